From an optimization exercise on the open Yosys and OpenROAD flow, aimed at small area and a short achievable clock period; shortcuts taken in it are not production practice. The RTL was checked by simulation tests, not by an equivalence proof against the original design. Runs are listed by start time; runs that overlapped did not see each other's results, and the first one shown may already differ from the original design. Some runs may be left out. An edit can pass the tests and still lose a function that they never use. Power figures rest on the tool's default switching activity, not on a simulated workload.

File: flow/config.mk
export PLATFORM = sky130hd
export DESIGN_NAME = cse_bubble
export DESIGN_NICKNAME = cse_bubble
export VERILOG_FILES = /design/flow/design.v
export SDC_FILE = /design/flow/constraint.sdc
export NUM_CORES = 4
export LEC_CHECK = 0
export CAP_MARGIN = 20
export CORE_MARGIN = 2
export CORE_UTILIZATION = 40
export SETUP_SLACK_MARGIN = 0.8
export SLEW_MARGIN = 20
File: flow/constraint.sdc
create_clock -name core_clock -period 11.0 [get_ports {clk}]
set_input_delay 2.2000 -clock core_clock [delete_from_list [all_inputs] [get_ports {clk}]]
set_output_delay 2.2000 -clock core_clock [all_outputs]
set_load 0.01 [all_outputs]
File: flow/design.v
module adder (
    input [31:0] a, b,
    output [31:0] result
);
assign result = a + b ;
endmodule
module subtractor (
    input [31:0] a, b,
    input c_in,
output [31:0] result 
);
assign result = a - b;
endmodule
module and_gate (
input [31:0] a, b,
output [31:0] result
);
assign result = a & b;
endmodule
module or_gate (
input [31:0] a, b,
output [31:0] result
);
assign result = a | b;
endmodule
module slte (
input [31:0] a, b,
output [31:0] result
);
assign result = (a <= b) ? 1 : 0;
endmodule
module slt (
input [31:0] a, b,
output [31:0] result
);
assign result = (a < b) ? 1 : 0;
endmodule
module shift_left (
input [31:0] a,
input [4:0] b,
output [31:0] result
);
assign result = a << b;
endmodule
module shift_right (
input [31:0] a,
input [4:0] b,
output [31:0] result
);
assign result = a >> b;
endmodule
module alu (
    input [31:0] op1, op2,
    input [2:0] alu_ctrl,
    output reg [31:0] result
);
wire [31:0] adder_out;
wire [31:0] sub_out;
wire [31:0] and_out;
wire [31:0] or_out;
wire [31:0] slte_out;
wire [31:0] slt_out;
wire [31:0] shift_left_out;
wire [31:0] shift_right_out;
adder adder_inst (
    .a(op1),
    .b(op2),
    .result(adder_out)
);
subtractor sub_inst (
    .a(op1),
    .b(op2),
    .c_in(1'b1),
    .result(sub_out)
);
and_gate and_inst (
    .a(op1),
    .b(op2),
    .result(and_out)
);
or_gate or_inst (
    .a(op1),
    .b(op2),
    .result(or_out)
);
slte slte_inst (
    .a(op1),
    .b(op2),
    .result(slte_out)
);
slt slt_inst (
    .a(op1),
    .b(op2),
    .result(slt_out)
);
shift_left shift_left_inst (
    .a(op1),
    .b(op2[4:0]),
    .result(shift_left_out)
);
shift_right shift_right_inst (
    .a(op1),
    .b(op2[4:0]),
    .result(shift_right_out)
);
always @(*)
begin
    case (alu_ctrl)
        3'b000: result = adder_out;  
        3'b001: result = sub_out;  
        3'b010: result = and_out;  
        3'b011: result = or_out;  
        3'b100: result = slte_out;  
        3'b101: result = slt_out;  
        3'b110: result = shift_left_out;  
        3'b111: result = shift_right_out;  
        default: result = 32'h0;  
    endcase
end
endmodule
module register_veda(
    input[4:0] read_reg_num1,
    input[4:0] read_reg_num2,
    input[4:0] write_reg,
    input[31:0] write_data,
    output[31:0] read_data1,
    output[31:0] read_data2,
    input write_enable,
    input clock,
    input mode,
    input reset
);
function [31:0] init_value;
input [4:0] idx;
begin
case(idx)
5'd0: init_value=17;
5'd17: init_value=16;
5'd18: init_value=4;
5'd19: init_value=2;
5'd20: init_value=3;
5'd21: init_value=10;
5'd22: init_value=9;
5'd23: init_value=11;
5'd24: init_value=8;
5'd25: init_value=7;
5'd26: init_value=6;
5'd27: init_value=1;
5'd29: init_value=1;
5'd30: init_value=11;
default: init_value=0;
endcase
end
endfunction
wire [31:0] mem[31:0];
genvar g;
generate
for (g = 0; g < 32; g = g + 1) begin:regs
reg [31:0] r;
always @(posedge clock or posedge reset)
begin
  if (reset) begin:loop0
    r <= init_value(g);
  end
  else if (write_enable && write_reg == g) begin:loop1
    r <= write_data;
  end
end
assign mem[g] = r;
end
endgenerate
assign read_data1=mem[read_reg_num1];
assign read_data2=mem[read_reg_num2];
endmodule
module control(opcode,alu_control,regwrite_ctrl,brnch_ctrl,imm_ctrl,lw_ctrl,sw_ctrl);
input[5:0] opcode;
output reg[2:0] alu_control;
output reg regwrite_ctrl;
output reg brnch_ctrl;
output reg imm_ctrl;
output reg lw_ctrl;
output reg sw_ctrl;
parameter Add=6'b000000;
parameter sub=6'b000001;
parameter addu=6'b000010;
parameter subu=6'b000011;
parameter addi=6'b000100;
parameter addiu=6'b000101;
parameter And=6'b000110;
parameter OR=6'b000111;
parameter andi=6'b001000;
parameter ori=6'b001001;
parameter sll=6'b001010;
parameter srl=6'b001011;
parameter lw=6'b001100;
parameter sw=6'b001101;
parameter beq=6'b001110;
parameter bne=6'b001111;
parameter bgt=6'b010000;
parameter bgte=6'b010001;
parameter ble=6'b010010;
parameter bleq=6'b010011;
parameter j=6'b010100;
parameter jr=6'b010101;
parameter jal=6'b010110;
parameter slt=6'b010111;
parameter slti=6'b011000;
always@(*) begin
case(opcode)
  Add: begin
    alu_control = 3'b000;
    regwrite_ctrl = 1'b1;
    brnch_ctrl = 1'b0;
    imm_ctrl=1'b0;
    lw_ctrl=1'b0;
    sw_ctrl=1'b0;
  end
  sub:begin 
    alu_control=3'b001;
    regwrite_ctrl=1'b1;
    brnch_ctrl=1'b0;
    imm_ctrl=1'b0;
    lw_ctrl=1'b0;
    sw_ctrl=1'b0;
  end
  addu:begin
    alu_control=3'b000;
    regwrite_ctrl=1'b1;
    brnch_ctrl=1'b0;
    imm_ctrl=1'b0;
    lw_ctrl=1'b0;
    sw_ctrl=1'b0;
  end
  subu:begin
    alu_control=3'b001;
    regwrite_ctrl=1'b1;
    brnch_ctrl=1'b0;
    imm_ctrl=1'b0;
    lw_ctrl=1'b0;
    sw_ctrl=1'b0;
  end
  addi:begin
    alu_control = 3'b000;
    regwrite_ctrl = 1'b1;
    brnch_ctrl = 1'b0;
    imm_ctrl=1'b1;
    lw_ctrl=1'b0;
    sw_ctrl=1'b0;
  end
  addiu:begin
    alu_control = 3'b000;
    regwrite_ctrl = 1'b1;
    brnch_ctrl = 1'b0;
    imm_ctrl=1'b1;
    lw_ctrl=1'b0;
    sw_ctrl=1'b0;
  end
  And:begin
    alu_control=3'b010;
    regwrite_ctrl=1'b1;
    brnch_ctrl=1'b0;
    imm_ctrl=1'b0;
    lw_ctrl=1'b0;
    sw_ctrl=1'b0;
  end
  OR:begin
    alu_control = 3'b011;
    regwrite_ctrl = 1'b1;
    brnch_ctrl = 1'b0;
    imm_ctrl=1'b0;
    lw_ctrl=1'b0;
    sw_ctrl=1'b0;
  end
  andi:begin
    alu_control = 3'b010;
    regwrite_ctrl = 1'b1;
    brnch_ctrl = 1'b0;
    imm_ctrl=1'b1;
    lw_ctrl=1'b0;
    sw_ctrl=1'b0;
  end
  ori:begin
    alu_control = 3'b011;
    regwrite_ctrl = 1'b1;
    brnch_ctrl = 1'b0;
    imm_ctrl=1'b1;
    lw_ctrl=1'b0;
    sw_ctrl=1'b0;
  end
  sll:begin
    alu_control = 3'b110;
    regwrite_ctrl = 1'b1;
    brnch_ctrl = 1'b0;
    imm_ctrl=1'b0;
    lw_ctrl=1'b0;
    sw_ctrl=1'b0;
  end
  srl:begin
    alu_control = 3'b111;
    regwrite_ctrl = 1'b1;
    brnch_ctrl = 1'b0;
    imm_ctrl=1'b0;
    lw_ctrl=1'b0;
    sw_ctrl=1'b0;
  end
  lw:begin
    alu_control=3'b0;
    regwrite_ctrl=1'b1;
    brnch_ctrl=1'b0;
    imm_ctrl=1'b0;
    lw_ctrl=1'b1;
    sw_ctrl=1'b0;
  end
  sw:begin
    alu_control=3'b0;
    regwrite_ctrl=1'b1;
    brnch_ctrl=1'b0;
    imm_ctrl=1'b0;
    lw_ctrl=1'b0;
    sw_ctrl=1'b1;
  end
  beq:begin
    alu_control=3'b001;
    regwrite_ctrl=1'b0;
    brnch_ctrl=1'b1;
    imm_ctrl=1'b1;
    lw_ctrl=1'b0;
    sw_ctrl=1'b0;
  end
  bne:begin
    alu_control=3'b001;
    regwrite_ctrl=1'b0;
    brnch_ctrl=1'b1;
    imm_ctrl=1'b0;
    lw_ctrl=1'b0;
    sw_ctrl=1'b0;
  end
  bgt:begin
    alu_control=3'b001;
    regwrite_ctrl=1'b0;
    brnch_ctrl=1'b1;
    imm_ctrl=1'b0;
    lw_ctrl=1'b0;
    sw_ctrl=1'b0;
  end
  bgte:begin
    alu_control=3'b101;
    regwrite_ctrl=1'b0;
    brnch_ctrl=1'b1;
    imm_ctrl=1'b0;
    lw_ctrl=1'b0;
    sw_ctrl=1'b0;
  end
  ble:begin
    alu_control=3'b100;
    regwrite_ctrl=1'b0;
    brnch_ctrl=1'b1;
    imm_ctrl=1'b0;
    lw_ctrl=1'b0;
    sw_ctrl=1'b0;
  end
  bleq:begin
    alu_control=3'b101;
    regwrite_ctrl=1'b0;
    brnch_ctrl=1'b1;
    imm_ctrl=1'b0;
    lw_ctrl=1'b0;
    sw_ctrl=1'b0;
  end
  j:begin
    alu_control=3'b000;
    regwrite_ctrl=1'b0;
    brnch_ctrl=1'b1;
    imm_ctrl=1'b0;
    lw_ctrl=1'b0;
    sw_ctrl=1'b0;
  end
  jr:begin
    alu_control=3'b000;
    regwrite_ctrl=1'b0;
    brnch_ctrl=1'b1;
    imm_ctrl=1'b0;
    lw_ctrl=1'b0;
    sw_ctrl=1'b0;
  end
  jal:begin
    alu_control=3'b000;
    regwrite_ctrl=1'b0;
    brnch_ctrl=1'b1;
    imm_ctrl=1'b0;
    lw_ctrl=1'b0;
    sw_ctrl=1'b0;
  end
  slt:begin
    alu_control=3'b101;
    regwrite_ctrl=1'b1;
    brnch_ctrl=1'b1;
    imm_ctrl=1'b0;
    lw_ctrl=1'b0;
    sw_ctrl=1'b0;
  end
  slti:begin
    alu_control=3'b101;
    regwrite_ctrl=1'b1;
    brnch_ctrl=1'b0;
    imm_ctrl=1'b1;
    lw_ctrl=1'b0;
    sw_ctrl=1'b0;
  end
  default:begin
    alu_control=3'b000;
    regwrite_ctrl=1'b0;
    brnch_ctrl=1'b0;
    imm_ctrl=1'b0;
    lw_ctrl=1'b0;
    sw_ctrl=1'b0;
  end
  endcase
end
endmodule
module datapath(
    input[4:0] read_reg_num1,
    input[4:0] read_reg_num2,
    input[4:0] write_reg,
    input[2:0] alu_control,
    input write_enable,
    input clock,
    input reset,
    input mode,
    input [15:0] immediate,
    input imm_ctrl,
    input lw_ctrl,
    input sw_ctrl,
    output[31:0] result,
    output[31:0] jr_data,
    output[4:0] dest_reg
);
    wire [31:0]read_data1;
    wire [31:0]read_data2;
        wire[31:0] result2;
    wire[4:0] write_reg1;
    wire[31:0] read_data12;
    wire[31:0] read_data22;
   register_veda reg_file_module(
    read_reg_num1,
    read_reg_num2,
    write_reg1,
    result,
    read_data1,
    read_data2,
    write_enable,
    clock,
    mode,
    reset
    );
    reg[31:0] rdata2;
    reg[31:0] rdata1;
    reg[4:0]  reg_write;
    reg[31:0] result1;
    always@(*) begin
    rdata1=read_data1;
    rdata2=read_data2;
    reg_write=write_reg;
    if(imm_ctrl) begin:loop1
    rdata1=immediate;
    rdata2=read_data2;
    end
    if(lw_ctrl) begin:loop3
    reg_write=read_reg_num1;
    rdata1=32'b0;
    rdata2=read_data2;
    end
    if(sw_ctrl) begin:loop5
    reg_write=read_reg_num2;
    rdata1=read_data1;
    rdata2=32'b0;
    end
    end
    assign read_data12=rdata1;
    assign read_data22=rdata2;
    assign write_reg1=reg_write;
    alu alu_module(read_data12,read_data22, alu_control, result);
    assign jr_data=read_data1;
    assign dest_reg=write_reg1;
endmodule
module cse_bubble(
input clk,
input reset,
output [7:0] imem_addr,
input [31:0] imem_data,
output rf_we,
output [4:0] rf_waddr,
output [31:0] rf_wdata
);
reg[7:0] program_counter;
reg[31:0] instruction;
reg[7:0] new_pc;
assign imem_addr=program_counter;
always@(posedge clk,posedge reset) begin
   if(reset) begin
     program_counter<=8'b0;
     instruction<=32'b0;
   end
   else begin
     program_counter<=new_pc;
     instruction<=imem_data;
   end
end
wire[2:0] aluctrl;
wire regwrite_ctrl;
wire brnch_ctrl;
wire imm_ctrl;
wire lw_ctrl;
wire sw_ctrl;
control cntrl(instruction[31:26],aluctrl,regwrite_ctrl,brnch_ctrl,imm_ctrl,lw_ctrl,sw_ctrl);
wire[31:0] result;
wire[31:0] read_data1;
wire[4:0] dest_reg;
datapath dp1(
.read_reg_num1(instruction[25:21]),
.read_reg_num2(instruction[20:16]),
.write_reg(instruction[15:11]),
.alu_control(aluctrl),
.write_enable(regwrite_ctrl),
.clock(clk),
.reset(reset),
.mode(1'b0),
.lw_ctrl(lw_ctrl),
.sw_ctrl(sw_ctrl),
.imm_ctrl(imm_ctrl),
.immediate(instruction[15:0]),
.result(result),
.jr_data(read_data1),
.dest_reg(dest_reg)
);
assign rf_we=regwrite_ctrl;
assign rf_waddr=dest_reg;
assign rf_wdata=result;
always @(*) begin
    if(brnch_ctrl) begin:loop1
    case(instruction[31:26])
    6'b001110:begin
    if(result==0) begin:loop2
    new_pc=program_counter+1+instruction[15:0];
    end
    else begin:loop3
    new_pc=program_counter+1;
    end
    end
    6'b001111:begin
    if(result==0) begin:loop4
    new_pc=program_counter+1;
    end
    else begin:loop5
    new_pc=program_counter+1+instruction[15:0];
    end
    end
    6'b01000:begin
    if(result==0) begin:loop6
    new_pc=program_counter+1+instruction[15:0];
    end
    else begin:loop7
    new_pc=program_counter+instruction[15:0];
    end
    end
    6'b010001:begin
    if(result==0) begin:loop8
    new_pc=program_counter+1+instruction[15:0];
    end
    else begin:loop9
    new_pc=program_counter+1;
    end
    end
    6'b010010:begin
     if(result== 1) begin:loop13
    new_pc=program_counter+1+instruction[15:0];
    end
    else begin:loop14
    new_pc=program_counter+1;
    end
    end
    6'b010011:begin
    if(result==1) begin:loop10
    new_pc=program_counter+1+instruction[15:0];
    end
    else begin:loop11
    new_pc=program_counter+1;
    end
    end
    6'b010100:begin
    new_pc=instruction[7:0];
    end
    6'b010101:begin
    new_pc=read_data1[7:0];
    end
    6'b010110:begin
    new_pc=program_counter+1;
    new_pc=instruction[7:0];
    end
    default:new_pc=program_counter+1;
    endcase
    end
    else begin:loop12
       new_pc = program_counter+1;
    end
end
endmodule
File: flow/run.sh
#!/bin/bash
# synth_recipe.tcl (not shown) runs the flow's synth.tcl, then flattens the netlist and writes it again
# the make line also repeats each setting of config.mk as NAME=value (left out here)
make -C /OpenROAD-flow-scripts/flow DESIGN_CONFIG=/design/flow/config.mk WORK_HOME=/design/flow/orfs CLKGATE_MAP_FILE= SYNTH_SCRIPT=/design/flow/synth_recipe.tcl finish
==> qor.csv, run 1 <==
stage,metric,value,unit
run_status,status,finished clean,
job,MaxCap Viol Count,0,
floorplanning,number of top-level design ports,80,
drt,"wirelength, routed",425000,um
clock_tree,master cell of the clock root buffer,clkbuf_16,
clock_tree,CTS max path bufs,3,
critical_path,startpoint-to-endpoint class of the critical path,register to output pin,
timing,largest clock skew in the final design,0.0992,ns
timing,f_max,97.1,MHz
synthesis,"Top FF cell, synth",dfrtp_1,
clock_tree,clock network latency to the later pin of the worst-skew pair,0.83,ns
floorplanning,core region area,158000,um2
pwr,standby leakage power,0.0337,uW
drt,number of search-and-repair iterations in the first detailed-routing pass,10,
floorplanning,die footprint,162000,um2
critical_path,CP required,8.80,ns
clock_tree,clock sink count,1064,
critical_path,arrival time reported for the critical path endpoint,8.10,ns
floorplanning,chip height,403,um
critical_path,cell with the largest stage delay on the worst path,a21oi_2,
finish,Final Net Count,8048,
global_routing,largest net degree at the start of global routing,141,
place,weighted congestion reported at the end of routability-driven placement,1.09,
pwr,Peak supply drop,0.151,mV
timing,period utilization,93.6,%
timing,Worst slew margin,11.2,%
drt,total vias in the final route,72800,
timing,unrepaired setup endpoints after global routing,false,
critical_path,count of cell instances traversed by the critical path,19,
critical_path,RR Startpoint,instruction[18],
synthesis,fraction of the yosys area taken by sequential cells,41.9,%
finish,area of combinational cells with multiple inputs,35200,um2
floorplanning,horizontal die dimension,403,um
critical_path,CP cell instances,"buf_6, nor2b_4, buf_4, buf_6, nand3_1, nand4_1, nor4_1, a21oi_2, ha_1, inv_1, nand4_1, nor3_1, nand4_1, o21ai_0, a41oi_1, nand3_1, nor4_1, a32oi_2, clkdlybuf4s50_1",
synthesis,fraction of registers with async set/reset,100,%
timing,shortest clock period the worst path allows after layout,10.30,ns
clock_tree,number of buffers created by CTS,118,
floorplanning,standard-cell rows,146,
place,count of buffers from port buffering,79,
pwr,power per unit of standard cell area,188,nW/um2
synthesis,summed instance area of the synthesized netlist,63700,um2
finish,combined flip-flop and latch cell area,26700,um2
synthesis,Yosys cell types,103,
drt,Initial DRC Count,12500,
global_routing,first-pass GRT wire length,570000,um
global_routing,via count of the first global-routing pass,65900,
global_routing,GR Overflow Total,0,
critical_path,endpoint of the worst register-to-register path,program_counter[5],
critical_path,type of destination of the critical path,output pin,
timing,setup violation total in the final timing report,0,
synthesis,warnings from Yosys,5,
critical_path,peak per-stage delay on the critical path,0.65,ns
synthesis,number of enable flip-flop cells after synthesis,0,
finish,"commonest non-fill, non-tap cells in the layout","1878 x nand2_1, 1029 x dfrtp_1, 808 x o21ai_0",
min_path,type of the most critical hold path,register to register,
critical_path,"delay-heaviest family, CP",buffers and inverters,
critical_path,Reg2Reg Depth,23,
synthesis,register bit count reported by yosys,1064,
floorplanning,initial core utilization,40.2,%
global_routing,Total GRT Usage,50.7,%
critical_path,Critical Path Start Type,register,
critical_path,Critical Path Source,instruction[21],
finish,Non-Filler Instances,10100,
critical_path,Crit path top cell by count,nand4_1,
timing,final hold slack,0.473,ns
drt,remaining design rule violation count,0,
timing,Max Transition Viols Final,0,
finish,most frequent standard cell in the layout excluding fill and tap cells,nand2_1,
timing,number of hold violations in the final report,0,
drt,antenna-violating nets left,0,
finish,number of filler instances in the final layout,15500,
timing,worst-margin pin slew,1.33,ns
pwr,Final Power,14000,uW
drt,via density per instance,7.20,
clock_tree,CTS Hold Buffers Added,0,
synthesis,syn_nets,8034,
timing,setup_tns,0,ns
synthesis,Mapped Avg Cell Area,8.07,um2
finish,"Area growth, synth to finish",16.9,%
clock_tree,clk slew on worst S/H paths,0.07,ns
synthesis,number of cells produced by synthesis,7885,
place,placed wire-length estimate after detailed placement,283000,um
critical_path,setup slack of the worst register-to-register path,1.85,ns
critical_path,buffering stage count on the worst path with inverters included,5,
clock_tree,CTS tree,yes,
clock_tree,H-tree levels,3,
critical_path,end point of the critical path,rf_wdata[0],
place,Placed Instances,9760,
critical_path,crit path max fanout,51,
drt,WL per Instance,42.1,um
finish,proportion of layout cells with a drive suffix above 1,14.3,%
global_routing,number of antenna violations at the first check in global routing,41,
## power by group
part,internal (uW),switching (uW),leakage [uW]
Combinational,1280,3090,0.0172
Clock,2480,1900,0.00203
Sequential,4510,744,0.0144
Total,8270,5740,0.0337
## kinds of logic (layout without fill, tap and decap cells)
family | Yosys count | count (layout) | share of synthesized area (%)
buffers and inverters | 845 | 953 | 5.17
AND/OR/NAND/NOR | 3530 | 3540 | 25.4
adder cells (fa/ha/maj) | 115 | 115 | 2.31
other | 0 | 32 | 0
AO/OA/AOI/OAI | 2104 | 2104 | 21.5
flip-flops | 1064 | 1064 | 41.9
multiplexers | 188 | 188 | 3.19
XOR/XNOR | 39 | 39 | 0.536
## routing by layer
layer | global-route usage (%) | part of all wire (%) | wire length (um)
met5 | 2.41 | 0.20 | 837
met4 | 39.2 | 10 | 43400
met1 | 60.8 | 35 | 148000
met2 | 69.6 | 39 | 167000
met3 | 23.6 | 16 | 66100
## synth_stat cells, types with 110 or more instances
master,n,area (um2)
dfrtp_1,1039,26000
a22oi_1,437,3280
nand3_1,510,2550
ha_1,111,1390
a21oi_1,241,1210
nand4_1,180,1130
o21ai_0,811,4060
nand2_1,1901,7140
inv_1,139,522
and3_1,226,1410
nor2_1,293,1100
clkbuf_1,586,2200
nor3_1,110,551
## worst register-to-register path, stage by stage, from the launching register on
cell	delay, ns
dfrtp_1	0.53
buf_4	0.28
and2_2	0.36
buf_4	0.27
and3_1	0.21
a2111o_1	0.37
or4_1	0.52
o21bai_4	0.40
buf_4	0.67
mux2_2	0.61
o2bb2ai_1	0.17
nor3_1	1.01
o22ai_1	0.15
a21o_1	0.22
a221o_1	0.48
buf_4	0.35
nor4_1	0.82
nand4_2	0.24
buf_4	0.25
nor3_4	0.34
buf_4	0.21
mux2i_1	0.26
o41ai_1	0.10
a21oi_1	0.23
## state kept, by name, indices dropped and copies added, names as in the netlist
signal                      count
instruction                    32
program_counter                 8
dp1.reg_file_module.regs.r   1024
## through the flow
stage               utilization [%]  cell area, um2  setup slack [ns]
finish                         47.1           74400             0.703
global route                   47.0           74400             0.783
detailed placement             43.3           68500             0.322
floorplan                         -           63700             -5.85
global placement               43.3           68500             0.179
CTS                            46.6           73700             0.768
## layout make-up
type,instances,share of cell area [%]
Multi-Input combinational cell,5986,47.3
Clock inverter,68,1.25
Sequential cell,1064,35.8
Inverter,147,0.755
Antenna cell,32,0.108
Timing Repair Buffer,582,6.84
Clock buffer,156,4.41
Tap cell,2072,3.48
## how the worst min path moves through the flow
| stage | start | to | slack (ns) | cells after the start |
|---|---|---|---|---|
| after floorplan | dp1.reg_file_module.regs[23].r[1] | dp1.reg_file_module.regs[23].r[1] | 0.44 | 2 |
| after global placement | dp1.reg_file_module.regs[26].r[1] | dp1.reg_file_module.regs[26].r[1] | 0.45 | 2 |
| after detailed placement | dp1.reg_file_module.regs[26].r[1] | dp1.reg_file_module.regs[26].r[1] | 0.46 | 2 |
| after CTS | dp1.reg_file_module.regs[26].r[1] | dp1.reg_file_module.regs[26].r[1] | 0.47 | 2 |
| after global routing | dp1.reg_file_module.regs[26].r[1] | dp1.reg_file_module.regs[26].r[1] | 0.50 | 2 |
| final | dp1.reg_file_module.regs[21].r[3] | dp1.reg_file_module.regs[21].r[3] | 0.47 | 2 |
## what timing repair did
item / in CTS / in global routing
setup endpoints to repair: 23 / 18
resized for setup: 87 / 97
pin swaps: 19 / 19
buffers inserted: 49 / 29
gates cloned: 5 / 5
==> run 2, diff against run 1 <==
==> flow/design.v (replaced) <==
module alu (
    input  [31:0] a,
    input  [31:0] b,
    input         sub,       
    input         lu_ka,     
    input         lu_kb,
    input         s_sum,
    input         s_lu,
    input         s_sll,
    input         s_srl,
    input         s_lt,
    output [31:0] result,
    output        lt,        
    output        eq         
);
wire [32:0] sum = {1'b0, a} + {1'b0, b ^ {32{sub}}} + {32'b0, sub};
assign lt = ~sum[32];
assign eq = (a == b);
wire [31:0] lu  = (a & ({32{lu_ka}} | b)) | (b & {32{lu_kb}});
wire [31:0] shl = a << b[4:0];
wire [31:0] shr = a >> b[4:0];
assign result = ({32{s_sum}} & sum[31:0]) |
                ({32{s_lu}}  & lu) |
                ({32{s_sll}} & shl) |
                ({32{s_srl}} & shr) |
                {31'b0, s_lt & lt};
endmodule
module register_veda(
    input         clock,
    input         reset,
    input  [4:0]  read_reg_num1,
    input  [4:0]  read_reg_num2,
    input         write_enable,
    input  [4:0]  write_reg,
    input  [31:0] write_data,
    output [31:0] read_data1,
    output [31:0] read_data2
);
function [31:0] init_value;
input [4:0] idx;
begin
case(idx)
5'd0: init_value=17;
5'd17: init_value=16;
5'd18: init_value=4;
5'd19: init_value=2;
5'd20: init_value=3;
5'd21: init_value=10;
5'd22: init_value=9;
5'd23: init_value=11;
5'd24: init_value=8;
5'd25: init_value=7;
5'd26: init_value=6;
5'd27: init_value=1;
5'd29: init_value=1;
5'd30: init_value=11;
default: init_value=0;
endcase
end
endfunction
wire [31:0] bus0 = write_data & {32{~reset}};    
wire [31:0] bus1 = write_data | {32{reset}};     
wire [31:0] mem [31:0];
wire [31:0] sel1, sel2;
genvar g, b;
generate
for (g = 0; g < 32; g = g + 1) begin : regs
  localparam [31:0] IV = init_value(g);
  wire wr = reset | (write_enable & (write_reg == g));
  reg [31:0] r;
  for (b = 0; b < 32; b = b + 1) begin : bits
    always @(posedge clock)
      if (wr) r[b] <= IV[b] ? bus1[b] : bus0[b];
  end
  assign mem[g] = r;
  assign sel1[g] = (read_reg_num1 == g);
  assign sel2[g] = (read_reg_num2 == g);
end
endgenerate
function [31:0] rd;
input [31:0] sel;
input [1023:0] flat;
integer i;
begin
  rd = 32'b0;
  for (i = 0; i < 32; i = i + 1)
    rd = rd | (flat[i*32 +: 32] & {32{sel[i]}});
end
endfunction
wire [1023:0] flat;
generate
for (g = 0; g < 32; g = g + 1) begin : fl
  assign flat[g*32 +: 32] = mem[g];
end
endgenerate
assign read_data1 = rd(sel1, flat);
assign read_data2 = rd(sel2, flat);
endmodule
module control(
    input  [5:0] op,
    output       we,
    output       imm_a,      
    output       dst_rs,     
    output       dst_rt,     
    output       sub,
    output       lu_ka,
    output       lu_kb,
    output       s_sum,
    output       s_lu,
    output       s_sll,
    output       s_srl,
    output       s_lt,
    output       b_eq,       
    output       b_ne,       
    output       b_ge,       
    output       b_le,       
    output       b_lt,       
    output       jmp_abs,    
    output       jmp_reg     
);
wire o_add  = (op == 6'd0) | (op == 6'd2) | (op == 6'd4) | (op == 6'd5);
wire o_sub  = (op == 6'd1) | (op == 6'd3);
wire o_and  = (op == 6'd6) | (op == 6'd8);
wire o_or   = (op == 6'd7) | (op == 6'd9);
wire o_sll  = (op == 6'd10);
wire o_srl  = (op == 6'd11);
wire o_lw   = (op == 6'd12);
wire o_sw   = (op == 6'd13);
wire o_slt  = (op == 6'd23) | (op == 6'd24);
assign we      = o_add | o_sub | o_and | o_or | o_sll | o_srl | o_lw | o_sw | o_slt;
assign imm_a   = (op == 6'd4) | (op == 6'd5) | (op == 6'd8) | (op == 6'd9) |
                 (op == 6'd14) | (op == 6'd24);
assign dst_rs  = o_lw;
assign dst_rt  = o_sw;
assign sub     = ~(o_add);
assign lu_ka   = o_or | o_sw;
assign lu_kb   = o_or | o_lw;
assign s_sum   = o_add | o_sub;
assign s_lu    = o_and | o_or | o_lw | o_sw;
assign s_sll   = o_sll;
assign s_srl   = o_srl;
assign s_lt    = o_slt;
assign b_eq    = (op == 6'd14);
assign b_ne    = (op == 6'd15);
assign b_ge    = (op == 6'd17);
assign b_le    = (op == 6'd18);
assign b_lt    = (op == 6'd19);
assign jmp_abs = (op == 6'd20) | (op == 6'd22);
assign jmp_reg = (op == 6'd21);
endmodule
module datapath(
    input         clock,
    input         reset,
    input  [31:0] instr,
    input         wb_we,
    input  [4:0]  wb_waddr,
    input  [31:0] wb_data,
    output        we,
    output [4:0]  waddr,
    output [31:0] result,
    output        taken,
    output        rel,       
    output [7:0]  tgt
);
wire [4:0] rs = instr[25:21];
wire [4:0] rt = instr[20:16];
wire [4:0] rd = instr[15:11];
wire imm_a, dst_rs, dst_rt, sub, lu_ka, lu_kb, s_sum, s_lu, s_sll, s_srl, s_lt;
wire b_eq, b_ne, b_ge, b_le, b_lt, jmp_abs, jmp_reg;
control cntrl(
    .op(instr[31:26]), .we(we), .imm_a(imm_a), .dst_rs(dst_rs), .dst_rt(dst_rt),
    .sub(sub), .lu_ka(lu_ka), .lu_kb(lu_kb), .s_sum(s_sum), .s_lu(s_lu),
    .s_sll(s_sll), .s_srl(s_srl), .s_lt(s_lt), .b_eq(b_eq), .b_ne(b_ne),
    .b_ge(b_ge), .b_le(b_le), .b_lt(b_lt), .jmp_abs(jmp_abs), .jmp_reg(jmp_reg));
wire [31:0] rd1, rd2;
register_veda reg_file_module(
    .clock(clock), .reset(reset),
    .read_reg_num1(rs), .read_reg_num2(rt),
    .write_enable(wb_we), .write_reg(wb_waddr), .write_data(wb_data),
    .read_data1(rd1), .read_data2(rd2));
wire fwd1 = wb_we & (wb_waddr == rs);
wire fwd2 = wb_we & (wb_waddr == rt);
wire [31:0] r1 = fwd1 ? wb_data : rd1;
wire [31:0] r2 = fwd2 ? wb_data : rd2;
wire [31:0] a = imm_a ? {16'b0, instr[15:0]} : r1;
wire [31:0] b = r2;
wire lt, eq;
alu alu_module(
    .a(a), .b(b), .sub(sub), .lu_ka(lu_ka), .lu_kb(lu_kb),
    .s_sum(s_sum), .s_lu(s_lu), .s_sll(s_sll), .s_srl(s_srl), .s_lt(s_lt),
    .result(result), .lt(lt), .eq(eq));
assign waddr = dst_rs ? rs : dst_rt ? rt : rd;
assign taken = (b_eq & eq) | (b_ne & ~eq) | (b_ge & ~lt) | (b_le & (lt | eq)) |
               (b_lt & lt) | jmp_abs | jmp_reg;
assign rel   = ~(jmp_abs | jmp_reg);
assign tgt   = jmp_reg ? r1[7:0] : instr[7:0];
endmodule
module cse_bubble(
input clk,
input reset,
output [7:0] imem_addr,
input [31:0] imem_data,
output rf_we,
output [4:0] rf_waddr,
output [31:0] rf_wdata
);
reg [7:0]  program_counter;
reg        we_r;
reg [4:0]  waddr_r;
reg [31:0] result_r;
reg        taken_r;
reg        rel_r;
reg [7:0]  tgt_r;
wire        we;
wire [4:0]  waddr;
wire [31:0] result;
wire        taken, rel;
wire [7:0]  tgt;
datapath dp1(
    .clock(clk), .reset(reset), .instr(imem_data),
    .wb_we(we_r), .wb_waddr(waddr_r), .wb_data(result_r),
    .we(we), .waddr(waddr), .result(result),
    .taken(taken), .rel(rel), .tgt(tgt));
wire [7:0] pc1 = program_counter + 8'd1;
wire [7:0] new_pc = ~taken_r ? pc1 : rel_r ? pc1 + tgt_r : tgt_r;
always @(posedge clk, posedge reset) begin
  if (reset) begin
    program_counter <= 8'd0;
    we_r     <= 1'b1;
    waddr_r  <= 5'd0;
    result_r <= 32'd34;
    taken_r  <= 1'b0;
    rel_r    <= 1'b1;
    tgt_r    <= 8'd0;
  end else begin
    program_counter <= new_pc;
    we_r     <= we;
    waddr_r  <= waddr;
    result_r <= result;
    taken_r  <= taken;
    rel_r    <= rel;
    tgt_r    <= tgt;
  end
end
assign imem_addr = program_counter;
assign rf_we     = we_r;
assign rf_waddr  = waddr_r;
assign rf_wdata  = result_r;
endmodule
==> qor.csv, run 2 <==
stage,metric,value,unit
run_status,status,finished clean,
min_path,hold worst-path end,program_counter[7],
global_routing,GR Overflow Total,0,
pwr,switching power share of the total,33.9,%
synthesis,Synth Area in Compound Gates,17.2,%
critical_path,setup slack of the worst register-to-register path,4.19,ns
job,MaxCap Viol Count,0,
critical_path,type of destination of the critical path,register,
synthesis,cell types with the highest counts after synthesis,"1024 x edfxtp_1, 577 x and3_1, 416 x nand3_1, 373 x a22oi_1, 317 x clkbuf_1",
critical_path,cell with the largest stage delay on the worst path,a31oi_1,
critical_path,"delay-heaviest family, CP",compound AO/OA/AOI/OAI gates,
drt,number of search-and-repair iterations in the first detailed-routing pass,13,
timing,worst-margin pin slew,1.35,ns
synthesis,cell types occupying the most area after synthesis,"edfxtp_1 54%, and3_1 6.4%, a22oi_1 4.9%",
finish,"commonest non-fill, non-tap cells in the layout","1024 x edfxtp_1, 575 x and3_1, 414 x nand3_1",
critical_path,Reg2Reg Depth,19,
critical_path,RR Startpoint,waddr_r[1],
synthesis,Mapped Avg Cell Area,11.3,um2
timing,setup violation total in the final timing report,0,
min_path,worst hold stages,1,
timing,Max Transition Viols Final,0,
pwr,design internal power,8000,uW
floorplanning,initial core utilization,40.1,%
critical_path,CP cell instances,"clkdlybuf4s50_1, buf_4, or3b_2, nor2_4, buf_4, a22oi_1, nand2_1, nor3_1, a31oi_1, xor2_1, ha_1, a21o_1, a21oi_1, o21a_1, nand2_1, a21oi_1, o21ai_0, o221ai_1, a31oi_1, o211ai_1",
floorplanning,die footprint,145000,um2
timing,period utilization,81.5,%
place,placed wire-length estimate after detailed placement,198000,um
critical_path,CP required,11.58,ns
synthesis,syn_nets,5074,
timing,f_max,112,MHz
floorplanning,core region area,141000,um2
finish,proportion of layout cells with a drive suffix above 1,12.9,%
synthesis,"area leader, netlist",edfxtp_1,
timing,shortest clock period the worst path allows after layout,8.96,ns
synthesis,number of cells produced by synthesis,4998,
global_routing,Total GRT Usage,42.7,%
critical_path,Critical Path Start Type,input pin,
critical_path,arrival time reported for the critical path endpoint,9.54,ns
synthesis,summed instance area of the synthesized netlist,56600,um2
timing,unrepaired setup endpoints after global routing,false,
synthesis,dominant combinational cell family by area after synthesis,simple AND/OR/NAND/NOR gates,
timing,Worst slew margin,9.77,%
synthesis,fraction of registers with async set/reset,5.19,%
critical_path,peak per-stage delay on the critical path,0.95,ns
drt,via density per instance,7.74,
pwr,Peak supply drop,0.139,mV
drt,remaining design rule violation count,0,
clock_tree,CTS max path bufs,3,
clock_tree,H-tree levels,3,
synthesis,mux cell area share after synthesis,1.22,%
global_routing,first-pass GRT wire length,426000,um
floorplanning,number of top-level design ports,80,
place,weighted congestion reported at the end of routability-driven placement,1.06,
drt,total vias in the final route,54600,
timing,number of hold violations in the final report,0,
pwr,clock network fraction of total power,33.3,%
drt,antenna-violating nets left,0,
floorplanning,horizontal die dimension,380,um
finish,Top Registers,"dp1.reg_file_module.regs.r (1024), result_r (32)",
finish,"Area growth, synth to finish",14.3,%
synthesis,fraction of the yosys area taken by sequential cells,56.8,%
synthesis,register bit count reported by yosys,1080,
finish,Final Net Count,5104,
finish,core occupancy in the finished layout,45.9,%
pwr,standby leakage power,0.0248,uW
critical_path,endpoint of the worst register-to-register path,taken_r,
drt,"wirelength, routed",320000,um
clock_tree,clock sink count,1080,
drt,WL per Instance,45.4,um
pwr,part of the power in registers,43.6,%
clock_tree,number of buffers created by CTS,114,
pwr,Comb pwr share,23.1,%
finish,register name with the most flops,dp1.reg_file_module.regs.r,
clock_tree,PostCTS Resize Cnt,0,
min_path,type of the most critical hold path,register to register,
finish,most frequent standard cell in the layout excluding fill and tap cells,edfxtp_1,
synthesis,most common cell in the synthesized netlist,edfxtp_1,
global_routing,via count of the first global-routing pass,49900,
synthesis,Yosys cell types,111,
place,Placed Instances,6802,
global_routing,largest net degree at the start of global routing,73,
floorplanning,chip height,380,um
place,count of buffers from port buffering,79,
global_routing,number of antenna violations at the first check in global routing,22,
clock_tree,CTS tree,yes,
timing,setup_tns,0,ns
min_path,Worst Hold Launch,tgt_r[7],
floorplanning,standard-cell rows,138,
clock_tree,clock network latency to the later pin of the worst-skew pair,0.81,ns
critical_path,buffering stage count on the worst path with inverters included,3,
synthesis,xor/xnor share of the synthesized area,1.49,%
critical_path,crit path max fanout,15,
critical_path,startpoint-to-endpoint class of the critical path,input pin to register,
timing,largest clock skew in the final design,0.0680,ns
synthesis,synthesized-area fraction occupied by and/or/nand/nor cells,18.8,%
clock_tree,clk slew on worst S/H paths,0.06,ns
drt,Initial DRC Count,11200,
synthesis,share of Yosys cell area claimed by the top area cell type,54.3,%
synthesis,"post-synthesis share of cell area spent on full adders, half adders and majority gates",0.955,%
synthesis,"Top FF cell, synth",edfxtp_1,
finish,Non-Filler Instances,7052,
synthesis,warnings from Yosys,2,
finish,number of filler instances in the final layout,12800,
synthesis,number of enable flip-flop cells after synthesis,1024,
pwr,switching pwr,4100,uW
clock_tree,CTS Hold Buffers Added,0,
clock_tree,master cell of the clock root buffer,clkbuf_16,
pwr,power per unit of standard cell area,187,nW/um2
clock_tree,Post-CTS Setup Repair Bufs,0,
finish,max FFs per register,1024,
run 2: changes by cell type in the layout (fill, tap and decap cells not counted), moves of 76 or more:
cell / change
a2111oi_0: +108
nand3_1: -94
nand2_1: -1666
mux2_2: -76
buf_4: -191
and3_1: +351
dfrtp_1: -977
o21ai_0: -685
edfxtp_1: +1024
inv_1: -93
nor2_1: -86
run 2: power by group through the flow:
stage,clock (uW),sequential [uW],combinational (uW)
5_1_grt,4160,5280,2860
3_3_place_gp,0,5330,2610
4_1_cts,4010,5240,2620
2_1_floorplan,0,5170,1480
6_report,4030,5270,2800
3_5_place_dp,0,5320,2610
run 2: cell type report:
type | instances | area, um2 | share of cell area [%]
Inverter | 45 | 171 | 0.265
Clock buffer | 131 | 2920 | 4.51
Multi-Input combinational cell | 3445 | 23300 | 36.0
Antenna cell | 40 | 100 | 0.155
Timing Repair Buffer | 342 | 2820 | 4.35
Clock inverter | 79 | 875 | 1.35
Sequential cell | 1080 | 32200 | 49.7
Tap cell | 1890 | 2360 | 3.65
run 2: worst register-to-register path, cell delays in order (launching register included):
cell and delay (ns):
dfrtp_1 0.56, xor2_1 0.22, nor4_1 0.49, nand3_2 0.54
nand2_1 0.90, buf_4 0.39, or4_1 0.41, and2_1 0.30
ha_1 0.33, and4_1 0.23, o21ai_0 0.09, nor2_1 0.07
o31a_1 0.16, o21ai_0 0.24, a21oi_1 0.17, o2111ai_1 0.37
nand4_1 0.44, and4_1 0.37, a311oi_1 0.25, o211ai_1 0.12
run 2: stage by stage:
stage	hold slack [ns]	setup slack [ns]	cell area (um2)	total power, uW
floorplan	0.521	4.02	56600	6650
CTS	0.551	2.67	64500	11900
global route	0.562	2.21	64600	12300
global placement	0.537	1.85	60700	7940
detailed placement	0.536	1.87	60700	7930
finish	0.548	2.04	64700	12100
run 2: how the worst max path moves through the flow:
stage | startpoint | to | slack, ns | depth (start not counted)
floorplan | imem_data[16] | taken_r | 4.02 | 24
global placement | imem_data[16] | taken_r | 1.85 | 21
CTS | imem_data[16] | taken_r | 2.67 | 21
finish | imem_data[16] | result_r[19] | 2.04 | 20
detailed placement | imem_data[16] | taken_r | 1.87 | 21
global route | imem_data[16] | taken_r | 2.21 | 20
run 2: kinds of logic after synthesis:
logic type / Yosys count
AO/OA/AOI/OAI: 1312
multiplexers: 67
AND/OR/NAND/NOR: 1928
buffers and inverters: 473
XOR/XNOR: 96
flip-flops: 1080
adder cells (fa/ha/maj): 42
run 2: per-layer routing:
metal	GRT usage (%)	routed length, um	up-vias	share of wire (%)
met1	49.9	105000	26200	33
met4	32.6	32500	12	10
li1	-	-	20200	-
met3	21.7	56600	1947	18
met5	1.72	346	-	0.11
met2	59.3	126000	6264	39
==> run 3, diff against run 2 <==
--- a/flow/design.v
+++ b/flow/design.v
@@ -79,12 +79,2 @@
 endgenerate
-function [31:0] rd;
-input [31:0] sel;
-input [1023:0] flat;
-integer i;
-begin
-  rd = 32'b0;
-  for (i = 0; i < 32; i = i + 1)
-    rd = rd | (flat[i*32 +: 32] & {32{sel[i]}});
-end
-endfunction
 wire [1023:0] flat;
@@ -94,5 +84,14 @@
 end
+for (b = 0; b < 32; b = b + 1) begin : rp
+  wire [31:0] col;
+  for (g = 0; g < 32; g = g + 1) begin : c
+    assign col[g] = flat[g*32 + b];
+  end
+  rdcol p1(.sel(sel1), .d(col), .y(read_data1[b]));
+  rdcol p2(.sel(sel2), .d(col), .y(read_data2[b]));
+end
 endgenerate
-assign read_data1 = rd(sel1, flat);
-assign read_data2 = rd(sel2, flat);
+endmodule
+module rdcol(input [31:0] sel, input [31:0] d, output y);
+assign y = |(sel & d);
 endmodule
--- a/flow/config.mk
+++ b/flow/config.mk
@@ -9,4 +9,8 @@
 export CORE_MARGIN = 2
-export CORE_UTILIZATION = 40
-export SETUP_SLACK_MARGIN = 0.8
+export CORE_UTILIZATION = 55
+export CTS_BUF_LIST = sky130_fd_sc_hd__clkbuf_4
+export CTS_CLUSTER_SIZE = 30
+export SETUP_SLACK_MARGIN = 5
 export SLEW_MARGIN = 20
+export SYNTH_HIERARCHICAL = 1
+export SYNTH_MINIMUM_KEEP_SIZE = 0
==> qor.csv, run 3 <==
stage,metric,value,unit
pwr,Final Power,11300,uW
place,placed cell areas,56200,um2
clock_tree,master cell of the clock root buffer,clkbuf_4,
pwr,Peak supply drop,0.121,mV
global_routing,Total GRT Usage,45.7,%
pwr,switching power share of the total,32.4,%
timing,largest clock skew in the final design,0.108,ns
clock_tree,CTS max path bufs,4,
place,count of buffers from port buffering,79,
synthesis,register bit count reported by yosys,1080,
synthesis,most common cell in the synthesized netlist,edfxtp_1,
critical_path,CP required,12.02,ns
pwr,standby leakage power,0.0215,uW
global_routing,GR Overflow Total,0,
drt,WL per Instance,38.9,um
critical_path,startpoint-to-endpoint class of the critical path,input pin to register,
synthesis,summed instance area of the synthesized netlist,52600,um2
finish,core occupancy in the finished layout,65.0,%
finish,"commonest non-fill, non-tap cells in the layout","1024 x edfxtp_1, 960 x a22oi_1, 410 x clkbuf_4",
pwr,part of the power in registers,45.9,%
timing,worst-margin pin slew,1.20,ns
drt,Initial DRC Count,7863,
timing,setup violation total in the final timing report,0,
finish,final design area excluding fillers,61700,um2
drt,total vias in the final route,45400,
critical_path,type of destination of the critical path,register,
timing,shortest clock period the worst path allows after layout,6.04,ns
critical_path,Critical Path Start Type,input pin,
job,MaxCap Viol Count,0,
place,placed wire-length estimate after detailed placement,143000,um
critical_path,arrival time reported for the critical path endpoint,7.06,ns
global_routing,first-pass GRT wire length,317000,um
clock_tree,number of buffers created by CTS,294,
pwr,design internal power,7610,uW
clock_tree,clock sink count,1080,
timing,f_max,166,MHz
critical_path,crit path max fanout,25,
finish,Top Registers,"dp1.reg_file_module.regs.r (1024), result_r (32)",
synthesis,fraction of the yosys area taken by sequential cells,61.2,%
floorplanning,initial core utilization,55.4,%
drt,remaining design rule violation count,0,
synthesis,number of enable flip-flop cells after synthesis,1024,
synthesis,cell types with the highest counts after synthesis,"1024 x edfxtp_1, 963 x a22oi_1, 273 x nand4_1, 183 x nor2_1, 159 x nand2_1",
synthesis,number of cells produced by synthesis,3890,
finish,Final Net Count,4506,
timing,Worst slew margin,20.0,%
place,weighted congestion reported at the end of routability-driven placement,1.08,
timing,period utilization,54.9,%
floorplanning,number of top-level design ports,80,
clock_tree,CTS tree,yes,
critical_path,Reg2Reg Depth,17,
synthesis,syn_nets,3975,
finish,register name with the most flops,dp1.reg_file_module.regs.r,
critical_path,RR Startpoint,waddr_r[1],
pwr,switching pwr,3650,uW
floorplanning,chip height,313,um
synthesis,warnings from Yosys,8,
synthesis,fraction of registers with async set/reset,5.19,%
floorplanning,core region area,94900,um2
clock_tree,clock network latency to the later pin of the worst-skew pair,1.22,ns
timing,Max Transition Viols Final,0,
floorplanning,die footprint,98100,um2
synthesis,Mapped Avg Cell Area,13.5,um2
finish,max FFs per register,1024,
min_path,type of the most critical hold path,register to register,
pwr,clock network fraction of total power,30.6,%
finish,number of filler instances in the final layout,7012,
global_routing,largest net degree at the start of global routing,50,
synthesis,cell types occupying the most area after synthesis,"edfxtp_1 58%, a22oi_1 14%, nand4_1 3.2%",
finish,most frequent standard cell in the layout excluding fill and tap cells,edfxtp_1,
floorplanning,standard-cell rows,113,
synthesis,"area leader, netlist",edfxtp_1,
min_path,worst hold stages,2,
timing,setup_tns,0,ns
run_status,status,finished clean,
min_path,Worst Hold Launch,tgt_r[3],
drt,"wirelength, routed",229000,um
synthesis,Yosys cell types,95,
drt,via density per instance,7.72,
timing,number of hold violations in the final report,0,
pwr,power per unit of standard cell area,182,nW/um2
synthesis,"Top FF cell, synth",edfxtp_1,
global_routing,via count of the first global-routing pass,42900,
clock_tree,clk slew on worst S/H paths,0.06,ns
global_routing,number of antenna violations at the first check in global routing,14,
critical_path,Critical Path Source,imem_data[20],
finish,"Area growth, synth to finish",17.3,%
drt,number of search-and-repair iterations in the first detailed-routing pass,9,
clock_tree,H-tree levels,5,
finish,proportion of layout cells with a drive suffix above 1,25.3,%
synthesis,share of Yosys cell area claimed by the top area cell type,58.5,%
pwr,Comb pwr share,23.5,%
floorplanning,horizontal die dimension,313,um
timing,unrepaired setup endpoints after global routing,true,
clock_tree,CTS Hold Buffers Added,0,
drt,antenna-violating nets left,0,
-- run 3: cell type report --
| type | instances | area [um2] | share of cell area [%] |
|---|---|---|---|
| multi-input cells | 2661 | 21200 | 34.3 |
| clock buffers | 405 | 3040 | 4.93 |
| clock inverters | 79 | 419 | 0.680 |
| diodes | 15 | 37.5 | 0.0609 |
| flip-flops and latches | 1080 | 32200 | 52.1 |
| well taps | 1265 | 1580 | 2.57 |
| repair buffers | 361 | 3180 | 5.16 |
| inverters | 23 | 91.3 | 0.148 |
-- run 3: per-module statistics from Yosys, one instance, submodules excluded --
module         copies in the design  flip-flops and latches
datapath                          1                       0
rdcol                            64                       0
alu                               1                       0
register_veda                     1                    1024
cse_bubble                        1                      56
control                           1                       0
-- run 3: logic make-up (layout without fill, tap and decap cells) --
| logic type | Yosys count | in the layout | share of synthesized area, % |
|---|---|---|---|
| AO/OA/AOI/OAI | 1454 | 1456 | 20.6 |
| XOR/XNOR | 104 | 104 | 1.80 |
| adder cells (fa/ha/maj) | 51 | 51 | 1.24 |
| buffers and inverters | 161 | 868 | 1.48 |
| flip-flops | 1080 | 1080 | 61.2 |
| multiplexers | 150 | 153 | 4.39 |
| other | 0 | 15 | 0 |
| AND/OR/NAND/NOR | 890 | 897 | 9.27 |
-- run 3: per-stage QoR --
stage                     hold slack [ns]  std cells  setup slack (ns)
final                               0.606       5889              4.96
after CTS                           0.607       5836              5.00
after global routing                0.626       5877              4.87
after detailed placement            0.594       5252              2.45
after global placement              0.556       5251              2.39
after floorplan                     0.467       3890              4.64
-- run 3: repair_timing --
item                       in CTS  in global routing
pin swaps                      41                 34
buffers inserted               90                 36
cloned                         10                  2
gates resized for setup       140                 94
setup endpoints to repair      33                 29
-- run 3: power by group through the flow --
stage	clock network (uW)	logic, uW	registers, uW
2_1_floorplan	0	1430	5150
4_1_cts	3470	2430	5150
3_3_place_gp	0	2300	5210
3_5_place_dp	0	2320	5240
5_1_grt	3700	2720	5190
6_report	3450	2640	5170
-- run 3: worst max-delay path, stage by stage --
cell and delay [ns]:
buf_2 0.19, or3b_4 0.33, nor2_4 0.09, buf_4 0.21, buf_4 0.17, a22oi_1 0.17
nand4_1 0.31, or4_1 0.58, mux2_4 0.47, xor2_1 0.20, ha_1 0.39, nand4_1 0.15
a21oi_4 0.26, o21ai_1 0.16, a21o_1 0.21, a21bo_2 0.26, a21oi_4 0.31, o22ai_2 0.15
o21ai_0 0.10, nand4_1 0.11
-- run 3: worst paths after layout --
| kind | end | slack [ns] |
|---|---|---|
| max in group asynchronous | tgt_r[4] | 8.50 |
| hold reg to reg | program_counter[3] | 0.61 |
| hold / removal | program_counter[3] | 0.61 |
| setup / recovery | taken_r | 4.96 |
| min in group asynchronous | taken_r | 1.37 |
| setup reg to reg | taken_r | 5.76 |
-- run 3: layer usage --
layer | part of all wire [%] | up-vias | global-route usage [%]
li1 | - | 17800 | -
met1 | 34 | 22200 | 58.2
met2 | 42 | 4488 | 66.5
met3 | 15 | 942 | 15.1
met4 | 8.5 | 6 | 31.4
met5 | 0.020 | - | 0
==> run 4, diff against run 3 <==
--- a/flow/design.v
+++ b/flow/design.v
@@ -3,2 +3,3 @@
     input  [31:0] b,
+    input         reset,
     input         sub,       
@@ -11,3 +12,4 @@
     input         s_lt,
-    output [31:0] result,
+    output [31:0] bus0,      
+    output [31:0] bus1,      
     output        lt,        
@@ -15,5 +17,21 @@
 );
-wire [32:0] sum = {1'b0, a} + {1'b0, b ^ {32{sub}}} + {32'b0, sub};
-assign lt = ~sum[32];
-assign eq = (a == b);
+wire [31:0] bx = b ^ {32{sub}};
+wire [31:0] p;
+wire [31:0] c;             
+wire        cout;
+genvar i;
+generate
+for (i = 0; i < 32; i = i + 1) begin : px
+  g_xor2 u(.a(a[i]), .b(bx[i]), .y(p[i]));
+end
+endgenerate
+prefix32 pf(.g(a & bx), .p(p), .cin(sub), .c(c), .cout(cout));
+wire [31:0] sum;
+generate
+for (i = 0; i < 32; i = i + 1) begin : sx
+  g_xor2 u(.a(p[i]), .b(c[i]), .y(sum[i]));
+end
+endgenerate
+assign lt = ~cout;
+assign eq = &p;
 wire [31:0] lu  = (a & ({32{lu_ka}} | b)) | (b & {32{lu_kb}});
@@ -21,7 +39,59 @@
 wire [31:0] shr = a >> b[4:0];
-assign result = ({32{s_sum}} & sum[31:0]) |
-                ({32{s_lu}}  & lu) |
-                ({32{s_sll}} & shl) |
-                ({32{s_srl}} & shr) |
-                {31'b0, s_lt & lt};
+wire k_sum = s_sum & ~reset;
+wire k_lu  = s_lu  & ~reset;
+wire k_sll = s_sll & ~reset;
+wire k_srl = s_srl & ~reset;
+wire k_lt  = s_lt  & ~reset;
+wire [31:0] result;
+generate
+for (i = 0; i < 32; i = i + 1) begin : rm
+  if (i == 0) begin : b0
+    wire [4:0] n;
+    g_nand2 n0(.a(k_sum), .b(sum[i]), .y(n[0]));
+    g_nand2 n1(.a(k_sll), .b(shl[i]), .y(n[1]));
+    g_nand2 n2(.a(k_srl), .b(shr[i]), .y(n[2]));
+    g_nand2 n3(.a(k_lu),  .b(lu[i]),  .y(n[3]));
+    g_nand2 n4(.a(k_lt),  .b(lt),     .y(n[4]));
+    assign result[i] = ~&n;
+  end else begin : bn
+    wire [3:0] n;
+    g_nand2 n0(.a(k_sum), .b(sum[i]), .y(n[0]));
+    g_nand2 n1(.a(k_sll), .b(shl[i]), .y(n[1]));
+    g_nand2 n2(.a(k_srl), .b(shr[i]), .y(n[2]));
+    g_nand2 n3(.a(k_lu),  .b(lu[i]),  .y(n[3]));
+    g_nand4 o(.a(n[0]), .b(n[1]), .c(n[2]), .d(n[3]), .y(result[i]));
+  end
+end
+endgenerate
+assign bus0 = result;
+assign bus1 = result | {32{reset}};
+endmodule
+module prefix32(input [31:0] g, input [31:0] p, input cin, output [31:0] c, output cout);
+reg [32:0] G [0:6];
+reg [32:0] P [0:6];
+integer l, k, j;
+always @(*) begin
+  G[0] = {g, cin};
+  P[0] = {p, 1'b0};
+  for (l = 0; l < 6; l = l + 1) begin
+    for (k = 0; k < 33; k = k + 1) begin
+      if ((k >> l) & 1) begin
+        j = ((k >> l) << l) - 1;
+        G[l+1][k] = G[l][k] | (P[l][k] & G[l][j]);
+        P[l+1][k] = P[l][k] & P[l][j];
+      end else begin
+        G[l+1][k] = G[l][k];
+        P[l+1][k] = P[l][k];
+      end
+    end
+  end
+end
+assign c = G[6][31:0];
+assign cout = G[6][32];
+endmodule
+module g_nand4(input a, b, c, d, output y);
+assign y = ~(a & b & c & d);
+endmodule
+module g_xor2(input a, b, output y);
+assign y = a ^ b;
 endmodule
@@ -30,7 +100,9 @@
     input         reset,
-    input  [4:0]  read_reg_num1,
-    input  [4:0]  read_reg_num2,
-    input         write_enable,
-    input  [4:0]  write_reg,
-    input  [31:0] write_data,
+    input  [31:0] sel1,        
+    input  [31:0] sel2,        
+    input         imm_a,       
+    input  [15:0] imm,
+    input  [31:0] wr,          
+    input  [31:0] bus0,
+    input  [31:0] bus1,
     output [31:0] read_data1,
@@ -42,3 +114,3 @@
 case(idx)
-5'd0: init_value=17;
+5'd0: init_value=34;
 5'd17: init_value=16;
@@ -60,6 +132,3 @@
 endfunction
-wire [31:0] bus0 = write_data & {32{~reset}};    
-wire [31:0] bus1 = write_data | {32{reset}};     
-wire [31:0] mem [31:0];
-wire [31:0] sel1, sel2;
+wire [31:0] col [31:0];    
 genvar g, b;
@@ -68,3 +137,2 @@
   localparam [31:0] IV = init_value(g);
-  wire wr = reset | (write_enable & (write_reg == g));
   reg [31:0] r;
@@ -72,21 +140,13 @@
     always @(posedge clock)
-      if (wr) r[b] <= IV[b] ? bus1[b] : bus0[b];
+      if (wr[g]) r[b] <= IV[b] ? bus1[b] : bus0[b];
+    assign col[b][g] = r[b];
   end
-  assign mem[g] = r;
-  assign sel1[g] = (read_reg_num1 == g);
-  assign sel2[g] = (read_reg_num2 == g);
-end
-endgenerate
-wire [1023:0] flat;
-generate
-for (g = 0; g < 32; g = g + 1) begin : fl
-  assign flat[g*32 +: 32] = mem[g];
 end
 for (b = 0; b < 32; b = b + 1) begin : rp
-  wire [31:0] col;
-  for (g = 0; g < 32; g = g + 1) begin : c
-    assign col[g] = flat[g*32 + b];
+  if (b < 16) begin : lo
+    rdcolx p1(.sel(sel1), .d(col[b]), .u(~imm_a), .k(imm_a & ~imm[b]), .y(read_data1[b]));
+  end else begin : hi
+    rdcolz p1(.sel(sel1), .d(col[b]), .z(imm_a), .y(read_data1[b]));
   end
-  rdcol p1(.sel(sel1), .d(col), .y(read_data1[b]));
-  rdcol p2(.sel(sel2), .d(col), .y(read_data2[b]));
+  rdcol p2(.sel(sel2), .d(col[b]), .y(read_data2[b]));
 end
@@ -95,3 +155,54 @@
 module rdcol(input [31:0] sel, input [31:0] d, output y);
-assign y = |(sel & d);
+wire [3:0] m;
+wire [1:0] o;
+genvar k;
+generate
+for (k = 0; k < 4; k = k + 1) begin : q
+  rd8 u(.s(sel[8*k +: 8]), .d(d[8*k +: 8]), .y(m[k]));
+end
+endgenerate
+g_nor2 o0(.a(m[0]), .b(m[1]), .y(o[0]));
+g_nor2 o1(.a(m[2]), .b(m[3]), .y(o[1]));
+g_nand2 oy(.a(o[0]), .b(o[1]), .y(y));
+endmodule
+module rdcolx(input [31:0] sel, input [31:0] d, input u, input k, output y);
+wire [3:0] m;
+wire [1:0] o;
+genvar q;
+generate
+for (q = 0; q < 4; q = q + 1) begin : r
+  rd8 v(.s(sel[8*q +: 8]), .d(d[8*q +: 8]), .y(m[q]));
+end
+endgenerate
+g_nor2 o0(.a(m[0]), .b(m[1]), .y(o[0]));
+g_nor2 o1(.a(m[2]), .b(m[3]), .y(o[1]));
+g_a31oi oy(.a(o[0]), .b(o[1]), .c(u), .d(k), .y(y));
+endmodule
+module rdcolz(input [31:0] sel, input [31:0] d, input z, output y);
+wire [3:0] m;
+wire [1:0] o;
+genvar q;
+generate
+for (q = 0; q < 4; q = q + 1) begin : r
+  rd8 v(.s(sel[8*q +: 8]), .d(d[8*q +: 8]), .y(m[q]));
+end
+endgenerate
+g_nor2 o0(.a(m[0]), .b(m[1]), .y(o[0]));
+g_nor2 o1(.a(m[2]), .b(m[3]), .y(o[1]));
+g_a21oi oy(.a(o[0]), .b(o[1]), .c(z), .y(y));
+endmodule
+module rd8(input [7:0] s, input [7:0] d, output y);
+assign y = |(s & d);
+endmodule
+module g_a31oi(input a, b, c, d, output y);
+assign y = ~((a & b & c) | d);
+endmodule
+module g_a21oi(input a, b, c, output y);
+assign y = ~((a & b) | c);
+endmodule
+module g_nand2(input a, b, output y);
+assign y = ~(a & b);
+endmodule
+module g_nor2(input a, b, output y);
+assign y = ~(a | b);
 endmodule
@@ -153,5 +264,2 @@
     input  [31:0] instr,
-    input         wb_we,
-    input  [4:0]  wb_waddr,
-    input  [31:0] wb_data,
     output        we,
@@ -173,20 +281,28 @@
     .b_ge(b_ge), .b_le(b_le), .b_lt(b_lt), .jmp_abs(jmp_abs), .jmp_reg(jmp_reg));
-wire [31:0] rd1, rd2;
+wire [3:0] hi1 = 4'b0001 << rs[4:3];
+wire [7:0] lo1 = 8'b00000001 << rs[2:0];
+wire [3:0] hi2 = 4'b0001 << rt[4:3];
+wire [7:0] lo2 = 8'b00000001 << rt[2:0];
+wire [31:0] sel1, sel2;
+genvar i;
+generate
+for (i = 0; i < 32; i = i + 1) begin : sl
+  assign sel1[i] = hi1[i >> 3] & lo1[i & 7];
+  assign sel2[i] = hi2[i >> 3] & lo2[i & 7];
+end
+endgenerate
+assign waddr = dst_rs ? rs : dst_rt ? rt : rd;
+wire [31:0] wr = {32{reset}} | ({32{we}} & (32'd1 << waddr));
+wire [31:0] a, b, bus0, bus1;
 register_veda reg_file_module(
     .clock(clock), .reset(reset),
-    .read_reg_num1(rs), .read_reg_num2(rt),
-    .write_enable(wb_we), .write_reg(wb_waddr), .write_data(wb_data),
-    .read_data1(rd1), .read_data2(rd2));
-wire fwd1 = wb_we & (wb_waddr == rs);
-wire fwd2 = wb_we & (wb_waddr == rt);
-wire [31:0] r1 = fwd1 ? wb_data : rd1;
-wire [31:0] r2 = fwd2 ? wb_data : rd2;
-wire [31:0] a = imm_a ? {16'b0, instr[15:0]} : r1;
-wire [31:0] b = r2;
+    .sel1(sel1), .sel2(sel2), .imm_a(imm_a), .imm(instr[15:0]),
+    .wr(wr), .bus0(bus0), .bus1(bus1),
+    .read_data1(a), .read_data2(b));
 wire lt, eq;
 alu alu_module(
-    .a(a), .b(b), .sub(sub), .lu_ka(lu_ka), .lu_kb(lu_kb),
+    .a(a), .b(b), .reset(reset), .sub(sub), .lu_ka(lu_ka), .lu_kb(lu_kb),
     .s_sum(s_sum), .s_lu(s_lu), .s_sll(s_sll), .s_srl(s_srl), .s_lt(s_lt),
-    .result(result), .lt(lt), .eq(eq));
-assign waddr = dst_rs ? rs : dst_rt ? rt : rd;
+    .bus0(bus0), .bus1(bus1), .lt(lt), .eq(eq));
+assign result = bus0;
 assign taken = (b_eq & eq) | (b_ne & ~eq) | (b_ge & ~lt) | (b_le & (lt | eq)) |
@@ -194,3 +310,3 @@
 assign rel   = ~(jmp_abs | jmp_reg);
-assign tgt   = jmp_reg ? r1[7:0] : instr[7:0];
+assign tgt   = jmp_reg ? a[7:0] : instr[7:0];
 endmodule
@@ -219,3 +335,2 @@
     .clock(clk), .reset(reset), .instr(imem_data),
-    .wb_we(we_r), .wb_waddr(waddr_r), .wb_data(result_r),
     .we(we), .waddr(waddr), .result(result),
==> qor.csv, run 4 <==
stage,metric,value,unit
run_status,status,finished clean,
pwr,standby leakage power,0.0220,uW
timing,number of hold violations in the final report,0,
synthesis,warnings from Yosys,11,
drt,via density per instance,7.58,
timing,setup_tns,0,ns
pwr,Final Power,11100,uW
timing,setup violation total in the final timing report,0,
floorplanning,horizontal die dimension,309,um
critical_path,peak per-stage delay on the critical path,0.68,ns
critical_path,type of destination of the critical path,register,
finish,max FFs per register,1024,
critical_path,startpoint-to-endpoint class of the critical path,input pin to register,
drt,total vias in the final route,45900,
finish,proportion of layout cells with a drive suffix above 1,26.1,%
timing,Max Transition Viols Final,0,
finish,most frequent standard cell in the layout excluding fill and tap cells,a22oi_1,
synthesis,number of cells produced by synthesis,3927,
finish,register name with the most flops,dp1.reg_file_module.regs.r,
job,MaxCap Viol Count,0,
timing,Worst slew margin,19.6,%
synthesis,syn_nets,3971,
global_routing,number of antenna violations at the first check in global routing,11,
place,placed cell areas,54700,um2
timing,f_max,161,MHz
finish,area of combinational cells with multiple inputs,20400,um2
critical_path,CP cell instances,"clkbuf_2, nand3b_1, buf_12, nor2_4, buf_12, buf_4, a22oi_1, nand4_1, nor2_4, a31oi_1, buf_4, xor2_4, a21oi_2, o21a_1, o22ai_4, buf_6, o311ai_4, a31oi_2, xor2_1, nand2_1, nand4_1, buf_6, clkbuf_16",
global_routing,Total GRT Usage,47.9,%
timing,unrepaired setup endpoints after global routing,false,
finish,Top Registers,"dp1.reg_file_module.regs.r (1024), result_r (32)",
critical_path,crit path max fanout,10,
floorplanning,core region area,91900,um2
drt,antenna-violating nets left,0,
critical_path,CP required,11.87,ns
floorplanning,standard-cell rows,111,
finish,"Area growth, synth to finish",21.4,%
finish,final design area excluding fillers,62200,um2
clock_tree,clk slew on worst S/H paths,0.06,ns
drt,WL per Instance,38.4,um
clock_tree,number of buffers created by CTS,291,
floorplanning,number of top-level design ports,80,
place,count of buffers from port buffering,79,
finish,core occupancy in the finished layout,67.7,%
drt,Initial DRC Count,8951,
pwr,power per unit of standard cell area,179,nW/um2
floorplanning,initial core utilization,55.7,%
clock_tree,CTS max path bufs,4,
global_routing,GR Overflow Total,0,
timing,worst-margin pin slew,1.21,ns
global_routing,via count of the first global-routing pass,42700,
floorplanning,die footprint,95600,um2
finish,combined flip-flop and latch cell area,32200,um2
critical_path,arrival time reported for the critical path endpoint,7.08,ns
finish,"commonest non-fill, non-tap cells in the layout","1033 x a22oi_1, 1024 x edfxtp_1, 417 x clkbuf_4",
clock_tree,clock network latency to the later pin of the worst-skew pair,1.29,ns
drt,"wirelength, routed",232000,um
clock_tree,CTS tree,yes,
global_routing,largest net degree at the start of global routing,50,
place,weighted congestion reported at the end of routability-driven placement,1.03,
pwr,Peak supply drop,0.139,mV
drt,number of search-and-repair iterations in the first detailed-routing pass,10,
synthesis,Mapped Avg Cell Area,13.0,um2
clock_tree,H-tree levels,5,
clock_tree,master cell of the clock root buffer,clkbuf_4,
clock_tree,CTS Hold Buffers Added,0,
min_path,type of the most critical hold path,register to register,
critical_path,Critical Path Start Type,input pin,
place,placed wire-length estimate after detailed placement,134000,um
finish,number of filler instances in the final layout,6726,
synthesis,summed instance area of the synthesized netlist,51200,um2
clock_tree,clock sink count,1080,
timing,largest clock skew in the final design,0.218,ns
timing,period utilization,56.4,%
finish,Final Net Count,4659,
critical_path,cell with the largest stage delay on the worst path,nand4_1,
global_routing,first-pass GRT wire length,318000,um
timing,shortest clock period the worst path allows after layout,6.20,ns
drt,remaining design rule violation count,0,
floorplanning,chip height,309,um
timing,final hold slack,0.495,ns
[run 4: changes by cell type in the layout (fill, tap and decap cells not counted), moves of 31 or more]
cell / previous run / this run
buf_4: 239 / 295
mux2_2: 10 / 55
or4_1: 46 / 2
mux4_2: 47 / 16
xor2_2: 4 / 37
buf_12: 17 / 50
o21ai_0: 97 / 32
nor2_2: 20 / 63
nor2_1: 118 / 223
nand2_1: 157 / 227
a22oi_2: 67 / 2
a22oi_1: 960 / 1033
nor2_4: 52 / 104
[run 4: final timing paths]
check	start	endpoint	slack, ns	cells past startpoint
worst max-delay path	imem_data[21]	dp1.reg_file_module.regs[9].r[28]	4.80	23
worst max register to register	dp1.reg_file_module.regs[3].r[6]	dp1.reg_file_module.regs[9].r[28]	6.34	17
worst min register to register	tgt_r[7]	program_counter[7]	0.50	1
min in group asynchronous	reset	result_r[16]	1.55	3
max in group asynchronous	reset	program_counter[3]	8.29	4
worst min-delay path	tgt_r[7]	program_counter[7]	0.50	1
[run 4: through the flow]
step           worst slack (ns)  cells
2_1_floorplan              4.29   3927
4_1_cts                    4.76   6002
5_1_grt                    4.97   6049
3_3_place_gp               1.87   5295
3_5_place_dp               1.92   5296
6_report                   4.80   6056
[run 4: what timing repair did]
action                                  in CTS  in global routing
gates resized for setup                    240                144
endpoints found under the setup margin    1057               1013
buffers inserted                           197                 37
pin swaps                                   90                 40
cloned                                      29                  6
[run 4: worst max-delay path, delay by kind of cell]
kind | cells | cell delay (ns)
compound gates | 7 | 1.28
buf+inv | 8 | 1.52
simple gates | 6 | 1.66
xor+xnor | 2 | 0.39
[run 4: where the power goes]
part / internal (uW) / total (uW) / switching [uW]
Combinational: 835 / 2560 / 1730
Clock: 1820 / 3470 / 1650
Sequential: 4890 / 5080 / 184
[run 4: layout make-up]
cell class / count / area share (%)
multi-input cells: 2757 / 32.8
well taps: 1243 / 2.50
repair buffers: 460 / 7.19
clock inverters: 65 / 0.587
clock buffers: 415 / 5.01
flip-flops and latches: 1080 / 51.7
inverters: 25 / 0.173
diodes: 11 / 0.0442
[run 4: per-layer routing]
layer | global-route usage (%) | share of wire, %
met1 | 59.3 | 33
met2 | 65.4 | 40
met3 | 23.6 | 18
met4 | 32.4 | 8.7
met5 | 3.59 | 0.25
==> run 5, diff against run 4 <==
==> flow/design.v (replaced) <==
module alu (
    input  [31:0] a,
    input  [31:0] b,
    input         sub,       
    input         lu_ka,     
    input         lu_kb,
    input         s_sum,
    input         s_lu,
    input         s_sll,
    input         s_srl,
    input         s_lt,
    output [31:0] result,
    output        lt,        
    output        eq         
);
wire [31:0] bx = b ^ {32{sub}};
wire [31:0] p;
wire [31:0] c;             
wire        cout;
genvar i;
generate
for (i = 0; i < 32; i = i + 1) begin : px
  g_xor2 u(.a(a[i]), .b(bx[i]), .y(p[i]));
end
endgenerate
prefix32 pf(.g(a & bx), .p(p), .cin(sub), .c(c), .cout(cout));
wire [31:0] sum;
generate
for (i = 0; i < 32; i = i + 1) begin : sx
  g_xor2 u(.a(p[i]), .b(c[i]), .y(sum[i]));
end
endgenerate
assign lt = ~cout;
assign eq = &p;
wire [31:0] lu  = (a & ({32{lu_ka}} | b)) | (b & {32{lu_kb}});
wire [31:0] arev, trev;
generate
for (i = 0; i < 32; i = i + 1) begin : rv
  assign arev[i] = a[31-i];
end
endgenerate
wire [31:0] t = (s_srl ? arev : a) << b[4:0];
generate
for (i = 0; i < 32; i = i + 1) begin : rt
  assign trev[i] = t[31-i];
end
endgenerate
wire [31:0] shl = t;
wire [31:0] shr = trev;
assign result = ({32{s_sum}} & sum[31:0]) |
                ({32{s_lu}}  & lu) |
                ({32{s_sll}} & shl) |
                ({32{s_srl}} & shr) |
                {31'b0, s_lt & lt};
endmodule
module prefix32(input [31:0] g, input [31:0] p, input cin, output [31:0] c, output cout);
wire [32:0] G [0:6];
wire [32:0] P [0:6];
assign G[0] = {g, cin};
assign P[0] = {p, 1'b0};
genvar l, k;
generate
for (l = 0; l < 6; l = l + 1) begin : lv
  for (k = 0; k < 33; k = k + 1) begin : bt
    if ((k >> l) & 1) begin : op
      assign G[l+1][k] = G[l][k] | (P[l][k] & G[l][((k >> l) << l) - 1]);
      assign P[l+1][k] = P[l][k] & P[l][((k >> l) << l) - 1];
    end else begin : pass
      assign G[l+1][k] = G[l][k];
      assign P[l+1][k] = P[l][k];
    end
  end
end
endgenerate
assign c = G[6][31:0];
assign cout = G[6][32];
endmodule
module g_xor2(input a, b, output y);
assign y = a ^ b;
endmodule
module register_veda(
    input         clock,
    input         reset,
    input  [4:0]  read_reg_num1,
    input  [4:0]  read_reg_num2,
    input         write_enable,
    input  [4:0]  write_reg,
    input  [31:0] write_data,
    output [31:0] read_data1,
    output [31:0] read_data2
);
function [31:0] init_value;
input [4:0] idx;
begin
case(idx)
5'd0: init_value=17;
5'd17: init_value=16;
5'd18: init_value=4;
5'd19: init_value=2;
5'd20: init_value=3;
5'd21: init_value=10;
5'd22: init_value=9;
5'd23: init_value=11;
5'd24: init_value=8;
5'd25: init_value=7;
5'd26: init_value=6;
5'd27: init_value=1;
5'd29: init_value=1;
5'd30: init_value=11;
default: init_value=0;
endcase
end
endfunction
wire [31:0] bus0 = write_data & {32{~reset}};    
wire [31:0] bus1 = write_data | {32{reset}};     
wire [31:0] mem [31:0];
wire [31:0] sel1, sel2;
genvar g, b;
generate
for (g = 0; g < 32; g = g + 1) begin : regs
  localparam [31:0] IV = init_value(g);
  wire wr = reset | (write_enable & (write_reg == g));
  reg [31:0] r;
  for (b = 0; b < 32; b = b + 1) begin : bits
    always @(posedge clock)
      if (wr) r[b] <= IV[b] ? bus1[b] : bus0[b];
  end
  assign mem[g] = r;
  assign sel1[g] = (read_reg_num1 == g);
  assign sel2[g] = (read_reg_num2 == g);
end
endgenerate
wire [1023:0] flat;
generate
for (g = 0; g < 32; g = g + 1) begin : fl
  assign flat[g*32 +: 32] = mem[g];
end
for (b = 0; b < 32; b = b + 1) begin : rp
  wire [31:0] col;
  for (g = 0; g < 32; g = g + 1) begin : c
    assign col[g] = flat[g*32 + b];
  end
  rdcol p1(.sel(sel1), .d(col), .y(read_data1[b]));
  rdcol p2(.sel(sel2), .d(col), .y(read_data2[b]));
end
endgenerate
endmodule
module rdcol(input [31:0] sel, input [31:0] d, output y);
assign y = |(sel & d);
endmodule
module control(
    input  [5:0] op,
    output       we,
    output       imm_a,      
    output       dst_rs,     
    output       dst_rt,     
    output       sub,
    output       lu_ka,
    output       lu_kb,
    output       s_sum,
    output       s_lu,
    output       s_sll,
    output       s_srl,
    output       s_lt,
    output       b_eq,       
    output       b_ne,       
    output       b_ge,       
    output       b_le,       
    output       b_lt,       
    output       jmp_abs,    
    output       jmp_reg     
);
wire o_add  = (op == 6'd0) | (op == 6'd2) | (op == 6'd4) | (op == 6'd5);
wire o_sub  = (op == 6'd1) | (op == 6'd3);
wire o_and  = (op == 6'd6) | (op == 6'd8);
wire o_or   = (op == 6'd7) | (op == 6'd9);
wire o_sll  = (op == 6'd10);
wire o_srl  = (op == 6'd11);
wire o_lw   = (op == 6'd12);
wire o_sw   = (op == 6'd13);
wire o_slt  = (op == 6'd23) | (op == 6'd24);
assign we      = o_add | o_sub | o_and | o_or | o_sll | o_srl | o_lw | o_sw | o_slt;
assign imm_a   = (op == 6'd4) | (op == 6'd5) | (op == 6'd8) | (op == 6'd9) |
                 (op == 6'd14) | (op == 6'd24);
assign dst_rs  = o_lw;
assign dst_rt  = o_sw;
assign sub     = ~(o_add);
assign lu_ka   = o_or | o_sw;
assign lu_kb   = o_or | o_lw;
assign s_sum   = o_add | o_sub;
assign s_lu    = o_and | o_or | o_lw | o_sw;
assign s_sll   = o_sll;
assign s_srl   = o_srl;
assign s_lt    = o_slt;
assign b_eq    = (op == 6'd14);
assign b_ne    = (op == 6'd15);
assign b_ge    = (op == 6'd17);
assign b_le    = (op == 6'd18);
assign b_lt    = (op == 6'd19);
assign jmp_abs = (op == 6'd20) | (op == 6'd22);
assign jmp_reg = (op == 6'd21);
endmodule
module datapath(
    input         clock,
    input         reset,
    input  [31:0] instr,
    input         wb_we,
    input  [4:0]  wb_waddr,
    input  [31:0] wb_data,
    output        we,
    output [4:0]  waddr,
    output [31:0] result,
    output        taken,
    output        rel,       
    output [7:0]  tgt
);
wire [4:0] rs = instr[25:21];
wire [4:0] rt = instr[20:16];
wire [4:0] rd = instr[15:11];
wire imm_a, dst_rs, dst_rt, sub, lu_ka, lu_kb, s_sum, s_lu, s_sll, s_srl, s_lt;
wire b_eq, b_ne, b_ge, b_le, b_lt, jmp_abs, jmp_reg;
control cntrl(
    .op(instr[31:26]), .we(we), .imm_a(imm_a), .dst_rs(dst_rs), .dst_rt(dst_rt),
    .sub(sub), .lu_ka(lu_ka), .lu_kb(lu_kb), .s_sum(s_sum), .s_lu(s_lu),
    .s_sll(s_sll), .s_srl(s_srl), .s_lt(s_lt), .b_eq(b_eq), .b_ne(b_ne),
    .b_ge(b_ge), .b_le(b_le), .b_lt(b_lt), .jmp_abs(jmp_abs), .jmp_reg(jmp_reg));
wire [31:0] rd1, rd2;
register_veda reg_file_module(
    .clock(clock), .reset(reset),
    .read_reg_num1(rs), .read_reg_num2(rt),
    .write_enable(wb_we), .write_reg(wb_waddr), .write_data(wb_data),
    .read_data1(rd1), .read_data2(rd2));
wire fwd1 = wb_we & (wb_waddr == rs);
wire fwd2 = wb_we & (wb_waddr == rt);
wire [31:0] r1 = fwd1 ? wb_data : rd1;
wire [31:0] r2 = fwd2 ? wb_data : rd2;
wire [31:0] a = imm_a ? {16'b0, instr[15:0]} : r1;
wire [31:0] b = r2;
wire lt, eq;
alu alu_module(
    .a(a), .b(b), .sub(sub), .lu_ka(lu_ka), .lu_kb(lu_kb),
    .s_sum(s_sum), .s_lu(s_lu), .s_sll(s_sll), .s_srl(s_srl), .s_lt(s_lt),
    .result(result), .lt(lt), .eq(eq));
assign waddr = dst_rs ? rs : dst_rt ? rt : rd;
assign taken = (b_eq & eq) | (b_ne & ~eq) | (b_ge & ~lt) | (b_le & (lt | eq)) |
               (b_lt & lt) | jmp_abs | jmp_reg;
assign rel   = ~(jmp_abs | jmp_reg);
assign tgt   = jmp_reg ? r1[7:0] : instr[7:0];
endmodule
module cse_bubble(
input clk,
input reset,
output [7:0] imem_addr,
input [31:0] imem_data,
output rf_we,
output [4:0] rf_waddr,
output [31:0] rf_wdata
);
reg [7:0]  program_counter;
reg        we_r;
reg [4:0]  waddr_r;
reg [31:0] result_r;
reg        taken_r;
reg        rel_r;
reg [7:0]  tgt_r;
wire        we;
wire [4:0]  waddr;
wire [31:0] result;
wire        taken, rel;
wire [7:0]  tgt;
datapath dp1(
    .clock(clk), .reset(reset), .instr(imem_data),
    .wb_we(we_r), .wb_waddr(waddr_r), .wb_data(result_r),
    .we(we), .waddr(waddr), .result(result),
    .taken(taken), .rel(rel), .tgt(tgt));
wire [7:0] pc1 = program_counter + 8'd1;
wire [7:0] new_pc = ~taken_r ? pc1 : rel_r ? pc1 + tgt_r : tgt_r;
always @(posedge clk, posedge reset) begin
  if (reset) begin
    program_counter <= 8'd0;
    we_r     <= 1'b1;
    waddr_r  <= 5'd0;
    result_r <= 32'd34;
    taken_r  <= 1'b0;
    rel_r    <= 1'b1;
    tgt_r    <= 8'd0;
  end else begin
    program_counter <= new_pc;
    we_r     <= we;
    waddr_r  <= waddr;
    result_r <= result;
    taken_r  <= taken;
    rel_r    <= rel;
    tgt_r    <= tgt;
  end
end
assign imem_addr = program_counter;
assign rf_we     = we_r;
assign rf_waddr  = waddr_r;
assign rf_wdata  = result_r;
endmodule
==> qor.csv, run 5 <==
stage,metric,value,unit
timing,Worst slew margin,20.3,%
timing,largest clock skew in the final design,0.116,ns
clock_tree,number of buffers created by CTS,296,
job,MaxCap Viol Count,0,
finish,"commonest non-fill, non-tap cells in the layout","1024 x edfxtp_1, 947 x a22oi_1, 409 x clkbuf_4",
synthesis,number of enable flip-flop cells after synthesis,1024,
timing,setup_tns,0,ns
timing,unrepaired setup endpoints after global routing,true,
synthesis,fraction of registers with async set/reset,5.19,%
drt,"wirelength, routed",229000,um
drt,remaining design rule violation count,0,
finish,Top Registers,"dp1.reg_file_module.regs.r (1024), result_r (32)",
synthesis,Yosys cell types,102,
finish,register name with the most flops,dp1.reg_file_module.regs.r,
clock_tree,master cell of the clock root buffer,clkbuf_4,
drt,uppermost layer routed,met5,
place,count of buffers from port buffering,79,
floorplanning,number of top-level design ports,80,
critical_path,"delay-heaviest family, CP",simple AND/OR/NAND/NOR gates,
run_status,status,finished clean,
clock_tree,clock sink count,1080,
clock_tree,CTS tree,yes,
floorplanning,chip height,310,um
synthesis,"post-synthesis share of cell area spent on full adders, half adders and majority gates",0.258,%
critical_path,crit path max fanout,32,
critical_path,Critical Path Start Type,input pin,
synthesis,cell types occupying the most area after synthesis,"edfxtp_1 60%, a22oi_1 14%, nand4_1 3.3%",
floorplanning,initial core utilization,55.3,%
synthesis,register bit count reported by yosys,1080,
global_routing,number of antenna violations at the first check in global routing,12,
critical_path,type of destination of the critical path,register,
drt,via density per instance,7.72,
synthesis,Mapped Avg Cell Area,14.0,um2
finish,"Area growth, synth to finish",22.7,%
finish,most frequent standard cell in the layout excluding fill and tap cells,edfxtp_1,
drt,WL per Instance,39.4,um
critical_path,CP cell instances,"buf_6, nand3b_1, buf_4, nor2_4, buf_6, a22oi_2, nand4_1, or4_4, mux2_4, xor2_2, xor2_4, and3_4, a22oi_4, o22ai_4, buf_12, o311ai_4, nand2_1, xor2_1, a22o_4, a2111oi_4, o211ai_1",
synthesis,synthesized-area fraction occupied by and/or/nand/nor cells,9.07,%
critical_path,Critical Path Source,imem_data[19],
drt,number of search-and-repair iterations in the first detailed-routing pass,14,
synthesis,dominant combinational cell family by area after synthesis,compound AO/OA/AOI/OAI gates,
global_routing,via count of the first global-routing pass,41700,
min_path,Worst Hold Launch,tgt_r[7],
global_routing,Total GRT Usage,46.3,%
critical_path,peak per-stage delay on the critical path,0.76,ns
synthesis,mux cell area share after synthesis,3.82,%
drt,Initial DRC Count,8013,
pwr,standby leakage power,0.0219,uW
timing,Max Transition Viols Final,0,
drt,antenna-violating nets left,0,
critical_path,cell with the largest stage delay on the worst path,or4_4,
floorplanning,die footprint,95800,um2
synthesis,Synth Area in Compound Gates,21.0,%
global_routing,first-pass GRT wire length,309000,um
critical_path,RR Startpoint,waddr_r[1],
synthesis,most common cell in the synthesized netlist,edfxtp_1,
timing,period utilization,59.3,%
synthesis,fraction of the yosys area taken by sequential cells,62.6,%
critical_path,buffering stage count on the worst path with inverters included,4,
floorplanning,standard-cell rows,112,
synthesis,syn_nets,3713,
drt,total vias in the final route,44900,
synthesis,"Top FF cell, synth",edfxtp_1,
clock_tree,CTS Hold Buffers Added,0,
drt,total routed wire length on the met1 layer,75100,um
synthesis,"area leader, netlist",edfxtp_1,
synthesis,xor/xnor share of the synthesized area,2.09,%
floorplanning,core region area,92900,um2
clock_tree,CTS max path bufs,4,
finish,number of filler instances in the final layout,6581,
timing,setup violation total in the final timing report,0,
finish,max FFs per register,1024,
timing,number of hold violations in the final report,0,
place,weighted congestion reported at the end of routability-driven placement,1.04,
timing,final critical-path setup slack,4.48,ns
finish,Final Net Count,4405,
floorplanning,horizontal die dimension,310,um
global_routing,GR Overflow Total,0,
pwr,power per unit of standard cell area,175,nW/um2
critical_path,CP required,11.92,ns
pwr,Peak supply drop,0.131,mV
global_routing,largest net degree at the start of global routing,55,
finish,proportion of layout cells with a drive suffix above 1,29.9,%
critical_path,startpoint-to-endpoint class of the critical path,input pin to register,
synthesis,summed instance area of the synthesized netlist,51400,um2
synthesis,cell types with the highest counts after synthesis,"1024 x edfxtp_1, 973 x a22oi_1, 271 x nand4_1, 129 x nand2_1, 112 x nor2_1",
timing,worst-margin pin slew,1.20,ns
critical_path,arrival time reported for the critical path endpoint,7.45,ns
place,placed wire-length estimate after detailed placement,139000,um
clock_tree,clock network latency to the later pin of the worst-skew pair,1.24,ns
timing,shortest clock period the worst path allows after layout,6.52,ns
drt,amount of wire on met3 after detailed routing,37200,um
critical_path,Crit path top cell by count,buf_6,
clock_tree,H-tree levels,5,
drt,Met2 Wirelength,94900,um
timing,f_max,153,MHz
clock_tree,clk slew on worst S/H paths,0.07,ns
min_path,type of the most critical hold path,register to register,
synthesis,number of cells produced by synthesis,3669,
place,post-place setup slack,2.02,ns
synthesis,warnings from Yosys,9,
synthesis,share of Yosys cell area claimed by the top area cell type,59.9,%
[run 5: timing repair]
| item | in CTS | in global routing |
|---|---|---|
| setup buffers | 149 | 85 |
| resized for setup | 260 | 162 |
| pin swaps | 105 | 96 |
| gates cloned | 13 | 14 |
| setup endpoints to repair | 33 | 33 |
[run 5: cell families (layout without fill, tap and decap cells)]
family | Yosys count | count (layout)
xor gates and xnor gates | 118 | 118
buffers and inverters | 116 | 989
other | 0 | 14
and+or+nand+nor | 808 | 818
adders and majority gates | 10 | 10
AOI/OAI and AO/OA | 1408 | 1408
muxes | 129 | 132
DFF | 1080 | 1080
[run 5: stage by stage]
step                      power (uW)  util (%)  std cells  instance area (um2)  hold slack [ns]
after detailed placement        7220      59.4       5056                55200            0.508
after global placement          7170      59.4       5056                55200            0.477
after floorplan                 6380         -       3669                51900            0.467
after global routing           11400      67.8       5814                63000            0.539
after CTS                      10800      65.8       5710                61100            0.523
final                          11000      67.8       5823                63000            0.522
[run 5: final timing paths]
check                           slack (ns)            endpoint  cells past startpoint
worst min register to register        0.52  program_counter[7]                      1
max in group asynchronous             8.02               rel_r                      4
worst max register to register        5.61        result_r[27]                     17
min in group asynchronous             2.01         result_r[2]                      3
worst min-delay path                  0.52  program_counter[7]                      1
worst max-delay path                  4.48        result_r[27]                     21
[run 5: power breakdown]
group	internal [uW]	switching (uW)
registers	4910	255
logic	892	1540
clock network	1750	1680
[run 5: per-module statistics from Yosys (local to each module, per instance)]
module	area (um2)	cells inside
control	299	46
cse_bubble	1980	137
rdcol	158	21
g_xor2	8.76	1
prefix32	810	119
datapath	1710	218
register_veda	31800	1211
alu	4060	530
[run 5: layout make-up]
class	count	area, um2	share of cell area, %
Clock inverter	83	375	0.596
Sequential cell	1080	32200	51.0
Tap cell	1254	1570	2.49
Multi-Input combinational cell	2486	20700	32.9
Inverter	23	92.6	0.147
Timing Repair Buffer	474	5010	7.95
Antenna cell	14	35.0	0.0556
Clock buffer	409	3070	4.87
[run 5: metal layers]
layer / global-route usage (%) / vias to the layer above
met1: 58.0 / 21800
met4: 36.4 / 2
met5: 0 / -
met3: 16.6 / 1079
met2: 65.1 / 4684
li1: - / 17400
==> run 6, diff against run 5 <==
--- a/flow/design.v
+++ b/flow/design.v
@@ -3,2 +3,3 @@
     input  [31:0] b,
+    input         reset,
     input         sub,       
@@ -11,3 +12,4 @@
     input         s_lt,
-    output [31:0] result,
+    output [31:0] bus0,      
+    output [31:0] bus1,      
     output        lt,        
@@ -41,3 +43,3 @@
 endgenerate
-wire [31:0] t = (s_srl ? arev : a) << b[4:0];
+wire [31:0] t   = (s_srl ? arev : a) << b[4:0];
 generate
@@ -49,23 +51,48 @@
 wire [31:0] shr = trev;
-assign result = ({32{s_sum}} & sum[31:0]) |
-                ({32{s_lu}}  & lu) |
-                ({32{s_sll}} & shl) |
-                ({32{s_srl}} & shr) |
-                {31'b0, s_lt & lt};
+wire k_sum = s_sum & ~reset;
+wire k_lu  = s_lu  & ~reset;
+wire k_sll = s_sll & ~reset;
+wire k_srl = s_srl & ~reset;
+wire k_lt  = s_lt  & ~reset;
+wire [31:0] result;
+generate
+for (i = 0; i < 32; i = i + 1) begin : rm
+  if (i == 0) begin : b0
+    wire [4:0] n;
+    g_nand2 n0(.a(k_sum), .b(sum[i]), .y(n[0]));
+    g_nand2 n1(.a(k_sll), .b(shl[i]), .y(n[1]));
+    g_nand2 n2(.a(k_srl), .b(shr[i]), .y(n[2]));
+    g_nand2 n3(.a(k_lu),  .b(lu[i]),  .y(n[3]));
+    g_nand2 n4(.a(k_lt),  .b(lt),     .y(n[4]));
+    assign result[i] = ~&n;
+  end else begin : bn
+    wire [3:0] n;
+    g_nand2 n0(.a(k_sum), .b(sum[i]), .y(n[0]));
+    g_nand2 n1(.a(k_sll), .b(shl[i]), .y(n[1]));
+    g_nand2 n2(.a(k_srl), .b(shr[i]), .y(n[2]));
+    g_nand2 n3(.a(k_lu),  .b(lu[i]),  .y(n[3]));
+    g_nand4 o(.a(n[0]), .b(n[1]), .c(n[2]), .d(n[3]), .y(result[i]));
+  end
+end
+endgenerate
+assign bus0 = result;
+assign bus1 = result | {32{reset}};
 endmodule
 module prefix32(input [31:0] g, input [31:0] p, input cin, output [31:0] c, output cout);
-wire [32:0] G [0:6];
-wire [32:0] P [0:6];
-assign G[0] = {g, cin};
-assign P[0] = {p, 1'b0};
-genvar l, k;
-generate
-for (l = 0; l < 6; l = l + 1) begin : lv
-  for (k = 0; k < 33; k = k + 1) begin : bt
-    if ((k >> l) & 1) begin : op
-      assign G[l+1][k] = G[l][k] | (P[l][k] & G[l][((k >> l) << l) - 1]);
-      assign P[l+1][k] = P[l][k] & P[l][((k >> l) << l) - 1];
-    end else begin : pass
-      assign G[l+1][k] = G[l][k];
-      assign P[l+1][k] = P[l][k];
+reg [32:0] G [0:6];
+reg [32:0] P [0:6];
+integer l, k, j;
+always @(*) begin
+  G[0] = {g, cin};
+  P[0] = {p, 1'b0};
+  for (l = 0; l < 6; l = l + 1) begin
+    for (k = 0; k < 33; k = k + 1) begin
+      if ((k >> l) & 1) begin
+        j = ((k >> l) << l) - 1;
+        G[l+1][k] = G[l][k] | (P[l][k] & G[l][j]);
+        P[l+1][k] = P[l][k] & P[l][j];
+      end else begin
+        G[l+1][k] = G[l][k];
+        P[l+1][k] = P[l][k];
+      end
     end
@@ -73,3 +100,2 @@
 end
-endgenerate
 assign c = G[6][31:0];
@@ -77,2 +103,5 @@
 endmodule
+module g_nand4(input a, b, c, d, output y);
+assign y = ~(a & b & c & d);
+endmodule
 module g_xor2(input a, b, output y);
@@ -83,7 +112,9 @@
     input         reset,
-    input  [4:0]  read_reg_num1,
-    input  [4:0]  read_reg_num2,
-    input         write_enable,
-    input  [4:0]  write_reg,
-    input  [31:0] write_data,
+    input  [31:0] sel1,        
+    input  [31:0] sel2,        
+    input         imm_a,       
+    input  [15:0] imm,
+    input  [31:0] wr,          
+    input  [31:0] bus0,
+    input  [31:0] bus1,
     output [31:0] read_data1,
@@ -95,3 +126,3 @@
 case(idx)
-5'd0: init_value=17;
+5'd0: init_value=34;
 5'd17: init_value=16;
@@ -113,6 +144,3 @@
 endfunction
-wire [31:0] bus0 = write_data & {32{~reset}};    
-wire [31:0] bus1 = write_data | {32{reset}};     
-wire [31:0] mem [31:0];
-wire [31:0] sel1, sel2;
+wire [31:0] col [31:0];    
 genvar g, b;
@@ -121,3 +149,2 @@
   localparam [31:0] IV = init_value(g);
-  wire wr = reset | (write_enable & (write_reg == g));
   reg [31:0] r;
@@ -125,21 +152,13 @@
     always @(posedge clock)
-      if (wr) r[b] <= IV[b] ? bus1[b] : bus0[b];
+      if (wr[g]) r[b] <= IV[b] ? bus1[b] : bus0[b];
+    assign col[b][g] = r[b];
   end
-  assign mem[g] = r;
-  assign sel1[g] = (read_reg_num1 == g);
-  assign sel2[g] = (read_reg_num2 == g);
-end
-endgenerate
-wire [1023:0] flat;
-generate
-for (g = 0; g < 32; g = g + 1) begin : fl
-  assign flat[g*32 +: 32] = mem[g];
 end
 for (b = 0; b < 32; b = b + 1) begin : rp
-  wire [31:0] col;
-  for (g = 0; g < 32; g = g + 1) begin : c
-    assign col[g] = flat[g*32 + b];
+  if (b < 16) begin : lo
+    rdcolx p1(.sel(sel1), .d(col[b]), .u(~imm_a), .k(imm_a & ~imm[b]), .y(read_data1[b]));
+  end else begin : hi
+    rdcolz p1(.sel(sel1), .d(col[b]), .z(imm_a), .y(read_data1[b]));
   end
-  rdcol p1(.sel(sel1), .d(col), .y(read_data1[b]));
-  rdcol p2(.sel(sel2), .d(col), .y(read_data2[b]));
+  rdcol p2(.sel(sel2), .d(col[b]), .y(read_data2[b]));
 end
@@ -148,3 +167,54 @@
 module rdcol(input [31:0] sel, input [31:0] d, output y);
-assign y = |(sel & d);
+wire [3:0] m;
+wire [1:0] o;
+genvar k;
+generate
+for (k = 0; k < 4; k = k + 1) begin : q
+  rd8 u(.s(sel[8*k +: 8]), .d(d[8*k +: 8]), .y(m[k]));
+end
+endgenerate
+g_nor2 o0(.a(m[0]), .b(m[1]), .y(o[0]));
+g_nor2 o1(.a(m[2]), .b(m[3]), .y(o[1]));
+g_nand2 oy(.a(o[0]), .b(o[1]), .y(y));
+endmodule
+module rdcolx(input [31:0] sel, input [31:0] d, input u, input k, output y);
+wire [3:0] m;
+wire [1:0] o;
+genvar q;
+generate
+for (q = 0; q < 4; q = q + 1) begin : r
+  rd8 v(.s(sel[8*q +: 8]), .d(d[8*q +: 8]), .y(m[q]));
+end
+endgenerate
+g_nor2 o0(.a(m[0]), .b(m[1]), .y(o[0]));
+g_nor2 o1(.a(m[2]), .b(m[3]), .y(o[1]));
+g_a31oi oy(.a(o[0]), .b(o[1]), .c(u), .d(k), .y(y));
+endmodule
+module rdcolz(input [31:0] sel, input [31:0] d, input z, output y);
+wire [3:0] m;
+wire [1:0] o;
+genvar q;
+generate
+for (q = 0; q < 4; q = q + 1) begin : r
+  rd8 v(.s(sel[8*q +: 8]), .d(d[8*q +: 8]), .y(m[q]));
+end
+endgenerate
+g_nor2 o0(.a(m[0]), .b(m[1]), .y(o[0]));
+g_nor2 o1(.a(m[2]), .b(m[3]), .y(o[1]));
+g_a21oi oy(.a(o[0]), .b(o[1]), .c(z), .y(y));
+endmodule
+module rd8(input [7:0] s, input [7:0] d, output y);
+assign y = |(s & d);
+endmodule
+module g_a31oi(input a, b, c, d, output y);
+assign y = ~((a & b & c) | d);
+endmodule
+module g_a21oi(input a, b, c, output y);
+assign y = ~((a & b) | c);
+endmodule
+module g_nand2(input a, b, output y);
+assign y = ~(a & b);
+endmodule
+module g_nor2(input a, b, output y);
+assign y = ~(a | b);
 endmodule
@@ -206,5 +276,2 @@
     input  [31:0] instr,
-    input         wb_we,
-    input  [4:0]  wb_waddr,
-    input  [31:0] wb_data,
     output        we,
@@ -226,20 +293,28 @@
     .b_ge(b_ge), .b_le(b_le), .b_lt(b_lt), .jmp_abs(jmp_abs), .jmp_reg(jmp_reg));
-wire [31:0] rd1, rd2;
+wire [3:0] hi1 = 4'b0001 << rs[4:3];
+wire [7:0] lo1 = 8'b00000001 << rs[2:0];
+wire [3:0] hi2 = 4'b0001 << rt[4:3];
+wire [7:0] lo2 = 8'b00000001 << rt[2:0];
+wire [31:0] sel1, sel2;
+genvar i;
+generate
+for (i = 0; i < 32; i = i + 1) begin : sl
+  assign sel1[i] = hi1[i >> 3] & lo1[i & 7];
+  assign sel2[i] = hi2[i >> 3] & lo2[i & 7];
+end
+endgenerate
+assign waddr = dst_rs ? rs : dst_rt ? rt : rd;
+wire [31:0] wr = {32{reset}} | ({32{we}} & (32'd1 << waddr));
+wire [31:0] a, b, bus0, bus1;
 register_veda reg_file_module(
     .clock(clock), .reset(reset),
-    .read_reg_num1(rs), .read_reg_num2(rt),
-    .write_enable(wb_we), .write_reg(wb_waddr), .write_data(wb_data),
-    .read_data1(rd1), .read_data2(rd2));
-wire fwd1 = wb_we & (wb_waddr == rs);
-wire fwd2 = wb_we & (wb_waddr == rt);
-wire [31:0] r1 = fwd1 ? wb_data : rd1;
-wire [31:0] r2 = fwd2 ? wb_data : rd2;
-wire [31:0] a = imm_a ? {16'b0, instr[15:0]} : r1;
-wire [31:0] b = r2;
+    .sel1(sel1), .sel2(sel2), .imm_a(imm_a), .imm(instr[15:0]),
+    .wr(wr), .bus0(bus0), .bus1(bus1),
+    .read_data1(a), .read_data2(b));
 wire lt, eq;
 alu alu_module(
-    .a(a), .b(b), .sub(sub), .lu_ka(lu_ka), .lu_kb(lu_kb),
+    .a(a), .b(b), .reset(reset), .sub(sub), .lu_ka(lu_ka), .lu_kb(lu_kb),
     .s_sum(s_sum), .s_lu(s_lu), .s_sll(s_sll), .s_srl(s_srl), .s_lt(s_lt),
-    .result(result), .lt(lt), .eq(eq));
-assign waddr = dst_rs ? rs : dst_rt ? rt : rd;
+    .bus0(bus0), .bus1(bus1), .lt(lt), .eq(eq));
+assign result = bus0;
 assign taken = (b_eq & eq) | (b_ne & ~eq) | (b_ge & ~lt) | (b_le & (lt | eq)) |
@@ -247,3 +322,3 @@
 assign rel   = ~(jmp_abs | jmp_reg);
-assign tgt   = jmp_reg ? r1[7:0] : instr[7:0];
+assign tgt   = jmp_reg ? a[7:0] : instr[7:0];
 endmodule
@@ -272,3 +347,2 @@
     .clock(clk), .reset(reset), .instr(imem_data),
-    .wb_we(we_r), .wb_waddr(waddr_r), .wb_data(result_r),
     .we(we), .waddr(waddr), .result(result),
==> qor.csv, run 6 <==
stage,metric,value,unit
run_status,status,finished clean,
finish,Final Net Count,4392,
clock_tree,clock sink count,1080,
critical_path,peak per-stage delay on the critical path,0.49,ns
critical_path,endpoint of the worst register-to-register path,dp1.reg_file_module.regs[2].r[14],
clock_tree,master cell of the clock root buffer,clkbuf_4,
floorplanning,die footprint,92500,um2
critical_path,RR Startpoint,dp1.reg_file_module.regs[19].r[1],
floorplanning,standard-cell rows,110,
finish,max FFs per register,1024,
timing,largest clock skew in the final design,0.0983,ns
finish,register name with the most flops,dp1.reg_file_module.regs.r,
floorplanning,initial core utilization,55.3,%
synthesis,summed instance area of the synthesized netlist,49600,um2
critical_path,startpoint-to-endpoint class of the critical path,input pin to register,
floorplanning,number of top-level design ports,80,
finish,proportion of layout cells with a drive suffix above 1,27.2,%
finish,core occupancy in the finished layout,67.4,%
drt,"wirelength, routed",213000,um
critical_path,Reg2Reg Depth,16,
place,placed wire-length estimate after detailed placement,127000,um
critical_path,setup slack of the worst register-to-register path,6.50,ns
timing,number of hold violations in the final report,0,
min_path,type of the most critical hold path,register to register,
floorplanning,horizontal die dimension,304,um
clock_tree,CTS max path bufs,4,
drt,number of search-and-repair iterations in the first detailed-routing pass,12,
clock_tree,H-tree levels,5,
global_routing,GR Overflow Total,0,
floorplanning,core region area,89600,um2
critical_path,cell with the largest stage delay on the worst path,or3b_4,
synthesis,warnings from Yosys,11,
critical_path,type of destination of the critical path,register,
drt,WL per Instance,37.1,um
pwr,Peak supply drop,0.106,mV
clock_tree,clock network latency to the later pin of the worst-skew pair,1.20,ns
critical_path,Critical Path Start Type,input pin,
critical_path,arrival time reported for the critical path endpoint,6.99,ns
clock_tree,number of buffers created by CTS,294,
pwr,Final Power,10700,uW
finish,number of filler instances in the final layout,6387,
synthesis,syn_nets,3682,
timing,setup violation total in the final timing report,0,
finish,most frequent standard cell in the layout excluding fill and tap cells,edfxtp_1,
global_routing,Total GRT Usage,45.1,%
timing,setup_tns,0,ns
timing,shortest clock period the worst path allows after layout,6.13,ns
global_routing,via count of the first global-routing pass,41000,
finish,"commonest non-fill, non-tap cells in the layout","1024 x edfxtp_1, 1023 x a22oi_1, 405 x clkbuf_4",
min_path,worst hold stages,1,
critical_path,crit path max fanout,33,
clock_tree,CTS Hold Buffers Added,0,
drt,remaining design rule violation count,0,
place,weighted congestion reported at the end of routability-driven placement,1.05,
critical_path,Crit path top cell by count,buf_4,
timing,Worst slew margin,18.6,%
pwr,standby leakage power,0.0214,uW
drt,Initial DRC Count,7631,
timing,final hold slack,0.516,ns
drt,antenna-violating nets left,0,
finish,"Area growth, synth to finish",21.9,%
place,count of buffers from port buffering,79,
finish,Non-Filler Instances,5722,
global_routing,first-pass GRT wire length,295000,um
job,MaxCap Viol Count,0,
global_routing,largest net degree at the start of global routing,45,
timing,period utilization,55.7,%
synthesis,number of cells produced by synthesis,3638,
min_path,hold worst-path end,program_counter[7],
timing,worst-margin pin slew,1.22,ns
clock_tree,clk slew on worst S/H paths,0.06,ns
floorplanning,chip height,304,um
clock_tree,CTS tree,yes,
synthesis,Mapped Avg Cell Area,13.6,um2
place,Placed Instances,4977,
min_path,Worst Hold Launch,tgt_r[7],
drt,via density per instance,7.44,
critical_path,CP cell instances,"clkdlybuf4s18_2, or3b_4, buf_4, nor2_4, buf_4, a22oi_1, nand4_1, nor2_2, nand2_1, buf_6, xor2_2, xor2_2, and3_4, a22oi_4, o21ai_2, a31oi_1, o21ai_0, xor2_1, nand2_1, nand4_1, buf_4",
drt,total vias in the final route,42500,
pwr,power per unit of standard cell area,176,nW/um2
global_routing,number of antenna violations at the first check in global routing,13,
timing,f_max,163,MHz
finish,Top Registers,"dp1.reg_file_module.regs.r (1024), result_r (32)",
critical_path,CP required,11.86,ns
timing,unrepaired setup endpoints after global routing,true,
timing,Max Transition Viols Final,0,
==> run 6: layout make-up <==
cell class                 count  area [um2]  share of cell area [%]
inverter                      25         109                   0.180
timing repair buffer         458        4280                    7.09
multi-input combinational   2489       18900                    31.3
clock buffer                 405        3040                    5.03
sequential                  1080       32200                    53.2
clock inverter                82         430                   0.712
tap                         1176        1470                    2.44
antenna                        7        17.5                  0.0290
==> run 6: timing repair <==
| action | 4_1_cts | 5_1_grt |
|---|---|---|
| resized for setup | 234 | 94 |
| setup buffers | 208 | 26 |
| cloned | 14 | 2 |
| endpoints found under the hold margin | 0 | 0 |
| pin swaps | 95 | 47 |
| endpoints found under the setup margin | 1057 | 678 |
==> run 6: worst max path at each step <==
stage	startpoint	slack [ns]	depth (start not counted)	endpoint
3_5_place_dp	imem_data[20]	1.73	19	dp1.reg_file_module.regs[24].r[15]
6_report	imem_data[18]	4.87	21	dp1.reg_file_module.regs[2].r[14]
5_1_grt	imem_data[20]	4.93	22	dp1.reg_file_module.regs[1].r[30]
4_1_cts	imem_data[17]	5.01	22	dp1.reg_file_module.regs[20].r[0]
2_1_floorplan	imem_data[22]	4.32	16	dp1.reg_file_module.regs[0].r[29]
3_3_place_gp	imem_data[25]	1.33	18	dp1.reg_file_module.regs[27].r[29]
==> run 6: stage by stage <==
stage	area (um2)	setup WS, ns
after floorplan	50000	4.32
after global placement	53100	1.33
after detailed placement	53200	1.73
after CTS	59800	5.01
after global routing	60400	4.93
final	60400	4.87
==> run 6: critical path, delay by kind of cell <==
kind / cells / cell delay, ns
xor+xnor: 3 / 0.74
buf+inv: 5 / 1.44
simple gates: 8 / 1.48
compound gates: 5 / 1.07
==> run 6: report_power, final <==
part	leakage, uW	internal [uW]	switching [uW]
Sequential	0.0113	4890	187
Clock	0.00209	1790	1650
Combinational	0.00797	729	1420
Total	0.0214	7410	3250
==> run 6: per-layer routing <==
layer	track usage, %	share of wire [%]	up-vias
met5	0	0.031	-
met2	65.0	42	4153
met4	31.1	8.7	10
li1	-	-	16800
met3	16.8	16	960
met1	56.6	33	20600
==> run 7, diff against run 6 <==
==> flow/design.v: back to that of run 3 <==
--- a/flow/config.mk
+++ b/flow/config.mk
@@ -10,4 +10,2 @@
 export CORE_UTILIZATION = 55
-export CTS_BUF_LIST = sky130_fd_sc_hd__clkbuf_4
-export CTS_CLUSTER_SIZE = 30
 export SETUP_SLACK_MARGIN = 5
==> qor.csv, run 7 <==
stage,metric,value,unit
pwr,part of the power in registers,42.5,%
clock_tree,clock sink count,1080,
floorplanning,initial core utilization,55.4,%
finish,register name with the most flops,dp1.reg_file_module.regs.r,
synthesis,"area leader, netlist",edfxtp_1,
critical_path,cell with the largest stage delay on the worst path,a222oi_1,
clock_tree,master cell of the clock root buffer,clkbuf_16,
synthesis,Yosys cell types,95,
pwr,design internal power,8410,uW
floorplanning,horizontal die dimension,313,um
synthesis,fraction of registers with async set/reset,5.19,%
floorplanning,core region area,94900,um2
synthesis,warnings from Yosys,8,
drt,total vias in the final route,45600,
critical_path,startpoint-to-endpoint class of the critical path,input pin to register,
place,weighted congestion reported at the end of routability-driven placement,1.08,
pwr,Peak supply drop,0.177,mV
min_path,type of the most critical hold path,register to register,
drt,WL per Instance,41.4,um
clock_tree,CTS tree,yes,
synthesis,Mapped Avg Cell Area,13.5,um2
synthesis,cell types occupying the most area after synthesis,"edfxtp_1 58%, a22oi_1 14%, nand4_1 3.2%",
finish,Final Net Count,4482,
clock_tree,H-tree levels,3,
critical_path,Critical Path Source,imem_data[25],
finish,"Area growth, synth to finish",24.0,%
timing,Max Transition Viols Final,0,
floorplanning,number of top-level design ports,80,
pwr,Comb pwr share,24.2,%
drt,"wirelength, routed",238000,um
synthesis,summed instance area of the synthesized netlist,52600,um2
pwr,Final Power,12200,uW
pwr,standby leakage power,0.0225,uW
timing,period utilization,57.7,%
synthesis,number of cells produced by synthesis,3890,
place,post-place setup slack,2.45,ns
finish,max FFs per register,1024,
critical_path,type of destination of the critical path,register,
critical_path,CP required,11.53,ns
pwr,power per unit of standard cell area,187,nW/um2
place,count of buffers from port buffering,79,
pwr,switching pwr,3780,uW
global_routing,Total GRT Usage,46.8,%
clock_tree,clk slew on worst S/H paths,0.07,ns
synthesis,share of Yosys cell area claimed by the top area cell type,58.5,%
drt,Initial DRC Count,8178,
pwr,clock network fraction of total power,33.3,%
global_routing,largest net degree at the start of global routing,51,
timing,setup violation total in the final timing report,0,
timing,Worst slew margin,16.4,%
critical_path,peak per-stage delay on the critical path,0.91,ns
global_routing,first-pass GRT wire length,324000,um
synthesis,syn_nets,3975,
critical_path,Critical Path Start Type,input pin,
drt,number of search-and-repair iterations in the first detailed-routing pass,12,
synthesis,number of enable flip-flop cells after synthesis,1024,
clock_tree,CTS max path bufs,3,
pwr,switching power share of the total,31.0,%
timing,worst-margin pin slew,1.25,ns
timing,f_max,158,MHz
clock_tree,clock network latency to the later pin of the worst-skew pair,0.74,ns
global_routing,GR Overflow Total,0,
run_status,status,finished clean,
timing,setup_tns,0,ns
min_path,Worst Hold Launch,tgt_r[0],
job,MaxCap Viol Count,0,
critical_path,arrival time reported for the critical path endpoint,6.88,ns
finish,"commonest non-fill, non-tap cells in the layout","1024 x edfxtp_1, 923 x a22oi_1, 310 x buf_4",
finish,Top Registers,"dp1.reg_file_module.regs.r (1024), result_r (32)",
synthesis,register bit count reported by yosys,1080,
synthesis,"Top FF cell, synth",edfxtp_1,
timing,shortest clock period the worst path allows after layout,6.35,ns
timing,number of hold violations in the final report,0,
synthesis,most common cell in the synthesized netlist,edfxtp_1,
critical_path,RR Startpoint,waddr_r[1],
synthesis,fraction of the yosys area taken by sequential cells,61.2,%
finish,most frequent standard cell in the layout excluding fill and tap cells,edfxtp_1,
finish,proportion of layout cells with a drive suffix above 1,26.6,%
timing,final critical-path setup slack,4.65,ns
synthesis,cell types with the highest counts after synthesis,"1024 x edfxtp_1, 963 x a22oi_1, 273 x nand4_1, 183 x nor2_1, 159 x nand2_1",
floorplanning,chip height,313,um
drt,via density per instance,7.91,
floorplanning,die footprint,98100,um2
global_routing,number of antenna violations at the first check in global routing,14,
drt,antenna-violating nets left,0,
place,placed wire-length estimate after detailed placement,143000,um
clock_tree,number of buffers created by CTS,108,
floorplanning,standard-cell rows,113,
timing,unrepaired setup endpoints after global routing,true,
drt,remaining design rule violation count,0,
critical_path,CP cell instances,"buf_12, or3b_4, buf_6, nor2_4, buf_12, a22oi_2, nand4_1, or4_4, nand2b_1, a21oi_1, a221o_2, buf_6, mux4_2, mux2i_4, o22ai_2, a222oi_1, nand4_1",
timing,largest clock skew in the final design,0.0507,ns
global_routing,via count of the first global-routing pass,42400,
critical_path,crit path max fanout,8,
run 7: cell types whose count changed in the layout (fill, tap and decap cells not counted), moves of 65 or more:
cell / delta
clkbuf_4: -404
clkbuf_16: +116
a22oi_1: -100
o21ai_0: +72
nor2_1: -65
a22oi_2: +103
run 7: Yosys stat by module (local to each module, per instance):
module         copies in the design  area, um2  flops+latches  cells
register_veda                     1      31800           1024   1211
alu                               1       6640              0    934
cse_bubble                        1       1980             56    137
datapath                          1       1710              0    218
control                           1        299              0     46
rdcol                            64        158              0     21
run 7: cell families (layout without fill, tap and decap cells):
group                      Yosys count  in the layout  share of synthesized area, %
xor gates and xnor gates           104            104                          1.80
and+or+nand+nor                    890            898                          9.27
muxes                              150            157                          4.39
other                                0             13                             0
DFF                               1080           1080                          61.2
AOI/OAI and AO/OA                 1454           1456                          20.6
buffers and inverters              161            742                          1.48
adders and majority gates           51             51                          1.24
run 7: repair_timing:
action | in CTS | in global routing
hold buffers | 0 | 0
cloned | 21 | 12
gates resized for setup | 349 | 185
setup endpoints to repair | 33 | 31
endpoints found under the hold margin | 0 | 0
pin swaps | 89 | 117
setup buffers | 185 | 82
run 7: power by group through the flow:
stage          registers, uW  logic, uW  clock network (uW)
2_1_floorplan           5150       1430                   0
3_5_place_dp            5240       2320                   0
5_1_grt                 5200       3020                4220
3_3_place_gp            5210       2300                   0
6_report                5180       2950                4060
4_1_cts                 5160       2610                4050
run 7: worst paths after layout:
kind | endpoint | slack (ns) | cells after the start
hold reg to reg | program_counter[0] | 0.61 | 2
setup reg to reg | result_r[31] | 5.98 | 14
min in group asynchronous | taken_r | 1.79 | 2
setup / recovery | result_r[26] | 4.65 | 17
hold / removal | program_counter[0] | 0.61 | 2
max in group asynchronous | program_counter[1] | 8.06 | 3
run 7: final cells by class:
class,instances,area [um2]
fill,6528,29700
tap,1265,1580
inverter,23,88.8
multi-input combinational,2666,22100
clock buffer,123,2810
timing repair buffer,518,5330
sequential,1080,32200
antenna,13,32.5
clock inverter,78,1080
run 7: layer usage:
metal	vias up	share of wire [%]	wire length [um]	global-route usage [%]
met5	-	0.067	159	0.484
li1	17600	-	-	-
met3	1068	16	38900	16.6
met4	16	9.1	21600	33.2
met2	4534	42	100000	67.7
met1	22400	33	77800	58.7
run 7: critical path, delay by kind of cell:
kind / cells / cell delay [ns]
and+or+nand+nor: 6 / 1.69
buffers and inverters: 4 / 0.58
muxes: 2 / 0.70
AOI/OAI and AO/OA: 5 / 1.69
run 7: stage by stage:
step	area (um2)	hold slack [ns]	cells	utilization, %
5_1_grt	65100	0.625	5753	68.7
4_1_cts	63300	0.608	5659	66.7
2_1_floorplan	53100	0.467	3890	-
3_5_place_dp	56200	0.594	5252	59.2
6_report	65200	0.608	5766	68.7
3_3_place_gp	56200	0.556	5251	59.2
==> run 8, diff against run 7 <==
==> flow/design.v: back to that of run 6 <==
==> qor.csv, run 8 <==
stage,metric,value,unit
run_status,status,finished clean,
finish,max FFs per register,1024,
place,weighted congestion reported at the end of routability-driven placement,1.05,
clock_tree,master cell of the clock root buffer,clkbuf_16,
pwr,switching power share of the total,29.2,%
pwr,Final Power,11300,uW
drt,uppermost layer routed,met5,
global_routing,largest net degree at the start of global routing,45,
finish,register name with the most flops,dp1.reg_file_module.regs.r,
min_path,Worst Hold Launch,tgt_r[7],
floorplanning,die footprint,92500,um2
critical_path,cell with the largest stage delay on the worst path,or3_4,
pwr,Peak supply drop,0.169,mV
drt,number of search-and-repair iterations in the first detailed-routing pass,8,
min_path,type of the most critical hold path,register to register,
pwr,Comb pwr share,21.3,%
timing,period utilization,56.3,%
critical_path,CP cell instances,"buf_4, or3_4, buf_4, nor2_4, buf_4, a22oi_1, nand4_1, nor2_1, nand2_1, xor2_1, xor2_2, and4_4, nand2_2, o22ai_4, buf_6, buf_6, o31ai_4, a21oi_2, xor2_1, nand2_1, nand4_1, buf_6, buf_12",
drt,antenna-violating nets left,0,
drt,WL per Instance,39.3,um
clock_tree,clk slew on worst S/H paths,0.06,ns
timing,setup_tns,0,ns
synthesis,summed instance area of the synthesized netlist,49600,um2
timing,Worst slew margin,20.1,%
synthesis,number of cells produced by synthesis,3638,
pwr,switching pwr,3310,uW
drt,Initial DRC Count,7779,
clock_tree,clock sink count,1080,
pwr,part of the power in registers,44.8,%
drt,total routed wire length on the met1 layer,70800,um
timing,unrepaired setup endpoints after global routing,true,
timing,f_max,161,MHz
drt,"wirelength, routed",219000,um
pwr,power per unit of standard cell area,180,nW/um2
synthesis,Mapped Avg Cell Area,13.6,um2
place,count of buffers from port buffering,79,
pwr,standby leakage power,0.0221,uW
critical_path,arrival time reported for the critical path endpoint,6.73,ns
place,placed wire-length estimate after detailed placement,127000,um
drt,via density per instance,7.66,
finish,"commonest non-fill, non-tap cells in the layout","1024 x edfxtp_1, 1008 x a22oi_1, 355 x buf_4",
critical_path,type of destination of the critical path,register,
job,MaxCap Viol Count,0,
clock_tree,clock network latency to the later pin of the worst-skew pair,0.73,ns
global_routing,number of antenna violations at the first check in global routing,8,
clock_tree,CTS tree,yes,
global_routing,Total GRT Usage,45.6,%
critical_path,Critical Path Start Type,input pin,
min_path,worst hold stages,1,
clock_tree,number of buffers created by CTS,107,
critical_path,RR Startpoint,dp1.reg_file_module.regs[19].r[1],
floorplanning,number of top-level design ports,80,
critical_path,Reg2Reg Depth,19,
finish,most frequent standard cell in the layout excluding fill and tap cells,edfxtp_1,
finish,Top Registers,"dp1.reg_file_module.regs.r (1024), result_r (32)",
finish,Final Net Count,4344,
synthesis,syn_nets,3682,
global_routing,via count of the first global-routing pass,40300,
clock_tree,CTS Hold Buffers Added,0,
critical_path,crit path max fanout,9,
timing,shortest clock period the worst path allows after layout,6.20,ns
place,placed cell areas,53200,um2
critical_path,"delay-heaviest family, CP",simple AND/OR/NAND/NOR gates,
critical_path,peak per-stage delay on the critical path,0.44,ns
finish,number of filler instances in the final layout,5957,
min_path,hold worst-path end,program_counter[7],
floorplanning,core region area,89600,um2
critical_path,CP required,11.53,ns
drt,amount of wire on met3 after detailed routing,36100,um
global_routing,GR Overflow Total,0,
floorplanning,horizontal die dimension,304,um
critical_path,endpoint of the worst register-to-register path,dp1.reg_file_module.regs[18].r[21],
clock_tree,H-tree levels,3,
floorplanning,chip height,304,um
critical_path,setup slack of the worst register-to-register path,6.64,ns
timing,number of hold violations in the final report,0,
synthesis,warnings from Yosys,11,
timing,largest clock skew in the final design,0.0672,ns
timing,setup violation total in the final timing report,0,
timing,worst-margin pin slew,1.20,ns
floorplanning,initial core utilization,55.3,%
pwr,clock network fraction of total power,33.9,%
global_routing,first-pass GRT wire length,299000,um
drt,Met2 Wirelength,90800,um
clock_tree,CTS max path bufs,3,
critical_path,startpoint-to-endpoint class of the critical path,input pin to register,
timing,Max Transition Viols Final,0,
floorplanning,standard-cell rows,110,
pwr,design internal power,8030,uW
drt,total vias in the final route,42700,
drt,remaining design rule violation count,0,
finish,final design area excluding fillers,63100,um2
finish,"Area growth, synth to finish",27.4,%
critical_path,buffering stage count on the worst path with inverters included,7,
finish,proportion of layout cells with a drive suffix above 1,27.0,%
[run 8: final cells by class]
class | count | area (um2) | share of cell area [%]
clock buffer | 143 | 2960 | 4.69
timing repair buffer | 594 | 6260 | 9.93
multi-input combinational | 2492 | 19400 | 30.8
antenna | 3 | 7.51 | 0.0119
tap | 1176 | 1470 | 2.33
inverter | 25 | 113 | 0.178
clock inverter | 55 | 712 | 1.13
sequential | 1080 | 32200 | 51.0
[run 8: how the worst max path moves through the flow]
stage                        startpoint                                  to  cells past startpoint
after floorplan           imem_data[22]   dp1.reg_file_module.regs[0].r[29]                     16
after global placement    imem_data[25]  dp1.reg_file_module.regs[27].r[29]                     18
after detailed placement  imem_data[20]  dp1.reg_file_module.regs[24].r[15]                     19
after CTS                 imem_data[17]   dp1.reg_file_module.regs[7].r[23]                     20
after global routing      imem_data[16]   dp1.reg_file_module.regs[6].r[21]                     23
final                     imem_data[16]   dp1.reg_file_module.regs[1].r[21]                     23
[run 8: power groups by stage]
stage                     sequential, uW  clock, uW  combinational, uW
after global placement              5140          0               1810
after detailed placement            5160          0               1830
final                               5090       3840               2410
after floorplan                     5110          0               1130
after CTS                           5070       3840               2120
after global routing                5120       4020               2480
[run 8: routing by layer]
layer / GRT usage [%] / vias to the layer above
li1: - / 16600
met1: 57.5 / 20800
met2: 65.7 / 4278
met3: 16.4 / 995
met4: 31.8 / 6
met5: 0 / -
[run 8: metrics by stage]
| step | instances | util, % | setup slack, ns | hold WS, ns |
|---|---|---|---|---|
| global route | 5565 | 70.4 | 4.81 | 0.540 |
| detailed placement | 4977 | 59.4 | 1.73 | 0.500 |
| global placement | 4971 | 59.3 | 1.33 | 0.489 |
| finish | 5568 | 70.4 | 4.80 | 0.510 |
| floorplan | 3638 | - | 4.32 | 0.467 |
| CTS | 5476 | 68.4 | 4.96 | 0.509 |
[run 8: repair_timing]
item | CTS | global route
pin swaps | 156 | 78
endpoints found under the hold margin | 0 | 0
gates cloned | 21 | 18
setup buffers | 280 | 69
setup endpoints to repair | 1057 | 998
resized for setup | 393 | 182

==> re-timing with driven ports <==
The results above use ideal ports. As a check the final layouts listed here were re-extracted and re-timed, cells and wires unchanged.
Step 1 assumes that a clkbuf_16 drives the clock port and a buf_2 every other input.
Step 2 adds t to the input delays and takes it off the output delays; t is the mean of the earliest and latest rising clock arrival at the registers after step 1. Input paths then give back, and output paths get back, about the clock's delay inside the block.
a / b / c = ideal ports / drivers / drivers and shift; a / b = the first two.
run | shift t [ns] | setup WS [ns] | clock arrival spread, ns
run 1 | 0.873 | 0.703 / 0.608 / 1.481 | 0.100 / 0.100
run 2 | 0.856 | 2.040 / 2.090 / 1.234 | 0.068 / 0.068
run 3 | 1.236 | 4.962 / 5.007 / 3.772 | 0.109 / 0.109
run 4 | 1.261 | 4.799 / 4.852 / 3.591 | 0.219 / 0.218
run 5 | 1.251 | 4.475 / 4.494 / 3.244 | 0.116 / 0.115
run 6 | 1.219 | 4.869 / 4.783 / 3.564 | 0.098 / 0.098
run 7 | 0.789 | 4.652 / 4.638 / 3.849 | 0.050 / 0.051
run 8 | 0.772 | 4.802 / 4.744 / 3.973 | 0.067 / 0.067
After both steps setup and hold are still met in every run listed. The setup slack of run 6, which loses most, moves by -0.086 ns with the drivers and by -1.305 ns with both steps.
